From an optimization exercise on the open Yosys and OpenROAD flow, aimed at small area, a short achievable clock period and few clock cycles per item; shortcuts taken in it are not production practice.
Where RTL was checked, it was by simulation tests only, not by an equivalence proof against the original.
Runs are listed by start time; runs that overlapped did not see each other's results, and the first one shown may already differ from the original design.
Not every run is shown, and edits may drop behaviour that the tests do not exercise.
Only the layout flow was run in run 1; the RTL was not checked for function there.
Power figures rest on the tool's default switching activity, not on a simulated workload.

<file path="design/flow/config.mk">
export PLATFORM = sky130hd
export DESIGN_NAME = SHA256
export DESIGN_NICKNAME = SHA256
export VERILOG_FILES = /design/flow/design.v
export SDC_FILE = /design/flow/constraint.sdc
export NUM_CORES = 4
export LEC_CHECK = 0
export CAP_MARGIN = 20
export CORE_MARGIN = 2
export CORE_UTILIZATION = 40
export SLEW_MARGIN = 20
</file>
<file path="design/flow/constraint.sdc">
create_clock -name core_clock -period 10.0 [get_ports {clk}]
set_input_delay 2.0000 -clock core_clock [delete_from_list [all_inputs] [get_ports {clk}]]
set_output_delay 2.0000 -clock core_clock [all_outputs]
set_load 0.01 [all_outputs]
</file>
<file path="design/flow/design.v">
`timescale 1ns / 1ps
module SHA256(
clk,
rst_n,
valid_in,
valid_out,
message,
Hash_result);
input clk, rst_n, valid_in;
input [439:0] message;
output reg valid_out;
output reg [255:0] Hash_result;
reg [1:0] next_state,state;
reg [6:0] count;
reg [31:0] a_temp, b_temp, c_temp, d_temp, e_temp, f_temp, g_temp, h_temp;
reg [31:0] k;
reg [511:0] chunk;
reg [31:0] mreg_0, mreg_1, mreg_2, mreg_3, mreg_4, mreg_5, mreg_6, mreg_7, mreg_8, mreg_9, mreg_10, mreg_11, mreg_12, mreg_13, mreg_14, mreg_15;
wire [31:0] sigma_0, sigma_1, cap_sigma_0, cap_sigma_1, maj, ch;
parameter H0 = 32'h6a09e667;
parameter H1 = 32'hbb67ae85;
parameter H2 = 32'h3c6ef372;
parameter H3 = 32'ha54ff53a;
parameter H5 = 32'h9b05688c;
parameter H4 = 32'h510e527f;
parameter H6 = 32'h1f83d9ab;
parameter H7 = 32'h5be0cd19;
parameter K0 = 32'h428a2f98;
parameter K1 = 32'h71374491;
parameter K2 = 32'hb5c0fbcf;
parameter K3 = 32'he9b5dba5;
parameter K4 = 32'h3956c25b;
parameter K5 = 32'h59f111f1;
parameter K6 = 32'h923f82a4;
parameter K7 = 32'hab1c5ed5;
parameter K8 = 32'hd807aa98;
parameter K9 = 32'h12835b01;
parameter K10 = 32'h243185be;
parameter K11 = 32'h550c7dc3;
parameter K12 = 32'h72be5d74;
parameter K13 = 32'h80deb1fe;
parameter K14 = 32'h9bdc06a7;
parameter K15 = 32'hc19bf174;
parameter K16 = 32'he49b69c1;
parameter K17 = 32'hefbe4786;
parameter K18 = 32'h0fc19dc6;
parameter K19 = 32'h240ca1cc;
parameter K20 = 32'h2de92c6f;
parameter K21 = 32'h4a7484aa;
parameter K22 = 32'h5cb0a9dc;
parameter K23 = 32'h76f988da;
parameter K24 = 32'h983e5152;
parameter K25 = 32'ha831c66d;
parameter K26 = 32'hb00327c8;
parameter K27 = 32'hbf597fc7;
parameter K28 = 32'hc6e00bf3;
parameter K29 = 32'hd5a79147;
parameter K30 = 32'h06ca6351;
parameter K31 = 32'h14292967;
parameter K32 = 32'h27b70a85;
parameter K33 = 32'h2e1b2138;
parameter K34 = 32'h4d2c6dfc;
parameter K35 = 32'h53380d13;
parameter K36 = 32'h650a7354;
parameter K37 = 32'h766a0abb;
parameter K38 = 32'h81c2c92e;
parameter K39 = 32'h92722c85;
parameter K40 = 32'ha2bfe8a1;
parameter K41 = 32'ha81a664b;
parameter K42 = 32'hc24b8b70;
parameter K43 = 32'hc76c51a3;
parameter K44 = 32'hd192e819;
parameter K45 = 32'hd6990624;
parameter K46 = 32'hf40e3585;
parameter K47 = 32'h106aa070;
parameter K48 = 32'h19a4c116;
parameter K49 = 32'h1e376c08;
parameter K50 = 32'h2748774c;
parameter K51 = 32'h34b0bcb5;
parameter K52 = 32'h391c0cb3;
parameter K53 = 32'h4ed8aa4a;
parameter K54 = 32'h5b9cca4f;
parameter K55 = 32'h682e6ff3;
parameter K56 = 32'h748f82ee;
parameter K57 = 32'h78a5636f;
parameter K58 = 32'h84c87814;
parameter K59 = 32'h8cc70208;
parameter K60 = 32'h90befffa;
parameter K61 = 32'ha4506ceb;
parameter K62 = 32'hbef9a3f7;
parameter K63 = 32'hc67178f2;
parameter PADDING = 'd0;
parameter COMPUTE = 'd1;
parameter IDLE = 'd2;
always@(next_state)begin   
	case(next_state)
		IDLE:  state = IDLE;
		COMPUTE:  state = COMPUTE;
		default:  state = IDLE;
	endcase
end
always@(posedge clk or negedge rst_n)begin
	if(!rst_n)begin
		next_state <= IDLE;
	end
	else begin
		if(next_state == IDLE && valid_in)begin
			next_state <= COMPUTE;
		end
      	else if(next_state == COMPUTE && count == 'd64)begin
			next_state <= IDLE;
		end
		else begin
			next_state <= next_state;
		end
	end
end
assign sigma_0 = ({a_temp[1:0], a_temp[31:2]}) ^ ({a_temp[12:0], a_temp[31:13]}) ^ ({a_temp[21:0], a_temp[31:22]});
assign sigma_1 = ({e_temp[5:0], e_temp[31:6]}) ^ ({e_temp[10:0], e_temp[31:11]}) ^ ({e_temp[24:0], e_temp[31:25]});
assign maj = (a_temp & b_temp) ^ (a_temp & c_temp) ^ (b_temp & c_temp);
assign ch = (e_temp & f_temp) ^ (~e_temp & g_temp);
assign cap_sigma_0 = {mreg_1[6:0], mreg_1[31:7]} ^ {mreg_1[17:0], mreg_1[31:18]} ^ (mreg_1[31:0] >> 2'b11) ;
  assign cap_sigma_1 = {mreg_14[16:0], mreg_14[31:17]} ^ {mreg_14[18:0], mreg_14[31:19]} ^ (mreg_14[31:0] >> 4'b1010);
always@(posedge clk or negedge rst_n)begin		 
	if(!rst_n)begin
		count <= 'd0;
	end
	else begin
		if(state == COMPUTE)begin
			count <= count + 'd1;
		end
		else begin
			count <= 0;
		end
	end
end
always@(posedge clk or negedge rst_n)begin		 
	if(!rst_n)begin
		chunk <= 'd0;
	end
	else begin
		if(state == IDLE && valid_in)begin
          chunk <= {message[408:0], {8'b10000000}, {55'b0,9'b110111000}, {32'b0}};
		end
		else if(state == IDLE)begin
			chunk <= chunk;
		end
		else begin
			chunk <= chunk << 'd32;
		end
	end
end
always@(posedge clk or negedge rst_n)begin		 
	if(!rst_n)begin
		a_temp <= 'd0;
		b_temp <= 'd0;
		c_temp <= 'd0;
		d_temp <= 'd0;
		e_temp <= 'd0;
		f_temp <= 'd0;
		g_temp <= 'd0;
		h_temp <= 'd0;
	end
	else begin
		if(state == IDLE)begin
			a_temp <= H0;
			b_temp <= H1;
			c_temp <= H2;
			d_temp <= H3;
			e_temp <= H4;
			f_temp <= H5;
			g_temp <= H6;
			h_temp <= H7;
		end
		else if(state == COMPUTE)begin
			a_temp <= h_temp + sigma_1 + ch + k + mreg_15 + sigma_0 + maj; 	 
			b_temp <= a_temp;
			c_temp <= b_temp;
			d_temp <= c_temp;
			e_temp <= d_temp + h_temp + sigma_1 + ch + k + mreg_15;		 
			f_temp <= e_temp;
			g_temp <= f_temp;
			h_temp <= g_temp;
		end
		else begin
			a_temp <= a_temp;
			b_temp <= b_temp;
			c_temp <= c_temp;
			d_temp <= d_temp;
			e_temp <= e_temp;
			f_temp <= f_temp;
			g_temp <= g_temp;
			h_temp <= h_temp;
		end
	end
end
always@(*)begin		 
	case(count)
		0: k = K0;
		1: k = K1;
		2: k = K2;
		3: k = K3;
		4: k = K4;
		5: k = K5;
		6: k = K6;
		7: k = K7;
		8: k = K8;
		9: k = K9;
		10: k = K10;
		11: k = K11;
		12: k = K12;
		13: k = K13;
		14: k = K14;
		15: k = K15;
		16: k = K16;
		17: k = K17;
		18: k = K18;
		19: k = K19;
		20: k = K20;
		21: k = K21;
		22: k = K22;
		23: k = K23;
		24: k = K24;
		25: k = K25;
		26: k = K26;
		27: k = K27;
		28: k = K28;
		29: k = K29;
		30: k = K30;
		31: k = K31;
		32: k = K32;
		33: k = K33;
		34: k = K34;
		35: k = K35;
		36: k = K36;
		37: k = K37;
		38: k = K38;
		39: k = K39;
		40: k = K40;
		41: k = K41;
		42: k = K42;
		43: k = K43;
		44: k = K44;
		45: k = K45;
		46: k = K46;
		47: k = K47;
		48: k = K48;
		49: k = K49;
		50: k = K50;
		51: k = K51;
		52: k = K52;
		53: k = K53;
		54: k = K54;
		55: k = K55;
		56: k = K56;
		57: k = K57;
		58: k = K58;
		59: k = K59;
		60: k = K60;
		61: k = K61;
		62: k = K62;
		63: k = K63;
		default: k = 32'd0;
	endcase
end
always@(posedge clk or negedge rst_n)begin		 
	if(!rst_n)begin
      	valid_out <= 'd0;
		Hash_result <= 'd0;
	end
	else begin
      if(state == COMPUTE && count == 'd64)begin
          	valid_out <= 'd1;
			Hash_result <= {H0 + a_temp, H1 + b_temp, H2 + c_temp, H3 + d_temp, H4 + e_temp, H5 + f_temp, H6 + g_temp, H7 + h_temp};
        end
      	else begin
          	valid_out <= 'd0;
			Hash_result <= 'd0;
        end
	end
end
always@(posedge clk or negedge rst_n)begin		 
	if(!rst_n)begin
		mreg_15 <= 'd0;
		mreg_14 <= 'd0;
		mreg_13 <= 'd0;
		mreg_12 <= 'd0;
		mreg_11 <= 'd0;
		mreg_10 <= 'd0;
		mreg_9 <= 'd0;
		mreg_8 <= 'd0;
		mreg_7 <= 'd0;
		mreg_6 <= 'd0;
		mreg_5 <= 'd0;
		mreg_4 <= 'd0;
		mreg_3 <= 'd0;
		mreg_2 <= 'd0;
		mreg_1 <= 'd0;
		mreg_0 <= 'd0;
	end
	else begin
      if(state== IDLE  && valid_in)begin
        mreg_15 <= message[439:408];
			mreg_14 <= mreg_15;
			mreg_13 <= mreg_14;
			mreg_12 <= mreg_13;
			mreg_11 <= mreg_12;
			mreg_10 <= mreg_11;
			mreg_9 <= mreg_10;
			mreg_8 <= mreg_9;
			mreg_7 <= mreg_8;
			mreg_6 <= mreg_7;
			mreg_5 <= mreg_6;
			mreg_4 <= mreg_5;
			mreg_3 <= mreg_4;
			mreg_2 <= mreg_3;
			mreg_1 <= mreg_2;
			mreg_0 <= mreg_1;
		end
      else if((count < 15 && state == COMPUTE))begin
			mreg_15 <= chunk[511:480];
			mreg_14 <= mreg_15;
			mreg_13 <= mreg_14;
			mreg_12 <= mreg_13;
			mreg_11 <= mreg_12;
			mreg_10 <= mreg_11;
			mreg_9 <= mreg_10;
			mreg_8 <= mreg_9;
			mreg_7 <= mreg_8;
			mreg_6 <= mreg_7;
			mreg_5 <= mreg_6;
			mreg_4 <= mreg_5;
			mreg_3 <= mreg_4;
			mreg_2 <= mreg_3;
			mreg_1 <= mreg_2;
			mreg_0 <= mreg_1;
		end
      else if(count >= 15 && state == COMPUTE)begin
			mreg_15 <= (mreg_0 + cap_sigma_0 + mreg_9 + cap_sigma_1);
			mreg_14 <= mreg_15;
			mreg_13 <= mreg_14;
			mreg_12 <= mreg_13;
			mreg_11 <= mreg_12;
			mreg_10 <= mreg_11;
			mreg_9 <= mreg_10;
			mreg_8 <= mreg_9;
			mreg_7 <= mreg_8;
			mreg_6 <= mreg_7;
			mreg_5 <= mreg_6;
			mreg_4 <= mreg_5;
			mreg_3 <= mreg_4;
			mreg_2 <= mreg_3;
			mreg_1 <= mreg_2;
			mreg_0 <= mreg_1;
		end
		else begin
			mreg_15 <= mreg_15;
			mreg_14 <= mreg_14;
			mreg_13 <= mreg_13;
			mreg_12 <= mreg_12;
			mreg_11 <= mreg_11;
			mreg_10 <= mreg_10;
			mreg_9 <= mreg_9;
			mreg_8 <= mreg_8;
			mreg_7 <= mreg_7;
			mreg_6 <= mreg_6;
			mreg_5 <= mreg_5;
			mreg_4 <= mreg_4;
			mreg_3 <= mreg_3;
			mreg_2 <= mreg_2;
			mreg_1 <= mreg_1;
			mreg_0 <= mreg_0;
		end
	end
end
endmodule
</file>
<file path="design/flow/run.sh">
#!/bin/bash
# synth_recipe.tcl (not shown) runs the flow's synth.tcl, then flattens the netlist and writes it again
# the make line also repeats each setting of config.mk as NAME=value (left out here)
make -C /OpenROAD-flow-scripts/flow DESIGN_CONFIG=/design/flow/config.mk WORK_HOME=/design/flow/orfs CLKGATE_MAP_FILE= SYNTH_SCRIPT=/design/flow/synth_recipe.tcl finish
</file>
==> results of run 1 <==
## worst min-delay path by stage
stage	from	to	slack, ns	cells after the start
2_1_floorplan	mreg_10[0]$_DFFE_PN0P_	mreg_10[0]$_DFFE_PN0P_	0.44	2
3_3_place_gp	mreg_10[5]$_DFFE_PN0P_	mreg_10[5]$_DFFE_PN0P_	0.45	2
3_5_place_dp	mreg_4[28]$_DFFE_PN0P_	mreg_4[28]$_DFFE_PN0P_	0.46	2
4_1_cts	mreg_6[4]$_DFFE_PN0P_	mreg_5[4]$_DFFE_PN0P_	0.45	2
5_1_grt	mreg_6[4]$_DFFE_PN0P_	mreg_5[4]$_DFFE_PN0P_	0.48	2
6_report	mreg_2[11]$_DFFE_PN0P_	mreg_1[11]$_DFFE_PN0P_	0.45	2
## cell usage after synthesis (all sizes together) (6+ instances only)
master,instances
nand2,1856
dfrtp,1445
o21ai,671
inv,597
clkbuf,462
mux2i,453
nor2,424
xnor2,345
fa,337
a21oi,216
xor2,166
nand2b,129
ha,124
and2,107
nor3,72
nand3,61
a21o,48
a31oi,46
a211oi,38
buf,35
or3,34
and3,32
maj3,29
o21a,28
nor2b,25
o31ai,24
o211ai,22
a311oi,14
nor4,14
or2,14
nand4,11
a21boi,10
o21bai,10
o311ai,10
mux2,9
o211a,9
a211o,8
a22oi,8
a31o,8
or4,8
o22ai,7
a2111oi,6
a221oi,6
nor3b,6
o41ai,6
## cells by family (layout without fill, tap and decap cells)
family                     after synthesis  after routing
buffers and inverters                 1097           1667
AOI/OAI and AO/OA                     1225           1225
DFF                                   1446           1446
other                                    0             31
muxes                                  466            466
and+or+nand+nor                       2808           2808
adders and majority gates              490            490
xor gates and xnor gates               511            511
## layout by cell type, fill, tap and decap left out, types with 215 or more instances in the layout
cell type        Yosys  final
o21ai_0            650    650
a21oi_1            215    215
nor2_1             424    423
dfrtp_1           1445   1442
clkdlybuf4s50_1      0    697
nand2_1           1856   1855
mux2i_1            453    452
inv_1              597    596
fa_1               337    337
xnor2_1            345    343
## critical path: cells and delay by family (launching register included)
kind | cells | cell delay (ns)
and+or+nand+nor | 4 | 1.41
DFF | 1 | 0.32
buffers and inverters | 3 | 0.81
muxes | 1 | 0.21
AOI/OAI and AO/OA | 9 | 2.15
adders and majority gates | 7 | 3.39
## metal layers
metal | vias to the layer above | wire (um) | GRT usage
met5 | - | 357 | 0
met4 | 52 | 12400 | 0.121
met3 | 414 | 21300 | 0.0677
met2 | 2053 | 125000 | 0.424
met1 | 29600 | 126000 | 0.407
li1 | 26800 | - | -
## power by group
group          switching [uW]  internal [uW]
combinational            2890           1940
clock                    2600           3620
sequential                421           6330
total                    5910          11900
## area by class of cell
cell class / count / share of cell area
diodes: 31 / 0.000846
repair buffers: 773 / 0.0844
clock inverters: 65 / 0.0105
inverters: 600 / 0.0246
multi-input cells: 5500 / 0.400
clock buffers: 229 / 0.0505
well taps: 2526 / 0.0345
flip-flops and latches: 1446 / 0.395
## stage by stage
stage | cell area [um2] | worst slack [ns] | hold WS [ns] | cells
2_1_floorplan | 77000 | 3.06 | 0.439 | 8043
3_3_place_gp | 86000 | 1.84 | 0.448 | 10800
3_5_place_dp | 86000 | 1.81 | 0.455 | 10800
4_1_cts | 91600 | 1.77 | 0.453 | 11100
5_1_grt | 91700 | 1.27 | 0.479 | 11200
6_report | 91700 | 1.58 | 0.454 | 11200
==> impl_metrics.tcl, run 1 <==
set metrics [dict create \
    totalPowerFinal_uw 17800 \
    cp-start-kind "flop" \
    area_growth_syn_to_layout_pct 19.2 \
    synth_area_mm2 0.0770 \
    slew_headroom 0.155 \
    synth_nets 8947 \
    finalHoldViolations 0 \
    synth_top_family_by_area "simple AND/OR/NAND/NOR gates" \
    cts_inserted_buffers 161 \
    powerDensity_mw_per_mm2 194 \
    r2r_end "a_temp[29]$_DFF_PN0_" \
    cts_tree "yes" \
    gp_congestion 1.02 \
    nets 9386 \
    clockRootBuffer "clkbuf_16" \
    ios 700 \
    fin_setup_tns_ns 0 \
    endpoint_kind "flop" \
    yosys.area.top_type "dfrtp_1" \
    drtPass1Iterations 6 \
    yosysSeqAreaShare 0.470 \
    synth_area_leaders "dfrtp_1 (47%), nand2_1 (9.1%), fa_1 (8.8%)" \
    cts_resized 0 \
    cp_slowest_cell "ha_1" \
    fp.dieW_um 443 \
    path_common_cell "fa_1" \
    endpoint "a_temp[29]$_DFF_PN0_" \
    synth_compound_gate_area_share 0.0921 \
    reg2regPathDepth 24 \
    synth_edf_count 0 \
    clock_tree.buffer_depth 3 \
    drv_slew 0 \
    post_drt_via_cell_ratio 5.27 \
    critPathKind "reg -> reg" \
    path_max_fanout 22 \
    fill_cells 18200 \
    cts_setup_buffers 0 \
    period_needed_ns 8.42 \
    worstSkewPairLatency_ns 0.86 \
    fin_worst_skew_ns 0.0685 \
    track_usage 0.288 \
    regToRegSetupSlack_ns 1.58 \
    vias 58900 \
    startpoint "count[0]$_DFF_PN0_" \
    holdBufCountCts 0 \
    first_global_vias 58100 \
    reg_top3 "chunk (412), Hash_result (256)" \
    drt-initial-drc-count 6025 \
    rsz0062_at_grt "false" \
    routedWlPerCell_um 25.5 \
    yosysWarnings 1 \
    outcome "timing/DRC/antenna clean" \
    fin_crit_sh 0.842 \
    r2r_start "count[0]$_DFF_PN0_" \
    grt_pass1_wl_um 412000 \
    core-area_mm2 0.192 \
    synth_top_area_frac 0.470 \
    cts_num_sinks 1446 \
    synthAdderAreaFrac 0.112 \
    finalWirelength_um 285000 \
    worst_ep_arrival_time_ns 9.18 \
    cp_slowest_stage_delay_ns 0.90 \
    max_freq_mhz 119 \
    power.leakage_uw 0.0421 \
    ys_types 84 \
    synthFlopType "dfrtp_1" \
    largest_reg_flops 412 \
    critPathRequiredTime_ns 10.76 \
    floorplan.initialDensity 0.401 \
    crit_path_cell_trace "buf_4, clkinv_1, ha_1, nand2_1, nand3_1, o21ai_0, o211a_1, or4_1, fa_1, fa_1, fa_1, inv_1, ha_1, ha_1, fa_1, a211oi_1, o21ai_1, a21oi_1, o41ai_2, a41oi_1, or3_1, a21boi_1, o31ai_1, mux2i_1" \
    peakVddDrop_v 0.000223 \
    port-buffer-count 699 \
    setup_violations 0 \
    yosys.area_share.simple 0.153 \
    cap_viol_max_count 0 \
    regArea_mm2 0.0362 \
    hp-class "reg -> reg" \
    dieArea_mm2 0.196 \
    htreeDepth 4 \
    synth-xor-area-share 0.0582 \
    clk_pin_slew_worst_paths_ns 0.06 \
    synth.area.mux_share 0.0614 \
    worst_pin_slew_ns 1.23 \
    avgSynthCellArea_um2 9.57 \
    netlist_instances 8043 \
    drc 0 \
    top_register "chunk" \
    antenna_left 0 \
    antenna_found_initial 66 \
    die_h_um 443 \
    multi_input_area_mm2 0.0367 \
    grt_overflow 0 \
    drive_above_1_share 0.0454 \
    synth-async-reset-ratio 1.00 \
    grt_max_degree 288 \
    rows 161 \
    utilization 0.478 \
    ys_seq_elements 1446 \
    hpwl_um 219000 \
]
==> run 2: changes to the inputs <==
==> design/flow/design.v (replaced) <==
`timescale 1ns / 1ps
module SHA256(
clk,
rst_n,
valid_in,
valid_out,
message,
Hash_result);
input clk, rst_n, valid_in;
input [439:0] message;
output reg valid_out;
output [255:0] Hash_result;
localparam [31:0] H0 = 32'h6a09e667, H1 = 32'hbb67ae85, H2 = 32'h3c6ef372, H3 = 32'ha54ff53a,
                  H4 = 32'h510e527f, H5 = 32'h9b05688c, H6 = 32'h1f83d9ab, H7 = 32'h5be0cd19;
function automatic [31:0] kconst(input [5:0] i);
  case (i)
    6'd0:  kconst = 32'h428a2f98; 6'd1:  kconst = 32'h71374491; 6'd2:  kconst = 32'hb5c0fbcf; 6'd3:  kconst = 32'he9b5dba5;
    6'd4:  kconst = 32'h3956c25b; 6'd5:  kconst = 32'h59f111f1; 6'd6:  kconst = 32'h923f82a4; 6'd7:  kconst = 32'hab1c5ed5;
    6'd8:  kconst = 32'hd807aa98; 6'd9:  kconst = 32'h12835b01; 6'd10: kconst = 32'h243185be; 6'd11: kconst = 32'h550c7dc3;
    6'd12: kconst = 32'h72be5d74; 6'd13: kconst = 32'h80deb1fe; 6'd14: kconst = 32'h9bdc06a7; 6'd15: kconst = 32'hc19bf174;
    6'd16: kconst = 32'he49b69c1; 6'd17: kconst = 32'hefbe4786; 6'd18: kconst = 32'h0fc19dc6; 6'd19: kconst = 32'h240ca1cc;
    6'd20: kconst = 32'h2de92c6f; 6'd21: kconst = 32'h4a7484aa; 6'd22: kconst = 32'h5cb0a9dc; 6'd23: kconst = 32'h76f988da;
    6'd24: kconst = 32'h983e5152; 6'd25: kconst = 32'ha831c66d; 6'd26: kconst = 32'hb00327c8; 6'd27: kconst = 32'hbf597fc7;
    6'd28: kconst = 32'hc6e00bf3; 6'd29: kconst = 32'hd5a79147; 6'd30: kconst = 32'h06ca6351; 6'd31: kconst = 32'h14292967;
    6'd32: kconst = 32'h27b70a85; 6'd33: kconst = 32'h2e1b2138; 6'd34: kconst = 32'h4d2c6dfc; 6'd35: kconst = 32'h53380d13;
    6'd36: kconst = 32'h650a7354; 6'd37: kconst = 32'h766a0abb; 6'd38: kconst = 32'h81c2c92e; 6'd39: kconst = 32'h92722c85;
    6'd40: kconst = 32'ha2bfe8a1; 6'd41: kconst = 32'ha81a664b; 6'd42: kconst = 32'hc24b8b70; 6'd43: kconst = 32'hc76c51a3;
    6'd44: kconst = 32'hd192e819; 6'd45: kconst = 32'hd6990624; 6'd46: kconst = 32'hf40e3585; 6'd47: kconst = 32'h106aa070;
    6'd48: kconst = 32'h19a4c116; 6'd49: kconst = 32'h1e376c08; 6'd50: kconst = 32'h2748774c; 6'd51: kconst = 32'h34b0bcb5;
    6'd52: kconst = 32'h391c0cb3; 6'd53: kconst = 32'h4ed8aa4a; 6'd54: kconst = 32'h5b9cca4f; 6'd55: kconst = 32'h682e6ff3;
    6'd56: kconst = 32'h748f82ee; 6'd57: kconst = 32'h78a5636f; 6'd58: kconst = 32'h84c87814; 6'd59: kconst = 32'h8cc70208;
    6'd60: kconst = 32'h90befffa; 6'd61: kconst = 32'ha4506ceb; 6'd62: kconst = 32'hbef9a3f7; default: kconst = 32'hc67178f2;
  endcase
endfunction
reg        busy;
reg  [5:0] cnt;
wire       start = valid_in & ~busy;
wire       last  = (cnt == 6'd63);
always @(posedge clk or negedge rst_n) begin
  if (!rst_n) begin
    busy      <= 1'b0;
    valid_out <= 1'b0;
  end else begin
    valid_out <= busy & last;
    if (start)     busy <= 1'b1;
    else if (last) busy <= 1'b0;
  end
end
always @(posedge clk) begin
  if (start) cnt <= 6'd0;
  else       cnt <= cnt + 6'd1;
end
reg  [31:0] w [0:15];
wire [511:0] blk = {message, 8'h80, 64'd440};
wire [31:0] ss0 = {w[1][6:0], w[1][31:7]} ^ {w[1][17:0], w[1][31:18]} ^ (w[1] >> 3);
wire [31:0] ss1 = {w[14][16:0], w[14][31:17]} ^ {w[14][18:0], w[14][31:19]} ^ (w[14] >> 10);
integer i;
always @(posedge clk) begin
  if (start) begin
    for (i = 0; i < 16; i = i + 1) w[i] <= blk[511 - 32*i -: 32];
  end else begin
    for (i = 0; i < 15; i = i + 1) w[i] <= w[i+1];
    w[15] <= wnew;
  end
end
reg [31:0] a, b, c, d, e, f, g, h;
wire [31:0] S0  = {a[1:0], a[31:2]} ^ {a[12:0], a[31:13]} ^ {a[21:0], a[31:22]};
wire [31:0] S1  = {e[5:0], e[31:6]} ^ {e[10:0], e[31:11]} ^ {e[24:0], e[31:25]};
wire [31:0] maj = (a & b) ^ (a & c) ^ (b & c);
wire [31:0] ch  = (e & f) ^ (~e & g);
wire [31:0] kt  = kconst(cnt);
function automatic [63:0] csa(input [31:0] x, input [31:0] y, input [31:0] z);
  csa = {((x & y) | (x & z) | (y & z)) << 1, x ^ y ^ z};
endfunction
wire [63:0] x1 = csa(h, w[0], kt);
wire [63:0] y1 = csa(S1, ch, S0);
wire [63:0] a2 = csa(x1[31:0], x1[63:32], maj);
wire [63:0] a3 = csa(a2[31:0], a2[63:32], y1[31:0]);
wire [63:0] a4 = csa(a3[31:0], a3[63:32], y1[63:32]);
wire [63:0] e2 = csa(x1[31:0], x1[63:32], d);
wire [63:0] e3 = csa(e2[31:0], e2[63:32], S1);
wire [63:0] e4 = csa(e3[31:0], e3[63:32], ch);
wire [63:0] w1 = csa(w[0], w[9], ss0);
wire [63:0] w2 = csa(w1[31:0], w1[63:32], ss1);
wire [31:0] wnew = w2[31:0] + w2[63:32];
wire [31:0] anew = a4[31:0] + a4[63:32];
wire [31:0] enew = e4[31:0] + e4[63:32];
always @(posedge clk) begin
  if (start) begin
    a <= H0; b <= H1; c <= H2; d <= H3; e <= H4; f <= H5; g <= H6; h <= H7;
  end else begin
    a <= anew; b <= a; c <= b; d <= c;
    e <= enew; f <= e; g <= f; h <= g;
  end
end
assign Hash_result = {a + H0, b + H1, c + H2, d + H3, e + H4, f + H5, g + H6, h + H7};
endmodule
==> run 2 against run 1 <==
- design area decreased by 38%
- sequential share of layout area fell by 11 points
- die area down 40%
- largest cell class unchanged
- via count down 33%
- final cell count decreased by 31%
- critical endpoint is now Hash_result[28]
- synthesized cell count decreased by 31%
- non-clock buffer count decreased by 38
==> impl_metrics.tcl, run 2 <==
set metrics [dict create \
    ys_types 92 \
    top_register "w" \
    regToRegSetupSlack_ns 4.14 \
    cp_slowest_stage_delay_ns 0.66 \
    cp_slowest_cell "clkdlybuf4s50_1" \
    yosysMostFrequentCell "nand2_1" \
    drive_above_1_share 0.0413 \
    avgSynthCellArea_um2 8.30 \
    holdBufCountCts 0 \
    critPathRequiredTime_ns 8.00 \
    synth_nets 6382 \
    synth_area_leaders "dfxtp_1 (35%), nand2_1 (13%), fa_1 (12%)" \
    synth_edf_count 0 \
    endpoint "Hash_result[28]" \
    drt-initial-drc-count 3790 \
    post_drt_via_cell_ratio 5.15 \
    setup_violations 0 \
    ys_top_cells_by_count "nand2_1 (1585), dfxtp_1 (806), inv_1 (400)" \
    vias 39500 \
    utilization 0.502 \
    max_freq_mhz 143 \
    cts_tree "yes" \
    gp_congestion 0.989 \
    synth-xor-area-share 0.111 \
    synth_compound_gate_area_share 0.0952 \
    critPathKind "reg -> out" \
    fin_setup_tns_ns 0 \
    yosysWarnings 2 \
    yosys.area_share.simple 0.212 \
    cp-start-kind "flop" \
    cts_num_sinks 808 \
    rows 124 \
    endpoint_kind "primary output" \
    drtPass1Iterations 7 \
    drc 0 \
    fin_worst_skew_ns 0.0355 \
    track_usage 0.308 \
    routedWlPerCell_um 24.4 \
    first_global_vias 37700 \
    synth-async-reset-ratio 0.00248 \
    fp.dieW_um 343 \
    outcome "timing/DRC/antenna clean" \
    clockRootBuffer "clkbuf_16" \
    finalWirelength_um 187000 \
    r2r_start "w[0][1]$_DFF_P_" \
    startpoint "h[0]$_SDFF_PP1_" \
    clock_tree.buffer_depth 3 \
    period_needed_ns 7.00 \
    rsz0062_at_grt "false" \
    fin_ws_ns 3.00 \
    ys_seq_elements 808 \
    antenna_found_initial 19 \
    core-area_mm2 0.114 \
    worstSkewPairLatency_ns 0.70 \
    mostFrequentLayoutCell "nand2_1" \
    r2r_end "e[31]$_SDFF_PP0_" \
    hpwl_um 150000 \
    place_ws_ns 3.74 \
    slew_headroom 0.213 \
    synth.area.mux_share 0.00822 \
    path_max_fanout 5 \
    cts_resized 0 \
    grt_max_degree 212 \
    hp-class "reg -> reg" \
    floorplan.initialDensity 0.403 \
    dieArea_mm2 0.118 \
    mostFrequentLayoutCells "nand2_1 (1583), dfxtp_1 (806), clkdlybuf4s50_1 (699)" \
    fill_cells 11100 \
    synth_top_area_frac 0.351 \
    largest_reg_flops 512 \
    finalHoldViolations 0 \
    die_h_um 343 \
    cts_setup_buffers 0 \
    synthAdderAreaFrac 0.164 \
    htreeDepth 3 \
    yosysSeqAreaShare 0.352 \
    synth_top_family_by_area "simple AND/OR/NAND/NOR gates" \
    worst_ep_arrival_time_ns 5.00 \
    synthFlopType "dfxtp_1" \
    drv_slew 0 \
    whs_ns 0.409 \
    min_from "w[11][6]$_DFF_P_" \
    antenna_left 0 \
    ios 700 \
    grt_pass1_wl_um 262000 \
    area_growth_syn_to_layout_pct 24.5 \
    port-buffer-count 699 \
    cts_inserted_buffers 90 \
    cap_viol_max_count 0 \
    fin_crit_sh 0.700 \
    clk_pin_slew_worst_paths_ns 0.06 \
    synth_area_mm2 0.0460 \
    yosys.area.top_type "dfxtp_1" \
    reg2regPathDepth 18 \
    path_common_cell "a211oi_1" \
    nets 6917 \
    worst_pin_slew_ns 1.18 \
    crit_path_cell_trace "ha_1, a211oi_1, nor4_1, o21ai_1, a211oi_1, nor3_1, nand4b_1, a21boi_1, nor2_1, xor2_1, clkdlybuf4s50_1" \
    netlist_instances 5539 \
    grt_overflow 0 \
]
[run 2: changes by cell type after synthesis, moves of 197 or more]
cell and change:
mux2i_1 -440, dfxtp_1 +806, o21ai_0 -503, inv_1 -197, dfrtp_1 -1443, clkbuf_1 -215
nand2_1 -271
[run 2: layout make-up]
| cell class | count | area (um2) | share of cell area |
|---|---|---|---|
| clock buffer | 120 | 2560 | 0.0446 |
| timing repair buffer | 735 | 7300 | 0.128 |
| clock inverter | 44 | 609 | 0.0106 |
| inverter | 402 | 1510 | 0.0263 |
| sequential | 808 | 16200 | 0.283 |
| tap | 1512 | 1890 | 0.0330 |
| multi-input combinational | 4037 | 27200 | 0.475 |
| antenna | 10 | 25.0 | 0.000437 |
[run 2: logic make-up after synthesis]
logic type,after synthesis
AOI/OAI and AO/OA,678
buffers and inverters,694
xor gates and xnor gates,585
DFF,808
and+or+nand+nor,2296
adders and majority gates,443
muxes,35
[run 2: worst min-delay path by stage]
| stage | to | cells after the start |
|---|---|---|
| after detailed placement | w[2][16]$_DFF_P_ | 2 |
| after global placement | w[10][26]$_DFF_P_ | 2 |
| after CTS | w[7][25]$_DFF_P_ | 2 |
| after global routing | w[7][25]$_DFF_P_ | 2 |
| final | w[10][6]$_DFF_P_ | 2 |
| after floorplan | w[10][0]$_DFF_P_ | 2 |
[run 2: critical path, delay by kind of cell (launching register included)]
kind / cells / cell delay (ns)
adder cells (fa/ha/maj): 1 / 0.25
AND/OR/NAND/NOR: 4 / 1.26
flip-flops: 1 / 0.45
buffers and inverters: 1 / 0.66
AO/OA/AOI/OAI: 4 / 1.17
XOR/XNOR: 1 / 0.51
[run 2: metrics by stage]
| stage | cell area (um2) | instances |
|---|---|---|
| after global placement | 54100 | 7494 |
| after detailed placement | 54100 | 7494 |
| after global routing | 57300 | 7668 |
| final | 57300 | 7668 |
| after floorplan | 46000 | 5539 |
| after CTS | 57200 | 7658 |
[run 2: per-layer routing]
layer | vias up | share of wire | GRT usage
met1 | 19100 | 0.43 | 0.429
met5 | - | 0.00043 | 0
met4 | 14 | 0.028 | 0.0892
met3 | 240 | 0.083 | 0.0649
met2 | 1501 | 0.45 | 0.480
li1 | 18600 | - | -
Testbench counts for the RTL of run 2, summed over its fixed seeds: cycles 16,648, hashes 256.
Power of run 2 is left out: the tool's default activity adds up to more than one toggle a clock period on the data nets, which glitch-free logic cannot reach.
==> run 3: changes to the inputs <==
--- a/design/flow/design.v
+++ b/design/flow/design.v
@@ -69,6 +69,25 @@
 wire [31:0] maj = (a & b) ^ (a & c) ^ (b & c);
 wire [31:0] ch  = (e & f) ^ (~e & g);
 wire [31:0] kt  = kconst(cnt);
+function automatic [31:0] add32(input [31:0] x, input [31:0] y);
+  reg [31:0] g, p, gn, pn;
+  integer l, j;
+  begin
+    g = x & y; p = x ^ y;
+    for (l = 1; l < 32; l = l * 2) begin
+      for (j = 0; j < 32; j = j + 1) begin
+        if (j >= l) begin
+          gn[j] = g[j] | (p[j] & g[j-l]);
+          pn[j] = p[j] & p[j-l];
+        end else begin
+          gn[j] = g[j]; pn[j] = p[j];
+        end
+      end
+      g = gn; p = pn;
+    end
+    add32 = (x ^ y) ^ {g[30:0], 1'b0};
+  end
+endfunction
 function automatic [63:0] csa(input [31:0] x, input [31:0] y, input [31:0] z);
   csa = {((x & y) | (x & z) | (y & z)) << 1, x ^ y ^ z};
 endfunction
@@ -82,9 +101,9 @@
 wire [63:0] e4 = csa(e3[31:0], e3[63:32], ch);
 wire [63:0] w1 = csa(w[0], w[9], ss0);
 wire [63:0] w2 = csa(w1[31:0], w1[63:32], ss1);
-wire [31:0] wnew = w2[31:0] + w2[63:32];
-wire [31:0] anew = a4[31:0] + a4[63:32];
-wire [31:0] enew = e4[31:0] + e4[63:32];
+wire [31:0] wnew = add32(w2[31:0], w2[63:32]);
+wire [31:0] anew = add32(a4[31:0], a4[63:32]);
+wire [31:0] enew = add32(e4[31:0], e4[63:32]);
 always @(posedge clk) begin
   if (start) begin
     a <= H0; b <= H1; c <= H2; d <= H3; e <= H4; f <= H5; g <= H6; h <= H7;
@@ -93,5 +112,6 @@
     e <= enew; f <= e; g <= f; h <= g;
   end
 end
-assign Hash_result = {a + H0, b + H1, c + H2, d + H3, e + H4, f + H5, g + H6, h + H7};
+assign Hash_result = {add32(a, H0), add32(b, H1), add32(c, H2), add32(d, H3),
+                       add32(e, H4), add32(f, H5), add32(g, H6), add32(h, H7)};
 endmodule
--- a/design/flow/config.mk
+++ b/design/flow/config.mk
@@ -8,4 +8,5 @@
 export CAP_MARGIN = 20
 export CORE_MARGIN = 2
 export CORE_UTILIZATION = 40
+export SETUP_SLACK_MARGIN = 5
 export SLEW_MARGIN = 20
==> run 3 against run 2 <==
- final cell count rose by 3.3%
- highest routed layer unchanged
- synthesized area grew 1.2%
- clock skew down 0.013 ns
- critical path depth decreased by 1
==> impl_metrics.tcl, run 3 <==
set metrics [dict create \
    cts_inserted_buffers 90 \
    grt_pass1_wl_um 270000 \
    area_growth_syn_to_layout_pct 30.4 \
    drtPass1Iterations 6 \
    synth_edf_count 0 \
    fin_crit_sh 0.524 \
    yosysSeqAreaShare 0.348 \
    fin_setup_tns_ns 0 \
    synth_area_leaders "dfxtp_1 (35%), nand2_1 (12%), fa_1 (12%)" \
    rows 125 \
    utilization 0.524 \
    synth_nets 6492 \
    fin_worst_skew_ns 0.0225 \
    holdBufCountCts 0 \
    routedWlPerCell_um 24.1 \
    track_usage 0.309 \
    vias 40600 \
    synth-async-reset-ratio 0.00248 \
    rsz0062_at_grt "true" \
    post_drt_via_cell_ratio 5.13 \
    yosysMostFrequentCell "nand2_1" \
    ys_types 96 \
    worst_pin_slew_ns 0.956 \
    dieArea_mm2 0.119 \
    nets 7159 \
    critPathRequiredTime_ns 8.00 \
    port-buffer-count 699 \
    slew_headroom 0.360 \
    crit_family "compound AO/OA/AOI/OAI gates" \
    critPathKind "reg -> out" \
    ys_top_cells_by_count "nand2_1 (1540), dfxtp_1 (806), inv_1 (514)" \
    dp.cells 7621 \
    first_global_vias 38700 \
    cap_viol_max_count 0 \
    hp-class "reg -> reg" \
    largest_reg_flops 512 \
    drv_slew 0 \
    grtUsageMet3 0.0575 \
    whs_ns 0.409 \
    clock_tree.buffer_depth 3 \
    path_max_fanout 4 \
    mostFrequentLayoutCells "nand2_1 (1533), dfxtp_1 (727), clkdlybuf4s50_1 (573)" \
    synth_top_area_frac 0.347 \
    worst-path-buf-inv 1 \
    gp_congestion 0.961 \
    cp_slowest_cell "or4_4" \
    period_needed_ns 5.24 \
    gr-usage-met2 0.487 \
    core-area_mm2 0.116 \
    fill_cells 10900 \
    ios 700 \
    yosys.area.top_type "dfxtp_1" \
    ys_seq_elements 808 \
    die_h_um 345 \
    outcome "timing/DRC/antenna clean" \
    grt_max_degree 201 \
    max_freq_mhz 191 \
    cp_slowest_stage_delay_ns 0.46 \
    synth_area_mm2 0.0465 \
    drt-initial-drc-count 4026 \
    crit_path_cell_trace "ha_4, or4_4, a31oi_4, o21bai_4, a211oi_4, o41ai_4, o211a_1, o21ai_2, xor2_1, buf_4" \
    worstSkewPairLatency_ns 0.68 \
    avgSynthCellArea_um2 8.24 \
    synthFlopType "dfxtp_1" \
    clockRootBuffer "clkbuf_16" \
    top_usage_layer "met2" \
    antenna_found_initial 22 \
    fp.dieW_um 345 \
    top_register "w" \
    clk_pin_slew_worst_paths_ns 0.06 \
    grt_use_met1 0.432 \
    cts_num_sinks 808 \
    hpwl_um 149000 \
    mostFrequentLayoutCell "nand2_1" \
    layout.cells.non_filler 7919 \
    finalWirelength_um 191000 \
    cp-start-kind "flop" \
    finalHoldViolations 0 \
    netlist_instances 5649 \
    drc 0 \
    yosysWarnings 2 \
    antenna_left 0 \
    floorplan.initialDensity 0.402 \
    cts_tree "yes" \
    drive_above_1_share 0.123 \
    endpoint_kind "primary output" \
    grt_overflow 0 \
    setup_violations 0 \
    htreeDepth 3 \
    worst_ep_arrival_time_ns 3.24 \
]
==> run 3: logic make-up after synthesis <==
| group | Yosys count | share of synthesized area |
|---|---|---|
| buffers and inverters | 814 | 0.0669 |
| xor gates and xnor gates | 569 | 0.107 |
| AOI/OAI and AO/OA | 694 | 0.0973 |
| muxes | 42 | 0.0100 |
| DFF | 808 | 0.348 |
| adders and majority gates | 431 | 0.159 |
| and+or+nand+nor | 2291 | 0.212 |
==> run 3: path summary, 6_finish.rpt <==
| kind | endpoint | depth (start not counted) | slack (ns) | from |
|---|---|---|---|---|
| max | Hash_result[159] | 10 | 4.76 | d[1]$_SDFF_PP1_ |
| min | w[14][15]$_SDFF_PP0_ | 1 | 0.41 | w[15][15]$_SDFF_PP0_ |
| max reg2reg | a[25]$_SDFF_PP1_ | 14 | 5.07 | e[18]$_SDFF_PP1_ |
| min reg2reg | w[14][15]$_SDFF_PP0_ | 1 | 0.41 | w[15][15]$_SDFF_PP0_ |
| max in group asynchronous | busy$_DFFE_PN0P_ | 1 | 8.40 | rst_n |
| min in group asynchronous | valid_out$_DFF_PN0_ | 1 | 1.48 | rst_n |
==> run 3: area by class of cell <==
cell class	instances	area, um2	share of cell area
clock buffers	126	2590	0.0427
multi-input cells	4030	29300	0.483
inverters	520	2010	0.0331
flip-flops and latches	808	16400	0.269
well taps	1524	1910	0.0314
repair buffers	866	8130	0.134
diodes	12	30.0	0.000495
clock inverters	33	350	0.00577
==> run 3: per-layer routing <==
layer / part of all wire / vias to the layer above / routed length (um)
met4: 0.031 / 12 / 5980
met5: 0.00049 / - / 93
met1: 0.44 / 19700 / 84500
met2: 0.45 / 1451 / 86900
met3: 0.072 / 281 / 13700
li1: - / 19100 / -
==> run 3: repair_timing <==
action / CTS / global route
pin swaps: 99 / 109
buffers inserted: 79 / 45
cloned: 3 / 0
setup endpoints to repair: 220 / 133
resized for setup: 566 / 281
==> run 3: through the flow <==
step / instance area (um2) / setup slack, ns
2_1_floorplan: 46500 / 5.27
3_3_place_gp: 54700 / 3.69
3_5_place_dp: 54700 / 3.52
4_1_cts: 59400 / 4.69
5_1_grt: 60700 / 4.67
6_report: 60700 / 4.76
Testbench counts for the RTL of run 3, summed over its fixed seeds: cycles 16,648, hashes 256.
Power of run 3 is left out for the same reason.
==> run 4: changes to the inputs <==
--- a/design/flow/design.v
+++ b/design/flow/design.v
@@ -29,13 +29,14 @@
     6'd48: kconst = 32'h19a4c116; 6'd49: kconst = 32'h1e376c08; 6'd50: kconst = 32'h2748774c; 6'd51: kconst = 32'h34b0bcb5;
     6'd52: kconst = 32'h391c0cb3; 6'd53: kconst = 32'h4ed8aa4a; 6'd54: kconst = 32'h5b9cca4f; 6'd55: kconst = 32'h682e6ff3;
     6'd56: kconst = 32'h748f82ee; 6'd57: kconst = 32'h78a5636f; 6'd58: kconst = 32'h84c87814; 6'd59: kconst = 32'h8cc70208;
-    6'd60: kconst = 32'h90befffa; 6'd61: kconst = 32'ha4506ceb; 6'd62: kconst = 32'hbef9a3f7; default: kconst = 32'hc67178f2;
+    6'd60: kconst = 32'h90befffa; 6'd61: kconst = 32'ha4506ceb; 6'd62: kconst = 32'hbef9a3f7; default: kconst = 32'hc67178f2 + 32'h6a09e667;  
   endcase
 endfunction
 reg        busy;
-reg  [5:0] cnt;
+reg  [5:0] idx;
 wire       start = valid_in & ~busy;
-wire       last  = (cnt == 6'd63);
+wire       last  = (idx == 6'd1);    
+wire       pre   = (idx == 6'd0);    
 always @(posedge clk or negedge rst_n) begin
   if (!rst_n) begin
     busy      <= 1'b0;
@@ -47,28 +48,9 @@
   end
 end
 always @(posedge clk) begin
-  if (start) cnt <= 6'd0;
-  else       cnt <= cnt + 6'd1;
+  if (start) idx <= 6'd2;
+  else       idx <= idx + 6'd1;
 end
-reg  [31:0] w [0:15];
-wire [511:0] blk = {message, 8'h80, 64'd440};
-wire [31:0] ss0 = {w[1][6:0], w[1][31:7]} ^ {w[1][17:0], w[1][31:18]} ^ (w[1] >> 3);
-wire [31:0] ss1 = {w[14][16:0], w[14][31:17]} ^ {w[14][18:0], w[14][31:19]} ^ (w[14] >> 10);
-integer i;
-always @(posedge clk) begin
-  if (start) begin
-    for (i = 0; i < 16; i = i + 1) w[i] <= blk[511 - 32*i -: 32];
-  end else begin
-    for (i = 0; i < 15; i = i + 1) w[i] <= w[i+1];
-    w[15] <= wnew;
-  end
-end
-reg [31:0] a, b, c, d, e, f, g, h;
-wire [31:0] S0  = {a[1:0], a[31:2]} ^ {a[12:0], a[31:13]} ^ {a[21:0], a[31:22]};
-wire [31:0] S1  = {e[5:0], e[31:6]} ^ {e[10:0], e[31:11]} ^ {e[24:0], e[31:25]};
-wire [31:0] maj = (a & b) ^ (a & c) ^ (b & c);
-wire [31:0] ch  = (e & f) ^ (~e & g);
-wire [31:0] kt  = kconst(cnt);
 function automatic [31:0] add32(input [31:0] x, input [31:0] y);
   reg [31:0] g, p, gn, pn;
   integer l, j;
@@ -91,27 +73,58 @@
 function automatic [63:0] csa(input [31:0] x, input [31:0] y, input [31:0] z);
   csa = {((x & y) | (x & z) | (y & z)) << 1, x ^ y ^ z};
 endfunction
-wire [63:0] x1 = csa(h, w[0], kt);
-wire [63:0] y1 = csa(S1, ch, S0);
-wire [63:0] a2 = csa(x1[31:0], x1[63:32], maj);
-wire [63:0] a3 = csa(a2[31:0], a2[63:32], y1[31:0]);
-wire [63:0] a4 = csa(a3[31:0], a3[63:32], y1[63:32]);
-wire [63:0] e2 = csa(x1[31:0], x1[63:32], d);
-wire [63:0] e3 = csa(e2[31:0], e2[63:32], S1);
-wire [63:0] e4 = csa(e3[31:0], e3[63:32], ch);
+reg  [31:0] w [0:15];
+wire [511:0] blk = {message, 8'h80, 64'd440};
+wire [31:0] ss0 = {w[1][6:0], w[1][31:7]} ^ {w[1][17:0], w[1][31:18]} ^ (w[1] >> 3);
+wire [31:0] ss1 = {w[14][16:0], w[14][31:17]} ^ {w[14][18:0], w[14][31:19]} ^ (w[14] >> 10);
 wire [63:0] w1 = csa(w[0], w[9], ss0);
 wire [63:0] w2 = csa(w1[31:0], w1[63:32], ss1);
 wire [31:0] wnew = add32(w2[31:0], w2[63:32]);
-wire [31:0] anew = add32(a4[31:0], a4[63:32]);
-wire [31:0] enew = add32(e4[31:0], e4[63:32]);
+integer i;
 always @(posedge clk) begin
+  if (start) begin
+    for (i = 0; i < 16; i = i + 1) w[i] <= blk[511 - 32*i -: 32];
+  end else begin
+    for (i = 0; i < 15; i = i + 1) w[i] <= w[i+1];
+    w[15] <= wnew;
+  end
+end
+reg [31:0] a, b, c, d, e, f, g, h;
+reg [31:0] kn;
+reg [31:0] ps, pc;
+wire [31:0] S0  = {a[1:0], a[31:2]} ^ {a[12:0], a[31:13]} ^ {a[21:0], a[31:22]};
+wire [31:0] S1  = {e[5:0], e[31:6]} ^ {e[10:0], e[31:11]} ^ {e[24:0], e[31:25]};
+wire [31:0] maj = (a & b) ^ (a & c) ^ (b & c);
+wire [31:0] ch  = (e & f) ^ (~e & g);
+localparam [31:0] K0 = 32'h428a2f98;
+wire [63:0] pn  = start ? csa(H7, K0, blk[511:480]) : csa(g, kn, w[1]);
+wire [63:0] a1 = csa(ps, pc, maj);
+wire [63:0] t1 = csa(S1, ch, S0);
+wire [63:0] a2 = csa(a1[31:0], a1[63:32], t1[31:0]);
+wire [63:0] a3 = csa(a2[31:0], a2[63:32], t1[63:32]);
+wire [63:0] e1 = csa(ps, pc, d);
+wire [63:0] e2 = csa(e1[31:0], e1[63:32], S1);
+wire [63:0] e3 = csa(e2[31:0], e2[63:32], ch);
+wire [31:0] anew = add32(a3[31:0], a3[63:32]);
+wire [31:0] enew = add32(e3[31:0], e3[63:32]);
+wire [31:0] ah1 = add32(a, H1), bh2 = add32(b, H2);
+wire [31:0] cd  = add32(c, last ? H3 : H4 - H0);
+wire [31:0] eh5 = add32(e, H5), fh6 = add32(f, H6), gh7 = add32(g, H7);
+always @(posedge clk) begin
+  kn <= start ? 32'h71374491 : kconst(idx);    
+  {pc, ps} <= pn;
   if (start) begin
     a <= H0; b <= H1; c <= H2; d <= H3; e <= H4; f <= H5; g <= H6; h <= H7;
   end else begin
-    a <= anew; b <= a; c <= b; d <= c;
-    e <= enew; f <= e; g <= f; h <= g;
+    a <= anew; e <= enew;
+    if (last) begin
+      b <= ah1; c <= bh2; d <= cd;
+      f <= eh5; g <= fh6; h <= gh7;
+    end else begin
+      b <= a; c <= b; d <= (pre ? cd : c);
+      f <= e; g <= f; h <= g;
+    end
   end
 end
-assign Hash_result = {add32(a, H0), add32(b, H1), add32(c, H2), add32(d, H3),
-                       add32(e, H4), add32(f, H5), add32(g, H6), add32(h, H7)};
+assign Hash_result = {a, b, c, d, e, f, g, h};
 endmodule
==> run 4 against run 3 <==
- non-clock buffer count is 97 lower
- maximum frequency is 4.1% higher
- worst setup slack better by 0.21 ns
- hold slack worse by 0.0061 ns
- sequential cell count is 63 higher
- critical path depth is 5 higher
- count of clock-buffer cells in the layout is 6 higher
==> impl_metrics.tcl, run 4 <==
set metrics [dict create \
    slew_headroom 0.117 \
    yosys.area.top_type "dfxtp_1" \
    antenna_left 0 \
    grt_max_degree 227 \
    setup_violations 0 \
    floorplan.initialDensity 0.404 \
    finalHoldViolations 0 \
    synth_area_leaders "dfxtp_1 (36%), fa_1 (13%), nand2_1 (13%)" \
    drive_above_1_share 0.0678 \
    drtPass1Iterations 6 \
    drt-initial-drc-count 4277 \
    hp-class "reg -> reg" \
    post_drt_via_cell_ratio 5.17 \
    ys_types 78 \
    synth-async-reset-ratio 0.00230 \
    synth_top_area_frac 0.364 \
    drc 0 \
    nets 7228 \
    worst_pin_slew_ns 1.32 \
    first_global_vias 39200 \
    finalWirelength_um 193000 \
    clock_tree.buffer_depth 3 \
    vias 41300 \
    synth_nets 6671 \
    grt_overflow 0 \
    worstSkewPairLatency_ns 0.71 \
    rsz0062_at_grt "true" \
    worst_ep_arrival_time_ns 5.59 \
    dieArea_mm2 0.122 \
    max_freq_mhz 199 \
    finish.instance_area_mm2 0.0603 \
    netlist_instances 5792 \
    synth_edf_count 0 \
    yosysMostFrequentCell "nand2_1" \
    fin_crit_sh 0.504 \
    gp_congestion 0.949 \
    ios 700 \
    track_usage 0.307 \
    synthFlopType "dfxtp_1" \
    yosysSeqAreaShare 0.365 \
    critPathKind "reg -> reg" \
    mostFrequentLayoutCell "nand2_1" \
    fill_cells 11400 \
    fin_worst_skew_ns 0.0518 \
    cap_viol_max_count 0 \
    largest_reg_flops 512 \
    fp.dieW_um 349 \
    outcome "timing/DRC/antenna clean" \
    yosysWarnings 2 \
    ys_top_cells_by_count "nand2_1 (1593), dfxtp_1 (869), inv_1 (562)" \
    place_ws_ns 4.00 \
    port-buffer-count 699 \
    mostFrequentLayoutCells "nand2_1 (1592), dfxtp_1 (792), clkdlybuf4s50_1 (699)" \
    cts_inserted_buffers 98 \
    path_max_fanout 7 \
    core-area_mm2 0.118 \
    clockRootBuffer "clkbuf_16" \
    fin_setup_tns_ns 0 \
    die_h_um 349 \
    antenna_found_initial 27 \
    clk_pin_slew_worst_paths_ns 0.06 \
    fin_ws_ns 4.96 \
    ys_seq_elements 871 \
    endpoint_kind "flop" \
    dpl_cell_area_mm2 0.0559 \
    drv_slew 0 \
    rows 126 \
    synth_area_mm2 0.0477 \
    cts_tree "yes" \
    top_register "w" \
    period_needed_ns 5.04 \
    grt_pass1_wl_um 273000 \
    routedWlPerCell_um 24.2 \
    area_growth_syn_to_layout_pct 26.3 \
    cp-start-kind "flop" \
    htreeDepth 3 \
    avgSynthCellArea_um2 8.24 \
    holdBufCountCts 0 \
    hpwl_um 152000 \
    cts_num_sinks 871 \
    critPathRequiredTime_ns 10.56 \
]
[run 4: cell count changes after synthesis, sizes merged, moves of 42 or more]
cell    delta
a21oi     +52
and2      -66
clkbuf    +42
dfxtp     +63
inv       +45
nand2     +53
nand2b    -92
o21ai     +63
xnor2     -86
[run 4: area by class of cell]
| class | instances | area [um2] | share of cell area |
|---|---|---|---|
| repair buffers | 769 | 7610 | 0.126 |
| multi-input cells | 4046 | 27600 | 0.458 |
| clock inverters | 49 | 583 | 0.00967 |
| well taps | 1536 | 1920 | 0.0319 |
| clock buffers | 132 | 2780 | 0.0461 |
| inverters | 563 | 2120 | 0.0351 |
| flip-flops and latches | 871 | 17600 | 0.292 |
| diodes | 18 | 45.0 | 0.000747 |
[run 4: final timing paths]
path	startpoint	to	slack, ns	depth (start not counted)
min in group asynchronous	rst_n	busy$_DFFE_PN0P_	1.52	1
max in group asynchronous	rst_n	valid_out$_DFF_PN0_	8.33	1
worst min-delay path	w[8][5]$_DFF_P_	w[7][5]$_DFF_P_	0.40	2
worst min register to register	w[8][5]$_DFF_P_	w[7][5]$_DFF_P_	0.40	2
worst max-delay path	w[1][27]$_DFF_P_	w[15][28]$_SDFF_PP0_	4.96	15
worst max register to register	w[1][27]$_DFF_P_	w[15][28]$_SDFF_PP0_	4.96	15
[run 4: metrics by stage]
| step | utilization | hold WS [ns] | instances |
|---|---|---|---|
| final | 0.510 | 0.403 | 7984 |
| after global routing | 0.510 | 0.427 | 7980 |
| after CTS | 0.504 | 0.411 | 7949 |
| after detailed placement | 0.473 | 0.405 | 7765 |
| after global placement | 0.473 | 0.403 | 7765 |
| after floorplan | - | 0.399 | 5792 |
[run 4: worst max-delay path, cell delays in order (launching register included)]
cell and delay, ns:
dfxtp_1 0.67, xor2_1 0.16, xnor2_1 0.44, fa_1 0.52, fa_1 0.55, inv_1 0.06, ha_1 0.35, a21o_1 0.20
a31o_2 0.23, a21oi_1 0.18, nand3_1 0.27, a221oi_4 0.44, o21ai_0 0.23, o32a_1 0.38, xnor2_1 0.14, nor2_1 0.05
[run 4: cells by family (layout without fill, tap and decap cells)]
| logic type | after synthesis | count (layout) | synth area share |
|---|---|---|---|
| adder cells (fa/ha/maj) | 467 | 467 | 0.169 |
| AO/OA/AOI/OAI | 800 | 800 | 0.104 |
| multiplexers | 43 | 43 | 0.0106 |
| XOR/XNOR | 451 | 451 | 0.0827 |
| buffers and inverters | 875 | 1513 | 0.0690 |
| other | 0 | 18 | 0 |
| AND/OR/NAND/NOR | 2285 | 2285 | 0.199 |
| flip-flops | 871 | 871 | 0.365 |
[run 4: repair_timing]
action,4_1_cts,5_1_grt
cloned,0,0
endpoints found under the hold margin,0,0
endpoints found under the setup margin,41,35
pin swaps,4,26
buffers inserted,3,17
gates resized for setup,83,113
[run 4: routing by layer]
| layer | share of wire | routed length (um) | track usage | vias to the layer above |
|---|---|---|---|---|
| met1 | 0.45 | 86100 | 0.440 | 19900 |
| li1 | - | - | - | 19500 |
| met3 | 0.081 | 15700 | 0.0610 | 273 |
| met5 | 0.00034 | 65 | 0 | - |
| met4 | 0.034 | 6650 | 0.102 | 12 |
| met2 | 0.44 | 84900 | 0.461 | 1610 |
Testbench counts for the RTL of run 4, summed over its fixed seeds: cycles 16,648, hashes 256.
Power of run 4 is left out for the same reason.
==> run 5: changes to the inputs <==
==> design/flow/flow/run.sh (new file) <==
#!/bin/bash
# The standard layout (standard.sh, whose synthesis is unchanged), with
# two changes to how the layout is made:
#  - repair_timing aims for a setup margin of 5.5 ns instead of 5 ns;
#  - the buffer put on every input and output port is buf_1.
# The make output goes to flow_make.log in this folder.
set -euo pipefail
bash standard.sh SETUP_SLACK_MARGIN=5.5 "BUFFER_PORTS_ARGS=-buffer_cell sky130_fd_sc_hd__buf_1" finish > flow_make.log 2>&1
==> design/flow/standard.sh (new file) <==
#!/bin/bash
# synth_recipe.tcl (not shown) runs the flow's synth.tcl, then flattens the netlist and writes it again
# the make line also repeats each setting of config.mk as NAME=value (left out here)
make -C /OpenROAD-flow-scripts/flow DESIGN_CONFIG=/design/flow/config.mk WORK_HOME=/design/flow/orfs CLKGATE_MAP_FILE= SYNTH_SCRIPT=/design/flow/synth_recipe.tcl "${@:-finish}"
removed: design/flow/run.sh
==> run 5 against run 4 <==
- still clean on timing, DRC and antenna
- register-to-register slack better by 0.31 ns
- non-clock buffer count rose by 45
- design area is 4.9% lower
- synthesized cell count did not move
- first-iteration DRC count up 9.2%
- hold slack better by 0.0099 ns
- via count rose by 1.8%
- final cell count rose by 0.36%
- synthesized area unchanged
- worst setup slack better by 0.31 ns
- global-route usage shrank 0.32 points
- clock skew up 0.0032 ns
- highest routed layer unchanged
==> impl_metrics.tcl, run 5 <==
set metrics [dict create \
    die_h_um 349 \
    floorplan.initialDensity 0.404 \
    yosys.area.top_type "dfxtp_1" \
    avgSynthCellArea_um2 8.24 \
    startpoint "a[3]$_SDFF_PP0_" \
    nets 7273 \
    fin_crit_sh 0.473 \
    ios 700 \
    antenna_found_initial 18 \
    setup_violations 0 \
    routedWlPerCell_um 24.1 \
    synth_area_leaders "dfxtp_1 (36%), fa_1 (13%), nand2_1 (13%)" \
    clock_tree.buffer_depth 3 \
    largest_reg_flops 512 \
    mostFrequentLayoutCell "nand2_1" \
    ys_types 78 \
    fp.dieW_um 349 \
    ys_seq_elements 871 \
    yosysSeqAreaShare 0.365 \
    reg2regPathDepth 17 \
    synth-async-reset-ratio 0.00230 \
    yosysWarnings 2 \
    dieArea_mm2 0.122 \
    rsz0062_at_grt "true" \
    drc 0 \
    cts_num_sinks 871 \
    drive_above_1_share 0.0951 \
    synth_area_mm2 0.0477 \
    post_drt_via_cell_ratio 5.24 \
    yosysMostFrequentCell "nand2_1" \
    r2r_start "a[3]$_SDFF_PP0_" \
    rows 126 \
    path_max_fanout 10 \
    gp_congestion 0.961 \
    max_freq_mhz 212 \
    vias 42000 \
    grt_overflow 0 \
    fin_worst_skew_ns 0.0550 \
    r2r_end "a[27]$_SDFF_PP1_" \
    hpwl_um 149000 \
    grt_pass1_wl_um 271000 \
    cts_inserted_buffers 96 \
    htreeDepth 3 \
    cp-start-kind "flop" \
    worst_pin_slew_ns 1.03 \
    finalHoldViolations 0 \
    worstSkewPairLatency_ns 0.71 \
    port-buffer-count 699 \
    core-area_mm2 0.118 \
    finalWirelength_um 193000 \
    top_register "w" \
    mostFrequentLayoutCells "nand2_1 (1592), dfxtp_1 (758), buf_1 (699)" \
    endpoint_kind "flop" \
    drtPass1Iterations 6 \
    cts_tree "yes" \
    slew_headroom 0.310 \
    drv_slew 0 \
    drt-initial-drc-count 4669 \
    first_global_vias 39600 \
    whs_ns 0.413 \
    critPathRequiredTime_ns 10.63 \
    area_growth_syn_to_layout_pct 20.1 \
    synth_top_area_frac 0.364 \
    clk_pin_slew_worst_paths_ns 0.06 \
    hp-class "reg -> reg" \
    period_needed_ns 4.73 \
    worst_ep_arrival_time_ns 5.36 \
    endpoint "a[27]$_SDFF_PP1_" \
    critPathKind "reg -> reg" \
    cap_viol_max_count 0 \
    ys_top_cells_by_count "nand2_1 (1593), dfxtp_1 (869), inv_1 (562)" \
    regToRegSetupSlack_ns 5.27 \
    fin_setup_tns_ns 0 \
    antenna_left 0 \
    clockRootBuffer "clkbuf_16" \
    synthFlopType "dfxtp_1" \
    synth_edf_count 0 \
    track_usage 0.304 \
    grt_max_degree 212 \
    outcome "timing/DRC/antenna clean" \
    fill_cells 11600 \
    synth_nets 6671 \
    netlist_instances 5792 \
]
[run 5: how the worst min path moves through the flow]
stage               cells after the start               end              from
finish                                  2  w[1][31]$_DFF_P_  w[2][31]$_DFF_P_
CTS                                     2  w[1][31]$_DFF_P_  w[2][31]$_DFF_P_
detailed placement                      2  w[1][31]$_DFF_P_  w[2][31]$_DFF_P_
global placement                        2  w[12][9]$_DFF_P_  w[13][9]$_DFF_P_
global route                            2  w[3][10]$_DFF_P_  w[4][10]$_DFF_P_
floorplan                               2  w[10][0]$_DFF_P_  w[11][0]$_DFF_P_
[run 5: metal layers]
| metal | global-route usage | part of all wire | vias to the layer above |
|---|---|---|---|
| met2 | 0.460 | 0.44 | 1830 |
| met4 | 0.108 | 0.039 | 10 |
| met5 | 0 | 0.00031 | - |
| met3 | 0.0563 | 0.085 | 314 |
| li1 | - | - | 19600 |
| met1 | 0.432 | 0.44 | 20300 |
[run 5: what timing repair did]
item / in CTS / in global routing
gates resized for setup: 241 / 159
hold buffers: 0 / 0
setup endpoints to repair: 90 / 44
pin swaps: 57 / 82
buffers inserted: 43 / 23
cloned: 1 / 1
[run 5: metrics by stage]
step	std cells	worst slack [ns]	instance area, um2	util
CTS	7982	5.28	56300	0.476
global placement	7764	4.19	51600	0.437
floorplan	5792	5.48	47900	-
detailed placement	7764	4.05	51600	0.437
global route	8011	5.14	57300	0.485
finish	8013	5.27	57300	0.485
[run 5: area by class of cell]
| class | count | area [um2] | share of cell area |
|---|---|---|---|
| timing repair buffer | 814 | 3570 | 0.0623 |
| tap | 1536 | 1920 | 0.0335 |
| sequential | 871 | 17700 | 0.310 |
| clock inverter | 45 | 702 | 0.0122 |
| inverter | 563 | 2120 | 0.0371 |
| clock buffer | 129 | 2760 | 0.0481 |
| antenna | 7 | 17.5 | 0.000306 |
| multi-input combinational | 4048 | 28500 | 0.497 |
[run 5: cells by family (layout without fill, tap and decap cells)]
group | after synthesis | in the layout | synth area share
AOI/OAI and AO/OA | 800 | 800 | 0.104
xor gates and xnor gates | 451 | 451 | 0.0827
adders and majority gates | 467 | 467 | 0.169
buffers and inverters | 875 | 1551 | 0.0690
DFF | 871 | 871 | 0.365
muxes | 43 | 43 | 0.0106
other | 0 | 7 | 0
and+or+nand+nor | 2285 | 2287 | 0.199
[run 5: worst max-delay path: stages (launching register included)]
cell	delay, ns
dfxtp_4	0.42
maj3_1	0.43
fa_1	0.52
inv_1	0.06
fa_1	0.55
inv_2	0.05
fa_2	0.50
ha_4	0.29
a211o_1	0.13
o211ai_1	0.14
a21oi_2	0.23
a31o_4	0.23
a21oi_4	0.08
o31ai_4	0.38
buf_4	0.18
a21oi_2	0.06
or3b_4	0.38
nand3_1	0.06
Power of run 5 is left out for the same reason.
==> run 6: changes to the inputs <==
==> design/flow/design.v (replaced) <==
`timescale 1ns / 1ps
module SHA256(
clk,
rst_n,
valid_in,
valid_out,
message,
Hash_result);
input clk, rst_n, valid_in;
input [439:0] message;
output reg valid_out;
output [255:0] Hash_result;
localparam [31:0] H0 = 32'h6a09e667, H1 = 32'hbb67ae85, H2 = 32'h3c6ef372, H3 = 32'ha54ff53a,
                  H4 = 32'h510e527f, H5 = 32'h9b05688c, H6 = 32'h1f83d9ab, H7 = 32'h5be0cd19;
function automatic [31:0] kconst(input [5:0] i);
  kconst =
    ({32{i == 6'd0}} & 32'h428a2f98) |
    ({32{i == 6'd1}} & 32'h71374491) |
    ({32{i == 6'd2}} & 32'hb5c0fbcf) |
    ({32{i == 6'd3}} & 32'he9b5dba5) |
    ({32{i == 6'd4}} & 32'h3956c25b) |
    ({32{i == 6'd5}} & 32'h59f111f1) |
    ({32{i == 6'd6}} & 32'h923f82a4) |
    ({32{i == 6'd7}} & 32'hab1c5ed5) |
    ({32{i == 6'd8}} & 32'hd807aa98) |
    ({32{i == 6'd9}} & 32'h12835b01) |
    ({32{i == 6'd10}} & 32'h243185be) |
    ({32{i == 6'd11}} & 32'h550c7dc3) |
    ({32{i == 6'd12}} & 32'h72be5d74) |
    ({32{i == 6'd13}} & 32'h80deb1fe) |
    ({32{i == 6'd14}} & 32'h9bdc06a7) |
    ({32{i == 6'd15}} & 32'hc19bf174) |
    ({32{i == 6'd16}} & 32'he49b69c1) |
    ({32{i == 6'd17}} & 32'hefbe4786) |
    ({32{i == 6'd18}} & 32'h0fc19dc6) |
    ({32{i == 6'd19}} & 32'h240ca1cc) |
    ({32{i == 6'd20}} & 32'h2de92c6f) |
    ({32{i == 6'd21}} & 32'h4a7484aa) |
    ({32{i == 6'd22}} & 32'h5cb0a9dc) |
    ({32{i == 6'd23}} & 32'h76f988da) |
    ({32{i == 6'd24}} & 32'h983e5152) |
    ({32{i == 6'd25}} & 32'ha831c66d) |
    ({32{i == 6'd26}} & 32'hb00327c8) |
    ({32{i == 6'd27}} & 32'hbf597fc7) |
    ({32{i == 6'd28}} & 32'hc6e00bf3) |
    ({32{i == 6'd29}} & 32'hd5a79147) |
    ({32{i == 6'd30}} & 32'h06ca6351) |
    ({32{i == 6'd31}} & 32'h14292967) |
    ({32{i == 6'd32}} & 32'h27b70a85) |
    ({32{i == 6'd33}} & 32'h2e1b2138) |
    ({32{i == 6'd34}} & 32'h4d2c6dfc) |
    ({32{i == 6'd35}} & 32'h53380d13) |
    ({32{i == 6'd36}} & 32'h650a7354) |
    ({32{i == 6'd37}} & 32'h766a0abb) |
    ({32{i == 6'd38}} & 32'h81c2c92e) |
    ({32{i == 6'd39}} & 32'h92722c85) |
    ({32{i == 6'd40}} & 32'ha2bfe8a1) |
    ({32{i == 6'd41}} & 32'ha81a664b) |
    ({32{i == 6'd42}} & 32'hc24b8b70) |
    ({32{i == 6'd43}} & 32'hc76c51a3) |
    ({32{i == 6'd44}} & 32'hd192e819) |
    ({32{i == 6'd45}} & 32'hd6990624) |
    ({32{i == 6'd46}} & 32'hf40e3585) |
    ({32{i == 6'd47}} & 32'h106aa070) |
    ({32{i == 6'd48}} & 32'h19a4c116) |
    ({32{i == 6'd49}} & 32'h1e376c08) |
    ({32{i == 6'd50}} & 32'h2748774c) |
    ({32{i == 6'd51}} & 32'h34b0bcb5) |
    ({32{i == 6'd52}} & 32'h391c0cb3) |
    ({32{i == 6'd53}} & 32'h4ed8aa4a) |
    ({32{i == 6'd54}} & 32'h5b9cca4f) |
    ({32{i == 6'd55}} & 32'h682e6ff3) |
    ({32{i == 6'd56}} & 32'h748f82ee) |
    ({32{i == 6'd57}} & 32'h78a5636f) |
    ({32{i == 6'd58}} & 32'h84c87814) |
    ({32{i == 6'd59}} & 32'h8cc70208) |
    ({32{i == 6'd60}} & 32'h90befffa) |
    ({32{i == 6'd61}} & 32'ha4506ceb) |
    ({32{i == 6'd62}} & 32'hbef9a3f7) |
    ({32{i == 6'd63}} & 32'h307b5f59);
endfunction
reg        busy;
reg  [5:0] idx;
wire       start = valid_in & ~busy;
wire       last  = (idx == 6'd0);    
wire       pre   = (idx == 6'd63);   
always @(posedge clk or negedge rst_n) begin
  if (!rst_n) begin
    busy      <= 1'b0;
    valid_out <= 1'b0;
  end else begin
    valid_out <= busy & last;
    if (start)     busy <= 1'b1;
    else if (last) busy <= 1'b0;
  end
end
always @(posedge clk) begin
  if (start) idx <= 6'd1;
  else       idx <= idx + 6'd1;
end
function automatic [31:0] add32(input [31:0] x, input [31:0] y);
  reg [31:0] g, p, gn, pn;
  integer l, j;
  begin
    g = x & y; p = x ^ y;
    for (l = 1; l < 32; l = l * 2) begin
      for (j = 0; j < 32; j = j + 1) begin
        if (j >= l) begin
          gn[j] = g[j] | (p[j] & g[j-l]);
          pn[j] = p[j] & p[j-l];
        end else begin
          gn[j] = g[j]; pn[j] = p[j];
        end
      end
      g = gn; p = pn;
    end
    add32 = (x ^ y) ^ {g[30:0], 1'b0};
  end
endfunction
function automatic [31:0] adds32(input [31:0] x, input [31:0] y);
  reg [31:0] g, p, gn, pn;
  integer l, j, m;
  begin
    g = x & y; p = x ^ y;
    for (l = 1; l < 32; l = l * 2) begin
      for (j = 0; j < 32; j = j + 1) begin
        m = (j / l) * l - 1;              
        if ((j / l) % 2 == 1) begin
          gn[j] = g[j] | (p[j] & g[m]);
          pn[j] = p[j] & p[m];
        end else begin
          gn[j] = g[j]; pn[j] = p[j];
        end
      end
      g = gn; p = pn;
    end
    adds32 = (x ^ y) ^ {g[30:0], 1'b0};
  end
endfunction
function automatic [63:0] csa(input [31:0] x, input [31:0] y, input [31:0] z);
  csa = {((x & y) | (x & z) | (y & z)) << 1, x ^ y ^ z};
endfunction
reg  [31:0] w [0:15];
wire [511:0] blk = {message, 8'h80, 64'd440};
wire [31:0] ss0 = {w[1][6:0], w[1][31:7]} ^ {w[1][17:0], w[1][31:18]} ^ (w[1] >> 3);
wire [31:0] ss1 = {w[14][16:0], w[14][31:17]} ^ {w[14][18:0], w[14][31:19]} ^ (w[14] >> 10);
wire [63:0] w1 = csa(w[0], w[9], ss0);
wire [63:0] w2 = csa(w1[31:0], w1[63:32], ss1);
wire [31:0] wnew = adds32(w2[31:0], w2[63:32]);
integer i;
always @(posedge clk) begin
  if (start) begin
    for (i = 0; i < 16; i = i + 1) w[i] <= blk[511 - 32*i -: 32];
  end else begin
    for (i = 0; i < 15; i = i + 1) w[i] <= w[i+1];
    w[15] <= wnew;
  end
end
reg [31:0] a, b, c, d, e, f, g, h;
reg [31:0] ps, pc;
wire [31:0] S0  = {a[1:0], a[31:2]} ^ {a[12:0], a[31:13]} ^ {a[21:0], a[31:22]};
wire [31:0] S1  = {e[5:0], e[31:6]} ^ {e[10:0], e[31:11]} ^ {e[24:0], e[31:25]};
wire [31:0] maj = (a & b) ^ (a & c) ^ (b & c);
wire [31:0] ch  = (e & f) ^ (~e & g);
localparam [31:0] K0 = 32'h428a2f98;
wire [63:0] pn  = start ? csa(H7, K0, blk[511:480]) : csa(g, kconst(idx), w[1]);
wire [63:0] a1 = csa(ps, pc, maj);
wire [63:0] t1 = csa(S1, ch, S0);
wire [63:0] a2 = csa(a1[31:0], a1[63:32], t1[31:0]);
wire [63:0] a3 = csa(a2[31:0], a2[63:32], t1[63:32]);
wire [63:0] e1 = csa(ps, pc, d);
wire [63:0] e2 = csa(e1[31:0], e1[63:32], S1);
wire [63:0] e3 = csa(e2[31:0], e2[63:32], ch);
wire [31:0] anew = add32(a3[31:0], a3[63:32]);
wire [31:0] enew = add32(e3[31:0], e3[63:32]);
wire [31:0] ah1 = adds32(a, H1), bh2 = adds32(b, H2);
wire [31:0] cd  = adds32(c, last ? H3 : H4 - H0);
wire [31:0] eh5 = adds32(e, H5), fh6 = adds32(f, H6), gh7 = adds32(g, H7);
always @(posedge clk) begin
  {pc, ps} <= pn;
  if (start) begin
    a <= H0; b <= H1; c <= H2; d <= H3; e <= H4; f <= H5; g <= H6; h <= H7;
  end else begin
    a <= anew; e <= enew;
    if (last) begin
      b <= ah1; c <= bh2; d <= cd;
      f <= eh5; g <= fh6; h <= gh7;
    end else begin
      b <= a; c <= b; d <= (pre ? cd : c);
      f <= e; g <= f; h <= g;
    end
  end
end
assign Hash_result = {a, b, c, d, e, f, g, h};
endmodule
==> run 6 against run 5 <==
- design area shrank 3.2%
- non-clock buffer count down 16
- maximum frequency is 3.7% lower
- highest routed layer unchanged
- largest cell class unchanged
- hold slack improved by 0.0031 ns
- clock skew decreased by 0.026 ns
==> impl_metrics.tcl, run 6 <==
set metrics [dict create \
    mostFrequentLayoutCells "nand2_1 (1536), dfxtp_1 (746), buf_1 (699)" \
    hpwl_um 153000 \
    finalHoldViolations 0 \
    path_max_fanout 3 \
    vias 41100 \
    yosysMostFrequentCell "nand2_1" \
    yosys.area.top_type "dfxtp_1" \
    rows 125 \
    grt_pass1_wl_um 276000 \
    clk_pin_slew_worst_paths_ns 0.06 \
    fill_cells 11500 \
    hold_depth 2 \
    floorplan.initialDensity 0.402 \
    yosysSeqAreaShare 0.361 \
    endpoint_kind "flop" \
    fin_setup_tns_ns 0 \
    worstHoldEndpoint "w[1][4]$_DFF_P_" \
    drtPass1Iterations 6 \
    dieArea_mm2 0.119 \
    fp.dieW_um 345 \
    clock_tree.buffer_depth 3 \
    first_global_vias 39800 \
    largest_reg_flops 512 \
    fin_worst_skew_ns 0.0292 \
    cts_num_sinks 839 \
    post_drt_via_cell_ratio 5.21 \
    reg2regPathDepth 21 \
    port-buffer-count 699 \
    ios 700 \
    finalWirelength_um 194000 \
    multi_input_area_mm2 0.0276 \
    r2r_end "a[28]$_SDFF_PP0_" \
    drt-initial-drc-count 3504 \
    regToRegSetupSlack_ns 5.09 \
    htreeDepth 3 \
    avgSynthCellArea_um2 8.18 \
    ys_top_cells_by_count "nand2_1 (1539), dfxtp_1 (837), inv_1 (610)" \
    synth_top_area_frac 0.360 \
    synth_edf_count 0 \
    cap_viol_max_count 0 \
    grt_max_degree 216 \
    cts_tree "yes" \
    r2r_start "a[24]$_SDFF_PP0_" \
    slew_headroom 0.160 \
    critPathKind "reg -> reg" \
    synth-async-reset-ratio 0.00238 \
    drc 0 \
    outcome "timing/DRC/antenna clean" \
    period_needed_ns 4.91 \
    top_register "w" \
    mostFrequentLayoutCell "nand2_1" \
    drv_slew 0 \
    area_growth_syn_to_layout_pct 19.2 \
    antenna_left 0 \
    die_h_um 345 \
    grt_overflow 0 \
    fin_crit_sh 0.491 \
    synth_area_leaders "dfxtp_1 (36%), fa_1 (13%), nand2_1 (12%)" \
    ys_types 77 \
    cp-start-kind "flop" \
    track_usage 0.317 \
    min_from "w[2][4]$_DFF_P_" \
    nets 7168 \
    drive_above_1_share 0.0845 \
    yosysWarnings 2 \
    rsz0062_at_grt "true" \
    netlist_instances 5688 \
    antenna_found_initial 16 \
    cts_inserted_buffers 95 \
    synth_nets 6578 \
    regArea_mm2 0.0170 \
    clockRootBuffer "clkbuf_16" \
    hp-class "reg -> reg" \
    max_freq_mhz 204 \
    synth_area_mm2 0.0465 \
    ys_seq_elements 839 \
    critPathRequiredTime_ns 10.55 \
    synthFlopType "dfxtp_1" \
    core-area_mm2 0.116 \
    worstSkewPairLatency_ns 0.71 \
    holdBufCountCts 0 \
    routedWlPerCell_um 24.7 \
    worst_pin_slew_ns 1.25 \
    worst_ep_arrival_time_ns 5.46 \
    setup_violations 0 \
    gp_congestion 1.03 \
]
==> run 6: cells by family (layout without fill, tap and decap cells) <==
kind of cell | after synthesis | after routing | synth area share
AOI/OAI and AO/OA | 773 | 773 | 0.101
xor gates and xnor gates | 444 | 444 | 0.0836
adders and majority gates | 477 | 477 | 0.177
buffers and inverters | 921 | 1589 | 0.0747
DFF | 839 | 839 | 0.361
muxes | 23 | 23 | 0.00495
other | 0 | 5 | 0
and+or+nand+nor | 2211 | 2211 | 0.198
==> run 6: repair_timing <==
| action | CTS | global route |
|---|---|---|
| cloned | 1 | 0 |
| endpoints found under the setup margin | 80 | 51 |
| gates resized for setup | 199 | 127 |
| buffers inserted | 22 | 23 |
| pin swaps | 43 | 44 |
==> run 6: critical path: stages, from the launching register on <==
cell,delay [ns]
dfxtp_4,0.40
xor2_4,0.25
xnor2_2,0.14
fa_1,0.54
inv_1,0.05
fa_1,0.47
inv_1,0.05
fa_1,0.42
inv_1,0.06
ha_2,0.17
inv_2,0.04
fa_2,0.36
nor2b_2,0.13
o21a_1,0.13
o211ai_1,0.14
a31oi_2,0.28
o211ai_1,0.13
buf_4,0.18
a2111oi_4,0.40
o31a_1,0.23
o21a_1,0.14
nor3_2,0.04
==> run 6: routing by layer <==
| metal | track usage | vias to the layer above | share of wire | wire length (um) |
|---|---|---|---|---|
| met5 | 0 | - | 0.00047 | 92 |
| met4 | 0.132 | 14 | 0.047 | 9130 |
| met3 | 0.0591 | 367 | 0.076 | 14700 |
| met2 | 0.526 | 1793 | 0.47 | 91400 |
| met1 | 0.404 | 19800 | 0.41 | 79100 |
| li1 | - | 19100 | - | - |
==> run 6: how the worst max path moves through the flow <==
stage,end,slack (ns),start,cells past startpoint
6_report,a[28]$_SDFF_PP0_,5.09,a[24]$_SDFF_PP0_,21
5_1_grt,a[30]$_SDFF_PP1_,4.95,e[27]$_SDFF_PP0_,22
4_1_cts,a[28]$_SDFF_PP0_,5.20,e[27]$_SDFF_PP0_,18
3_5_place_dp,a[30]$_SDFF_PP1_,4.08,a[24]$_SDFF_PP0_,20
3_3_place_gp,a[30]$_SDFF_PP1_,4.08,a[24]$_SDFF_PP0_,20
2_1_floorplan,a[30]$_SDFF_PP1_,5.30,e[27]$_SDFF_PP0_,22
==> run 6: stage by stage <==
stage / setup slack (ns) / instance area, um2 / utilization / hold WS (ns) / cells
6_report: 5.09 / 55500 / 0.479 / 0.416 / 7885
5_1_grt: 4.95 / 55500 / 0.479 / 0.423 / 7884
4_1_cts: 5.20 / 54700 / 0.473 / 0.406 / 7857
3_5_place_dp: 4.08 / 50500 / 0.436 / 0.403 / 7659
3_3_place_gp: 4.08 / 50500 / 0.436 / 0.402 / 7659
2_1_floorplan: 5.30 / 46600 / - / 0.399 / 5688
==> run 6: final cells by class <==
| class | count | area share |
|---|---|---|
| Multi-Input combinational cell | 3928 | 0.497 |
| Inverter | 616 | 0.0420 |
| Tap cell | 1524 | 0.0344 |
| Antenna cell | 5 | 0.000226 |
| Clock buffer | 136 | 0.0493 |
| Timing Repair Buffer | 798 | 0.0631 |
| Clock inverter | 39 | 0.00794 |
| Sequential cell | 839 | 0.306 |
Testbench counts for the RTL of run 6, summed over its fixed seeds: cycles 16,648, hashes 256.
Power of run 6 is left out for the same reason.
==> run 7: changes to the inputs <==
==> design/flow/flow/run.sh (replaced) <==
#!/bin/bash
# The standard layout (standard.sh, whose synthesis is unchanged), with
# two changes to how the layout is made:
#  - repair_timing aims for a setup margin of 6 ns instead of 5 ns;
#  - the buffer put on every input and output port is buf_1.
# The make output goes to flow_make.log in this folder.
set -euo pipefail
bash standard.sh SETUP_SLACK_MARGIN=6 "BUFFER_PORTS_ARGS=-buffer_cell sky130_fd_sc_hd__buf_1" finish > flow_make.log 2>&1
==> run 7 against run 6 <==
- die area did not move
- now fails the layout checks on antenna violations
- maximum frequency rose by 0.36%
- utilization rose by 0.98 points
- routed wire length rose by 1.9%
- critical path type unchanged
==> impl_metrics.tcl, run 7 <==
set metrics [dict create \
    drive_above_1_share 0.111 \
    grt_max_degree 235 \
    period_needed_ns 4.89 \
    path_max_fanout 3 \
    outcome "failed layout checks" \
    track_usage 0.323 \
    top_register "w" \
    max_freq_mhz 204 \
    regToRegSetupSlack_ns 5.11 \
    hpwl_um 155000 \
    largest_reg_flops 512 \
    cp-start-kind "flop" \
    nets 7199 \
    slew_headroom 0.229 \
    ios 700 \
    worstSkewPairLatency_ns 0.72 \
    grt_overflow 0 \
    finalWirelength_um 198000 \
    netlist_instances 5688 \
    avgSynthCellArea_um2 8.18 \
    yosys.area.top_type "dfxtp_1" \
    setup_violations 0 \
    clk_pin_slew_worst_paths_ns 0.06 \
    yosysSeqAreaShare 0.361 \
    cts_num_sinks 839 \
    drv_slew 0 \
    htreeDepth 3 \
    rows 125 \
    ys_seq_elements 839 \
    port-buffer-count 699 \
    synth_top_area_frac 0.360 \
    so_faults "antenna violations" \
    multi_input_area_mm2 0.0282 \
    routedWlPerCell_um 25.0 \
    synth_area_leaders "dfxtp_1 (36%), fa_1 (13%), nand2_1 (12%)" \
    fin_setup_tns_ns 0 \
    mostFrequentLayoutCell "nand2_1" \
    drt-initial-drc-count 3899 \
    critPathKind "reg -> reg" \
    mostFrequentLayoutCells "nand2_1 (1529), dfxtp_1 (718), buf_1 (699)" \
    gp_congestion 0.974 \
    worst_pin_slew_ns 1.16 \
    critPathRequiredTime_ns 10.52 \
    place_ws_ns 4.16 \
    worst_ep_arrival_time_ns 5.41 \
    antenna_left 1 \
    fp.dieW_um 345 \
    hp-class "reg -> reg" \
    clockRootBuffer "clkbuf_16" \
    antenna_found_initial 29 \
    fill_cells 11500 \
    core-area_mm2 0.116 \
    fin_ws_ns 5.11 \
    synth-async-reset-ratio 0.00238 \
    synth_area_mm2 0.0465 \
    drc 0 \
    fin_worst_skew_ns 0.0449 \
    cap_viol_max_count 0 \
    synth_edf_count 0 \
    finalHoldViolations 0 \
    clock_tree.buffer_depth 3 \
    die_h_um 345 \
    floorplan.initialDensity 0.402 \
    ys_types 77 \
    drtPass1Iterations 6 \
    yosysMostFrequentCell "nand2_1" \
    post_drt_via_cell_ratio 5.20 \
    yosysWarnings 2 \
    grt_pass1_wl_um 281000 \
    endpoint_kind "flop" \
    synth_nets 6578 \
    vias 41200 \
    regArea_mm2 0.0171 \
    dieArea_mm2 0.119 \
    cts_inserted_buffers 93 \
    area_growth_syn_to_layout_pct 21.7 \
    synthFlopType "dfxtp_1" \
    fin_crit_sh 0.489 \
    rsz0062_at_grt "true" \
    ys_top_cells_by_count "nand2_1 (1539), dfxtp_1 (837), inv_1 (610)" \
    first_global_vias 39800 \
    holdBufCountCts 0 \
    cts_tree "yes" \
]
## run 7: cell counts after synthesis
No cell type changed its count.
## run 7: area by class of cell
cell class | instances | area share
flip-flops and latches | 839 | 0.302
inverters | 616 | 0.0412
clock buffers | 123 | 0.0461
diodes | 13 | 0.000575
clock inverters | 48 | 0.0119
repair buffers | 831 | 0.0674
well taps | 1524 | 0.0337
multi-input cells | 3928 | 0.498
## run 7: cells by family after synthesis
logic type	share of synthesized area
AO/OA/AOI/OAI	0.101
XOR/XNOR	0.0836
adder cells (fa/ha/maj)	0.177
buffers and inverters	0.0747
flip-flops	0.361
multiplexers	0.00495
AND/OR/NAND/NOR	0.198
## run 7: final timing paths
kind / startpoint / endpoint / cells past startpoint
setup / recovery: e[27]$_SDFF_PP0_ / a[28]$_SDFF_PP0_ / 22
hold reg to reg: w[13][31]$_DFF_P_ / w[12][31]$_DFF_P_ / 2
hold / removal: w[13][31]$_DFF_P_ / w[12][31]$_DFF_P_ / 2
setup reg to reg: e[27]$_SDFF_PP0_ / a[28]$_SDFF_PP0_ / 22
max in group asynchronous: rst_n / valid_out$_DFF_PN0_ / 1
min in group asynchronous: rst_n / busy$_DFFE_PN0P_ / 1
## run 7: layer usage
| metal | vias to the layer above | global-route usage | wire length [um] |
|---|---|---|---|
| met1 | 19900 | 0.421 | 81600 |
| met5 | - | 0 | 192 |
| li1 | 19100 | - | - |
| met3 | 367 | 0.0668 | 16200 |
| met2 | 1768 | 0.528 | 91800 |
| met4 | 28 | 0.119 | 8430 |
## run 7: timing repair
action	in CTS	in global routing
gates resized for setup	339	166
gates cloned	1	1
endpoints found under the setup margin	151	143
buffers inserted	51	31
pin swaps	82	70
## run 7: worst max-delay path, cell delays in order, from the launching register on
cell and delay, ns:
dfxtp_4 0.38, xnor2_4 0.15, xnor2_4 0.23, inv_2 0.06, fa_1 0.47, inv_1 0.05, fa_1 0.49, inv_2 0.04
fa_1 0.48, inv_2 0.08, ha_4 0.13, inv_2 0.03, fa_2 0.34, nor2b_2 0.14, o21a_1 0.14, o211ai_1 0.15
a31oi_2 0.26, o211ai_1 0.13, buf_4 0.19, a2111oi_4 0.37, o31a_1 0.22, o21a_1 0.15, nor3_2 0.04
## run 7: per-stage QoR
stage | hold WS (ns) | instance area, um2 | util | instances
floorplan | 0.399 | 46800 | - | 5688
global placement | 0.402 | 50500 | 0.437 | 7654
detailed placement | 0.404 | 50500 | 0.437 | 7654
CTS | 0.388 | 55600 | 0.480 | 7877
global route | 0.405 | 56600 | 0.489 | 7914
finish | 0.392 | 56600 | 0.489 | 7922
Power of run 7 is left out for the same reason.
==> run 8: changes to the inputs <==
==> design/flow/flow/run.sh (replaced) <==
#!/bin/bash
# The standard layout (standard.sh, whose synthesis is unchanged), with
# two changes to how the layout is made:
#  - repair_timing aims for a setup margin of 5.5 ns instead of 5 ns;
#  - the buffer put on every input and output port is buf_1.
# The make output goes to flow_make.log in this folder.
set -euo pipefail
bash standard.sh SETUP_SLACK_MARGIN=5.5 "BUFFER_PORTS_ARGS=-buffer_cell sky130_fd_sc_hd__buf_1" finish > flow_make.log 2>&1
--- a/design/flow/config.mk
+++ b/design/flow/config.mk
@@ -8,5 +8,7 @@
 export CAP_MARGIN = 20
 export CORE_MARGIN = 2
 export CORE_UTILIZATION = 40
+export CTS_CLUSTER_DIAMETER = 80
+export CTS_CLUSTER_SIZE = 20
 export SETUP_SLACK_MARGIN = 5
 export SLEW_MARGIN = 20
==> run 8 against run 7 <==
- now clean on timing, DRC and antenna
- maximum frequency down 1.1%
- sequential share of layout area up 1.3 points
- synthesized area unchanged
- design area down 4.7%
- hold slack worse by 0.016 ns
- first-iteration DRC count down 13%
- count of clock-buffer cells in the layout down 65
==> impl_metrics.tcl, run 8 <==
set metrics [dict create \
    drive_above_1_share 0.0731 \
    grt_pass1_wl_um 274000 \
    synth_area_mm2 0.0465 \
    cts_inserted_buffers 55 \
    fin_crit_sh 0.495 \
    slew_headroom 0.0431 \
    finalHoldViolations 0 \
    synth_area_leaders "dfxtp_1 (36%), fa_1 (13%), nand2_1 (12%)" \
    fin_worst_skew_ns 0.0744 \
    startpoint "a[24]$_SDFF_PP0_" \
    synth-async-reset-ratio 0.00238 \
    grt_max_degree 216 \
    yosysWarnings 2 \
    gp_congestion 1.03 \
    rsz0062_at_grt "true" \
    r2r_start "a[24]$_SDFF_PP0_" \
    fin_setup_tns_ns 0 \
    hpwl_um 153000 \
    yosysMostFrequentCell "nand2_1" \
    min_from "w[11][17]$_DFF_P_" \
    rows 125 \
    avgSynthCellArea_um2 8.18 \
    routedWlPerCell_um 24.8 \
    finalWirelength_um 193000 \
    area_growth_syn_to_layout_pct 15.9 \
    path_max_fanout 3 \
    synth_edf_count 0 \
    grt_overflow 0 \
    outcome "timing/DRC/antenna clean" \
    clockRootBuffer "clkbuf_16" \
    critPathRequiredTime_ns 10.62 \
    worstSkewPairLatency_ns 0.73 \
    mostFrequentLayoutCells "nand2_1 (1536), dfxtp_1 (750), buf_1 (699)" \
    cts_tree "yes" \
    ys_seq_elements 839 \
    mostFrequentLayoutCell "nand2_1" \
    htreeDepth 2 \
    synth_top_area_frac 0.360 \
    antenna_found_initial 19 \
    holdBufCountCts 0 \
    max_freq_mhz 202 \
    nets 7136 \
    worst_ep_arrival_time_ns 5.57 \
    hp-class "reg -> reg" \
    ys_top_cells_by_count "nand2_1 (1539), dfxtp_1 (837), inv_1 (610)" \
    cp-start-kind "flop" \
    post_drt_via_cell_ratio 5.21 \
    drv_slew 0 \
    setup_violations 0 \
    synth_nets 6578 \
    drc 0 \
    drtPass1Iterations 6 \
    netlist_instances 5688 \
    clock_tree.buffer_depth 3 \
    drt-initial-drc-count 3405 \
    fill_cells 11700 \
    cts_num_sinks 839 \
    period_needed_ns 4.95 \
    die_h_um 345 \
    largest_reg_flops 512 \
    worst_pin_slew_ns 1.44 \
    track_usage 0.314 \
    synthFlopType "dfxtp_1" \
    utilization 0.466 \
    first_global_vias 39300 \
    yosys.area.top_type "dfxtp_1" \
    fp.dieW_um 345 \
    dieArea_mm2 0.119 \
    top_register "w" \
    floorplan.initialDensity 0.402 \
    yosysSeqAreaShare 0.361 \
    ys_types 77 \
    endpoint_kind "flop" \
    antenna_left 0 \
    ios 700 \
    cap_viol_max_count 0 \
    vias 40600 \
    port-buffer-count 699 \
    critPathKind "reg -> reg" \
    core-area_mm2 0.116 \
    clk_pin_slew_worst_paths_ns 0.08 \
]
-- run 8: changes by cell type in the layout (fill, tap and decap cells not counted), moves of 15 or more --
cell and delta:
clkbuf_16 -40, dfxtp_1 +32, inv_1 +27, clkinv_2 -25
inv_2 -25, xnor2_1 +21, ha_1 +19, ha_4 -19
dfxtp_4 -17, dfxtp_2 -15, xnor2_2 -15
-- run 8: kinds of logic (layout without fill, tap and decap cells) --
logic type | count (synthesis) | after routing | share of synthesized area
and+or+nand+nor | 2211 | 2211 | 0.198
buffers and inverters | 921 | 1502 | 0.0747
DFF | 839 | 839 | 0.361
AOI/OAI and AO/OA | 773 | 773 | 0.101
adders and majority gates | 477 | 477 | 0.177
xor gates and xnor gates | 444 | 444 | 0.0836
muxes | 23 | 23 | 0.00495
other | 0 | 6 | 0
-- run 8: path summary, 6_finish.rpt --
kind / to / cells after the start / slack, ns
worst max-delay path: a[30]$_SDFF_PP1_ / 21 / 5.05
worst min-delay path: w[10][17]$_DFF_P_ / 2 / 0.38
worst max register to register: a[30]$_SDFF_PP1_ / 21 / 5.05
worst min register to register: w[10][17]$_DFF_P_ / 2 / 0.38
max in group asynchronous: busy$_DFFE_PN0P_ / 1 / 8.78
min in group asynchronous: valid_out$_DFF_PN0_ / 1 / 1.10
-- run 8: layout make-up --
type,instances,area [um2],area share
Antenna cell,6,15.0,0.000278
Clock buffer,58,1410,0.0261
Clock inverter,22,312,0.00578
Inverter,616,2330,0.0432
Multi-Input combinational cell,3928,27400,0.508
Sequential cell,839,17000,0.315
Tap cell,1524,1910,0.0354
Timing Repair Buffer,806,3560,0.0660
-- run 8: worst max-delay path: stages, from the launching register on --
cell       delay (ns)
dfxtp_4          0.41
xor2_4           0.27
xnor2_2          0.14
fa_1             0.54
inv_1            0.05
fa_1             0.47
inv_1            0.05
fa_1             0.46
inv_1            0.06
ha_2             0.17
inv_2            0.04
fa_2             0.34
nor2b_2          0.13
o21a_1           0.14
o211ai_1         0.14
a31oi_2          0.28
o211ai_1         0.12
buf_4            0.18
a2111oi_4        0.42
o31ai_1          0.15
and3b_1          0.18
o21ai_1          0.12
-- run 8: metal layers --
layer	track usage	part of all wire	vias up
li1	-	-	19000
met1	0.402	0.41	19600
met2	0.525	0.47	1672
met3	0.0562	0.072	363
met4	0.125	0.049	18
met5	0	0.00059	-
-- run 8: timing repair --
| action | in CTS | in global routing |
|---|---|---|
| setup buffers | 25 | 28 |
| pin swaps | 37 | 36 |
| setup endpoints to repair | 77 | 52 |
| cloned | 1 | 0 |
| gates resized for setup | 192 | 115 |
-- run 8: per-stage QoR --
stage | setup WS (ns) | std cells | hold WS (ns) | instance area, um2
3_5_place_dp | 4.08 | 7659 | 0.403 | 50500
2_1_floorplan | 5.30 | 5688 | 0.399 | 46600
3_3_place_gp | 4.08 | 7659 | 0.402 | 50500
5_1_grt | 4.88 | 7796 | 0.405 | 53900
6_report | 5.05 | 7799 | 0.377 | 53900
4_1_cts | 5.18 | 7765 | 0.372 | 53200
Power of run 8 is left out for the same reason.
==> run 9: changes to the inputs <==
--- a/design/flow/design.v
+++ b/design/flow/design.v
@@ -164,13 +164,12 @@
 wire [31:0] ch  = (e & f) ^ (~e & g);
 localparam [31:0] K0 = 32'h428a2f98;
 wire [63:0] pn  = start ? csa(H7, K0, blk[511:480]) : csa(g, kconst(idx), w[1]);
-wire [63:0] a1 = csa(ps, pc, maj);
-wire [63:0] t1 = csa(S1, ch, S0);
-wire [63:0] a2 = csa(a1[31:0], a1[63:32], t1[31:0]);
+wire [63:0] x1 = csa(ps, pc, ch);
+wire [63:0] t1 = csa(S1, S0, maj);
+wire [63:0] a2 = csa(x1[31:0], x1[63:32], t1[31:0]);
 wire [63:0] a3 = csa(a2[31:0], a2[63:32], t1[63:32]);
-wire [63:0] e1 = csa(ps, pc, d);
-wire [63:0] e2 = csa(e1[31:0], e1[63:32], S1);
-wire [63:0] e3 = csa(e2[31:0], e2[63:32], ch);
+wire [63:0] e2 = csa(x1[31:0], x1[63:32], d);
+wire [63:0] e3 = csa(e2[31:0], e2[63:32], S1);
 wire [31:0] anew = add32(a3[31:0], a3[63:32]);
 wire [31:0] enew = add32(e3[31:0], e3[63:32]);
 wire [31:0] ah1 = adds32(a, H1), bh2 = adds32(b, H2);
==> design/flow/flow/run.sh (replaced) <==
#!/bin/bash
# The standard layout (standard.sh, whose synthesis is unchanged), with
# two changes to how the layout is made:
#  - repair_timing aims for a setup margin of 6 ns instead of 5 ns;
#  - the buffer put on every input and output port is buf_1.
# The make output goes to flow_make.log in this folder.
set -euo pipefail
bash standard.sh SETUP_SLACK_MARGIN=6 "BUFFER_PORTS_ARGS=-buffer_cell sky130_fd_sc_hd__buf_1" finish > flow_make.log 2>&1
--- a/design/flow/config.mk
+++ b/design/flow/config.mk
@@ -5,6 +5,7 @@
 export SDC_FILE = /design/flow/constraint.sdc
 export NUM_CORES = 4
 export LEC_CHECK = 0
+export ABC_AREA = 1
 export CAP_MARGIN = 20
 export CORE_MARGIN = 2
 export CORE_UTILIZATION = 40
==> run 9 against run 8 <==
- largest cell class unchanged
- count of clock-buffer cells in the layout did not move
- critical path depth fell by 5
- non-clock buffer count rose by 115
- final cell count rose by 12%
- via count rose by 13%
- clock skew fell by 0.023 ns
==> impl_metrics.tcl, run 9 <==
set metrics [dict create \
    cts_num_sinks 839 \
    slew_headroom 0.180 \
    vias 46100 \
    drt-initial-drc-count 5534 \
    routedWlPerCell_um 24.7 \
    cp_slowest_cell "fa_2" \
    endpoint_kind "flop" \
    path_max_fanout 5 \
    hp-class "reg -> reg" \
    synth_top_area_frac 0.356 \
    drtPass1Iterations 8 \
    cts_tree "yes" \
    nets 8011 \
    area_growth_syn_to_layout_pct 22.3 \
    worst-path-buf-inv 3 \
    drive_above_1_share 0.131 \
    finalWirelength_um 215000 \
    yosysSeqAreaShare 0.357 \
    first_global_vias 43200 \
    worstSkewPairLatency_ns 0.74 \
    cp-start-kind "flop" \
    top_register "w" \
    ys_types 45 \
    floorplan.initialDensity 0.404 \
    yosys.area.top_type "dfxtp_1" \
    htreeDepth 2 \
    grt_overflow 0 \
    worst_pin_slew_ns 1.23 \
    drv_slew 0 \
    dieArea_mm2 0.121 \
    mostFrequentLayoutCell "nand2_1" \
    cts_inserted_buffers 55 \
    largest_reg_flops 512 \
    fin_worst_skew_ns 0.0514 \
    critPathKind "reg -> reg" \
    ios 700 \
    track_usage 0.340 \
    synthFlopType "dfxtp_1" \
    rows 125 \
    avgSynthCellArea_um2 7.34 \
    drc 0 \
    worst_ep_arrival_time_ns 4.66 \
    crit_path_cell_trace "buf_4, nand2_1, o21ai_2, fa_2, inv_1, fa_1, fa_1, inv_1, ha_4, a21oi_2, o21a_1, nor2_1, nor2_2, nand3_2, o21ai_0, a21oi_1" \
    max_freq_mhz 246 \
    ys_seq_elements 839 \
    grt_pass1_wl_um 299000 \
    drt-met1-wl_um 88000 \
    core-area_mm2 0.117 \
    clk_pin_slew_worst_paths_ns 0.09 \
    synth_nets 7273 \
    dr_wl_met2_um 99200 \
    period_needed_ns 4.06 \
    port-buffer-count 699 \
    setup_violations 0 \
    antenna_left 0 \
    grt_max_degree 222 \
    ys_top_cells_by_count "nand2_1 (2042), inv_1 (857), dfxtp_1 (837)" \
    hpwl_um 170000 \
    critPathRequiredTime_ns 10.59 \
    mostFrequentLayoutCells "nand2_1 (1984), inv_1 (818), buf_1 (699)" \
    finalHoldViolations 0 \
    met3_length_um 17300 \
    rsz0062_at_grt "true" \
    fp.dieW_um 347 \
    synth-async-reset-ratio 0.00238 \
    clockRootBuffer "clkbuf_16" \
    synth_area_leaders "dfxtp_1 (36%), nand2_1 (16%), fa_1 (12%)" \
    yosysMostFrequentCell "nand2_1" \
    synth_edf_count 0 \
    antenna_found_initial 11 \
    fill_cells 11700 \
    netlist_instances 6414 \
    cap_viol_max_count 0 \
    cp_slowest_stage_delay_ns 0.65 \
    post_drt_via_cell_ratio 5.29 \
    yosysWarnings 2 \
    die_h_um 347 \
    fin_setup_tns_ns 0 \
    synth_area_mm2 0.0471 \
    gp_congestion 1.05 \
    routed.top_layer "met5" \
    crit_family "adder cells" \
    clock_tree.buffer_depth 3 \
    outcome "timing/DRC/antenna clean" \
    fin_crit_sh 0.406 \
]
==> run 9: per-layer routing <==
layer	up-vias	global-route usage
met2	2154	0.556
met4	6	0.131
li1	21300	-
met5	-	0
met1	22100	0.453
met3	484	0.0508
==> run 9: area by class of cell <==
cell class              count  area, um2  share of cell area
multi-input cells        4467      28900               0.502
repair buffers            921       4640              0.0806
well taps                1524       1910              0.0331
diodes                      6       15.0            0.000261
clock inverters            20        289             0.00502
flip-flops and latches    839      17200               0.298
inverters                 868       3300              0.0572
clock buffers              58       1390              0.0241
==> run 9: stage by stage <==
stage               instances  setup slack (ns)  hold WS (ns)  cell area (um2)   util
global placement         8417              5.02         0.394            50900  0.437
floorplan                6414              5.97         0.394            47100      -
global route             8703              5.80         0.421            57600  0.494
finish                   8703              5.94         0.412            57600  0.494
CTS                      8578              5.92         0.412            54700  0.470
detailed placement       8417              4.96         0.400            50900  0.437
==> run 9: path summary, 6_finish.rpt <==
path / depth (start not counted) / to / slack (ns) / startpoint
max: 16 / a[22]$_SDFF_PP0_ / 5.94 / e[15]$_SDFF_PP0_
max in group asynchronous: 1 / valid_out$_DFF_PN0_ / 8.81 / rst_n
min: 2 / w[14][16]$_SDFF_PP0_ / 0.41 / w[15][16]$_SDFF_PP0_
min reg2reg: 2 / w[14][16]$_SDFF_PP0_ / 0.41 / w[15][16]$_SDFF_PP0_
max reg2reg: 16 / a[22]$_SDFF_PP0_ / 5.94 / e[15]$_SDFF_PP0_
min in group asynchronous: 1 / busy$_DFFE_PN0P_ / 1.06 / rst_n
==> run 9: logic make-up after synthesis <==
family                   count (synthesis)  synth area share
AND/OR/NAND/NOR                       3082             0.269
flip-flops                             839             0.357
XOR/XNOR                               262            0.0487
AO/OA/AOI/OAI                          707            0.0802
buffers and inverters                 1108            0.0902
adder cells (fa/ha/maj)                416             0.155
==> run 9: worst reg2reg max path: stages (launching register included) <==
cell and delay, ns:
dfxtp_4 0.41, buf_4 0.16, nand2_1 0.08, o21ai_2 0.07
fa_2 0.65, inv_1 0.07, fa_1 0.48, fa_1 0.56
inv_1 0.08, ha_4 0.28, a21oi_2 0.20, o21a_1 0.24
nor2_1 0.08, nor2_2 0.20, nand3_2 0.16, o21ai_0 0.19
a21oi_1 0.05
==> run 9: what timing repair did <==
action | CTS | global route
resized for setup | 446 | 420
gates cloned | 0 | 1
pin swaps | 48 | 174
hold buffers | 0 | 0
endpoints found under the setup margin | 202 | 86
buffers inserted | 83 | 118
Testbench counts for the RTL of run 9, summed over its fixed seeds: cycles 16,648, hashes 256.
Power of run 9 is left out for the same reason.
==> run 10: changes to the inputs <==
--- a/design/flow/design.v
+++ b/design/flow/design.v
@@ -137,6 +137,24 @@
     adds32 = (x ^ y) ^ {g[30:0], 1'b0};
   end
 endfunction
+function automatic [31:0] addb32(input [31:0] x, input [31:0] y);
+  reg [31:0] g, p;
+  integer l, j;
+  begin
+    g = x & y; p = x ^ y;
+    for (l = 1; l < 32; l = l * 2)
+      for (j = 2 * l - 1; j < 32; j = j + 2 * l) begin
+        g[j] = g[j] | (p[j] & g[j-l]);
+        p[j] = p[j] & p[j-l];
+      end
+    for (l = 8; l >= 1; l = l / 2)
+      for (j = 3 * l - 1; j < 32; j = j + 2 * l) begin
+        g[j] = g[j] | (p[j] & g[j-l]);
+        p[j] = p[j] & p[j-l];
+      end
+    addb32 = (x ^ y) ^ {g[30:0], 1'b0};
+  end
+endfunction
 function automatic [63:0] csa(input [31:0] x, input [31:0] y, input [31:0] z);
   csa = {((x & y) | (x & z) | (y & z)) << 1, x ^ y ^ z};
 endfunction
@@ -146,7 +164,7 @@
 wire [31:0] ss1 = {w[14][16:0], w[14][31:17]} ^ {w[14][18:0], w[14][31:19]} ^ (w[14] >> 10);
 wire [63:0] w1 = csa(w[0], w[9], ss0);
 wire [63:0] w2 = csa(w1[31:0], w1[63:32], ss1);
-wire [31:0] wnew = adds32(w2[31:0], w2[63:32]);
+wire [31:0] wnew = addb32(w2[31:0], w2[63:32]);
 integer i;
 always @(posedge clk) begin
   if (start) begin
@@ -172,9 +190,9 @@
 wire [63:0] e3 = csa(e2[31:0], e2[63:32], S1);
 wire [31:0] anew = add32(a3[31:0], a3[63:32]);
 wire [31:0] enew = add32(e3[31:0], e3[63:32]);
-wire [31:0] ah1 = adds32(a, H1), bh2 = adds32(b, H2);
-wire [31:0] cd  = adds32(c, last ? H3 : H4 - H0);
-wire [31:0] eh5 = adds32(e, H5), fh6 = adds32(f, H6), gh7 = adds32(g, H7);
+wire [31:0] ah1 = addb32(a, H1), bh2 = addb32(b, H2);
+wire [31:0] cd  = addb32(c, last ? H3 : H4 - H0);
+wire [31:0] eh5 = addb32(e, H5), fh6 = addb32(f, H6), gh7 = addb32(g, H7);
 always @(posedge clk) begin
   {pc, ps} <= pn;
   if (start) begin
==> run 10 against run 9 <==
- sequential share of layout area increased by 0.43 points
- maximum frequency increased by 0.28%
- utilization decreased by 0.30 points
- highest routed layer unchanged
- final cell count decreased by 3.4%
- still clean
- critical endpoint is now e[28]$_SDFF_PP1_
- design area decreased by 1.1%
- critical path depth decreased by 1
- die area decreased by 1.1%
- worst setup slack improved by 0.011 ns
- routed wire length decreased by 1.7%
- sequential cell count unchanged
- synthesized area decreased by 1.1%
==> impl_metrics.tcl, run 10 <==
set metrics [dict create \
    drt-initial-drc-count 4519 \
    post_drt_via_cell_ratio 5.29 \
    track_usage 0.337 \
    cap_viol_max_count 0 \
    netlist_instances 6148 \
    cp-start-kind "flop" \
    fp.dieW_um 345 \
    r2r_start "e[19]$_SDFF_PP1_" \
    regToRegSetupSlack_ns 5.95 \
    place_ws_ns 5.10 \
    worst_ep_arrival_time_ns 4.58 \
    period_needed_ns 4.05 \
    crit_path_cell_trace "buf_4, nand2_1, o21ai_2, fa_2, fa_1, inv_1, fa_1, inv_1, ha_2, nand2_1, o21ai_0, o21bai_2, a21oi_2, nand3_1, nand3_1" \
    min_from "w[15][12]$_SDFF_PP0_" \
    mostFrequentLayoutCells "nand2_1 (1779), inv_1 (769), buf_1 (699)" \
    avgSynthCellArea_um2 7.58 \
    layout.cells.non_filler 8406 \
    rsz0062_at_grt "true" \
    dp.cells 8152 \
    fin_ws_ns 5.95 \
    holdBufCountCts 0 \
    grt_pass1_wl_um 292000 \
    antenna_left 0 \
    synth_top_area_frac 0.360 \
    finish.instance_area_mm2 0.0569 \
    fin_crit_sh 0.405 \
    critPathKind "reg -> reg" \
    dieArea_mm2 0.119 \
    top_register "w" \
    finalWirelength_um 211000 \
    port-buffer-count 699 \
    cts_tree "yes" \
    hpwl_um 169000 \
    cp_slowest_stage_delay_ns 0.53 \
    synth_area_leaders "dfxtp_1 (36%), nand2_1 (15%), fa_1 (13%)" \
    die_h_um 345 \
    worst_pin_slew_ns 1.12 \
    cts_num_sinks 839 \
    max_freq_mhz 247 \
    path_max_fanout 6 \
    routedWlPerCell_um 25.1 \
    synth-async-reset-ratio 0.00238 \
    fin_setup_tns_ns 0 \
    synthFlopType "dfxtp_1" \
    yosysSeqAreaShare 0.361 \
    cp_slowest_cell "fa_2" \
    setup_violations 0 \
    antenna_found_initial 15 \
    core-area_mm2 0.116 \
    startpoint "e[19]$_SDFF_PP1_" \
    drv_slew 0 \
    fill_cells 11600 \
    htreeDepth 2 \
    dpl_cell_area_mm2 0.0504 \
    fin_worst_skew_ns 0.0702 \
    clock_tree.buffer_depth 3 \
    slew_headroom 0.245 \
    mostFrequentLayoutCell "nand2_1" \
    vias 44400 \
    yosys.area.top_type "dfxtp_1" \
    rows 125 \
    grt_max_degree 211 \
    drtPass1Iterations 7 \
    crit_family "adder cells" \
    gp_congestion 1.05 \
    worstSkewPairLatency_ns 0.72 \
    synth_area_mm2 0.0466 \
    multi_input_area_mm2 0.0286 \
    largest_reg_flops 512 \
    hp-class "reg -> reg" \
    synth_edf_count 0 \
    floorplan.initialDensity 0.402 \
    synth_nets 7082 \
    first_global_vias 41700 \
    grt_overflow 0 \
    yosysWarnings 2 \
    area_growth_syn_to_layout_pct 22.2 \
    clk_pin_slew_worst_paths_ns 0.09 \
    outcome "timing/DRC/antenna clean" \
    yosysMostFrequentCell "nand2_1" \
    finalHoldViolations 0 \
    worst-path-buf-inv 3 \
    drc 0 \
    ys_types 41 \
    drive_above_1_share 0.132 \
    ys_top_cells_by_count "nand2_1 (1829), dfxtp_1 (837), inv_1 (809)" \
    clockRootBuffer "clkbuf_16" \
    regArea_mm2 0.0172 \
    ios 700 \
    critPathRequiredTime_ns 10.53 \
    cts_inserted_buffers 54 \
    endpoint_kind "flop" \
    nets 7789 \
    ys_seq_elements 839 \
]
## run 10: worst paths after layout
kind	endpoint	cells past startpoint
setup reg to reg	e[28]$_SDFF_PP1_	15
max in group asynchronous	valid_out$_DFF_PN0_	1
setup / recovery	e[28]$_SDFF_PP1_	15
hold / removal	w[14][12]$_SDFF_PP0_	2
min in group asynchronous	busy$_DFFE_PN0P_	1
hold reg to reg	w[14][12]$_SDFF_PP0_	2
## run 10: metal layers
metal / share of wire / GRT usage / routed length, um
met2: 0.46 / 0.548 / 97700
met5: 0.00059 / 0 / 125
met1: 0.39 / 0.424 / 83400
met4: 0.051 / 0.153 / 10800
met3: 0.091 / 0.0796 / 19300
## run 10: worst register-to-register path: stages, from the launching register on
cell and delay, ns:
dfxtp_4 0.46, buf_4 0.19, nand2_1 0.07, o21ai_2 0.12, fa_2 0.53, fa_1 0.51
inv_1 0.06, fa_1 0.47, inv_1 0.04, ha_2 0.40, nand2_1 0.12, o21ai_0 0.39
o21bai_2 0.27, a21oi_2 0.12, nand3_1 0.08, nand3_1 0.07
## run 10: area by class of cell
| cell class | count | share of cell area |
|---|---|---|
| Multi-Input combinational cell | 4247 | 0.502 |
| Sequential cell | 839 | 0.302 |
| Timing Repair Buffer | 891 | 0.0766 |
| Inverter | 822 | 0.0555 |
| Tap cell | 1524 | 0.0335 |
| Clock buffer | 58 | 0.0242 |
| Clock inverter | 20 | 0.00598 |
| Antenna cell | 5 | 0.000220 |
## run 10: logic make-up after synthesis
| kind of cell | synth area share |
|---|---|
| AND/OR/NAND/NOR | 0.234 |
| buffers and inverters | 0.0863 |
| flip-flops | 0.361 |
| AO/OA/AOI/OAI | 0.0885 |
| adder cells (fa/ha/maj) | 0.179 |
| XOR/XNOR | 0.0507 |
## run 10: stage by stage
| step | util | hold slack (ns) |
|---|---|---|
| global route | 0.491 | 0.412 |
| floorplan | - | 0.394 |
| detailed placement | 0.435 | 0.398 |
| finish | 0.491 | 0.406 |
| global placement | 0.435 | 0.395 |
| CTS | 0.468 | 0.403 |
## run 10: timing repair
action / in CTS / in global routing
endpoints found under the setup margin: 100 / 241
gates resized for setup: 465 / 394
buffers inserted: 67 / 102
pin swaps: 46 / 138
cloned: 0 / 2
Testbench counts for the RTL of run 10, summed over its fixed seeds: cycles 16,648, hashes 256.
Power of run 10 is left out for the same reason.
==> run 11: changes to the inputs <==
--- a/design/flow/config.mk
+++ b/design/flow/config.mk
@@ -8,7 +8,7 @@
 export ABC_AREA = 1
 export CAP_MARGIN = 20
 export CORE_MARGIN = 2
-export CORE_UTILIZATION = 40
+export CORE_UTILIZATION = 55
 export CTS_CLUSTER_DIAMETER = 80
 export CTS_CLUSTER_SIZE = 20
 export SETUP_SLACK_MARGIN = 5
==> run 11 against run 10 <==
- synthesized area unchanged
- worst setup slack got worse by 0.042 ns
- design area decreased by 1.5%
- critical path depth increased by 1
- first-iteration DRC count increased by 27%
- die area decreased by 27%
- via count increased by 4.1%
- largest cell class unchanged
- highest routed layer unchanged
==> impl_metrics.tcl, run 11 <==
set metrics [dict create \
    finalHoldViolations 0 \
    avgSynthCellArea_um2 7.58 \
    port-buffer-count 699 \
    worstSkewPairLatency_ns 0.69 \
    r2r_end "e[24]$_SDFF_PP1_" \
    synth_edf_count 0 \
    routedWlPerCell_um 26.0 \
    critPathKind "reg -> reg" \
    drv_slew 0 \
    cp-start-kind "flop" \
    cts_inserted_buffers 54 \
    track_usage 0.445 \
    r2r_start "g[3]$_SDFF_PP1_" \
    nets 7789 \
    netlist_instances 6148 \
    grt_overflow 0 \
    drtPass1Iterations 9 \
    critPathRequiredTime_ns 10.50 \
    area_growth_syn_to_layout_pct 20.3 \
    fin_setup_tns_ns 0 \
    fin_worst_skew_ns 0.0396 \
    fin_crit_sh 0.409 \
    drc 0 \
    yosys.area.top_type "dfxtp_1" \
    clockRootBuffer "clkbuf_16" \
    regToRegSetupSlack_ns 5.91 \
    antenna_left 0 \
    worst_ep_arrival_time_ns 4.60 \
    reg2regPathDepth 16 \
    clock_tree.buffer_depth 3 \
    yosysWarnings 2 \
    ys_seq_elements 839 \
    layout.cells.non_filler 8017 \
    outcome "timing/DRC/antenna clean" \
    die_h_um 295 \
    synth_top_area_frac 0.360 \
    grt_pass1_wl_um 280000 \
    largest_reg_flops 512 \
    cap_viol_max_count 0 \
    mostFrequentLayoutCells "nand2_1 (1781), inv_1 (777), buf_1 (699)" \
    drive_above_1_share 0.131 \
    period_needed_ns 4.09 \
    dp.cells 7760 \
    mostFrequentLayoutCell "nand2_1" \
    floorplan.initialDensity 0.556 \
    fp.dieW_um 295 \
    worstHoldEndpoint "w[14][0]$_SDFF_PP0_" \
    vias 46300 \
    ios 700 \
    yosysSeqAreaShare 0.361 \
    yosysMostFrequentCell "nand2_1" \
    synth_area_leaders "dfxtp_1 (36%), nand2_1 (15%), fa_1 (13%)" \
    dieArea_mm2 0.0871 \
    max_freq_mhz 244 \
    first_global_vias 42700 \
    antenna_found_initial 15 \
    grt_max_degree 227 \
    setup_violations 0 \
    ys_types 41 \
    synth-async-reset-ratio 0.00238 \
    min_from "w[15][0]$_SDFF_PP0_" \
    cts_tree "yes" \
    fill_cells 6958 \
    core-area_mm2 0.0838 \
    ys_top_cells_by_count "nand2_1 (1829), dfxtp_1 (837), inv_1 (809)" \
    rows 106 \
    synth_nets 7082 \
    synth_area_mm2 0.0466 \
    hpwl_um 161000 \
    top_register "w" \
    slew_headroom 0.178 \
    finalWirelength_um 208000 \
    hp-class "reg -> reg" \
    rsz0062_at_grt "true" \
    holdBufCountCts 0 \
    cts_num_sinks 839 \
    endpoint_kind "flop" \
    worst_pin_slew_ns 1.22 \
    post_drt_via_cell_ratio 5.77 \
    htreeDepth 2 \
    path_max_fanout 7 \
    drt-initial-drc-count 5749 \
    gp_congestion 1.11 \
    clk_pin_slew_worst_paths_ns 0.09 \
    synthFlopType "dfxtp_1" \
    hold_depth 2 \
]
## run 11: worst max-delay path, stage by stage, from the launching register on
cell and delay [ns]:
dfxtp_2 0.37, inv_2 0.10, o21ai_2 0.16, fa_1 0.48, fa_1 0.52, inv_1 0.06
fa_2 0.62, inv_1 0.10, ha_4 0.25, a21oi_2 0.24, nand2_2 0.15, nand2_1 0.10
o211ai_1 0.25, nand3_1 0.20, nand3_1 0.09, nand2_1 0.07, nand3_1 0.10
## run 11: how the worst max path moves through the flow
stage / start / endpoint / cells after the start
floorplan: e[21]$_SDFF_PP0_ / a[19]$_SDFF_PP1_ / 16
global placement: valid_in / a[11]$_SDFF_PP0_ / 7
detailed placement: valid_in / a[11]$_SDFF_PP0_ / 7
CTS: e[13]$_SDFF_PP0_ / a[30]$_SDFF_PP1_ / 20
global route: w[1][15]$_DFF_P_ / w[15][31]$_SDFF_PP0_ / 22
finish: g[3]$_SDFF_PP1_ / e[24]$_SDFF_PP1_ / 16
## run 11: final cells by class
type	instances	area (um2)	share of cell area
multi-input cells	4247	28300	0.505
flip-flops and latches	839	17200	0.307
repair buffers	891	4320	0.0769
inverters	822	3130	0.0558
well taps	1134	1420	0.0253
clock buffers	59	1400	0.0250
clock inverters	15	233	0.00415
diodes	10	25.0	0.000446
## run 11: per-stage QoR
step | utilization | setup WS [ns] | hold slack [ns] | area [um2]
finish | 0.669 | 5.91 | 0.405 | 56100
global route | 0.669 | 5.81 | 0.425 | 56100
CTS | 0.635 | 5.87 | 0.412 | 53200
detailed placement | 0.596 | 4.84 | 0.401 | 49900
global placement | 0.596 | 4.87 | 0.395 | 49900
floorplan | - | 6.00 | 0.394 | 46600
## run 11: cell families after synthesis
family / after synthesis / share of synthesized area
AO/OA/AOI/OAI: 774 / 0.0885
XOR/XNOR: 270 / 0.0507
flip-flops: 839 / 0.361
AND/OR/NAND/NOR: 2712 / 0.234
adder cells (fa/ha/maj): 491 / 0.179
buffers and inverters: 1062 / 0.0863
## run 11: layer usage
| metal | vias up | share of wire | track usage | wire (um) |
|---|---|---|---|---|
| met4 | 18 | 0.080 | 0.272 | 16700 |
| li1 | 20400 | - | - | - |
| met2 | 3271 | 0.42 | 0.656 | 88100 |
| met3 | 916 | 0.13 | 0.142 | 27900 |
| met1 | 21700 | 0.36 | 0.569 | 75500 |
| met5 | - | 0.00099 | 0.00831 | 206 |
## run 11: what timing repair did
action                     4_1_cts  5_1_grt
setup endpoints to repair      170       88
cloned                           0        3
setup buffers                   65      104
pin swaps                       37      129
resized for setup              381      469
Power of run 11 is left out for the same reason.
==> run 12: changes to the inputs <==
==> design/flow/flow/run.sh (replaced) <==
#!/bin/bash
# The standard layout (standard.sh, whose synthesis is unchanged), with
# two changes to how the layout is made:
#  - repair_timing aims for a setup margin of 6.25 ns instead of 5 ns;
#  - the buffer put on every input and output port is buf_1.
# The make output goes to flow_make.log in this folder.
set -euo pipefail
bash standard.sh SETUP_SLACK_MARGIN=6.25 "BUFFER_PORTS_ARGS=-buffer_cell sky130_fd_sc_hd__buf_1" finish > flow_make.log 2>&1
--- a/design/flow/config.mk
+++ b/design/flow/config.mk
@@ -8,7 +8,7 @@
 export ABC_AREA = 1
 export CAP_MARGIN = 20
 export CORE_MARGIN = 2
-export CORE_UTILIZATION = 55
+export CORE_UTILIZATION = 40
 export CTS_CLUSTER_DIAMETER = 80
 export CTS_CLUSTER_SIZE = 20
 export SETUP_SLACK_MARGIN = 5
==> run 12 against run 11 <==
- still clean
- via count is 2.2% lower
- synthesized cell count stayed put
- first-iteration DRC count decreased by 23%
- global-route usage down 9.5 points
- design area up 7.4%
- critical path type unchanged
==> impl_metrics.tcl, run 12 <==
set metrics [dict create \
    synthAdderAreaFrac 0.179 \
    vias 45300 \
    rsz0062_at_grt "true" \
    layout.cells.non_filler 8548 \
    hp-class "reg -> reg" \
    cap_viol_max_count 0 \
    drv_slew 0 \
    critPathRequiredTime_ns 10.61 \
    yosys.area_share.simple 0.234 \
    fin_setup_tns_ns 0 \
    largest_reg_flops 512 \
    holdBufCountCts 0 \
    finish.instance_area_mm2 0.0602 \
    cts_num_sinks 839 \
    dieArea_mm2 0.119 \
    yosysWarnings 2 \
    finalHoldViolations 0 \
    r2r_start "e[22]$_SDFF_PP0_" \
    setup_violations 0 \
    cp-start-kind "flop" \
    synth-xor-area-share 0.0507 \
    netlist_instances 6148 \
    yosysMostFrequentCell "nand2_1" \
    track_usage 0.351 \
    synth_area_leaders "dfxtp_1 (36%), nand2_1 (15%), fa_1 (13%)" \
    antenna_left 0 \
    clockRootBuffer "clkbuf_16" \
    synth.area.mux_share 0 \
    die_h_um 345 \
    drc 0 \
    ys_types 41 \
    dpl_cell_area_mm2 0.0506 \
    synth_area_mm2 0.0466 \
    path_max_fanout 6 \
    htreeDepth 2 \
    post_drt_via_cell_ratio 5.30 \
    yosysSeqAreaShare 0.361 \
    hpwl_um 170000 \
    floorplan.initialDensity 0.402 \
    critPathKind "reg -> reg" \
    cts_inserted_buffers 56 \
    worst_ep_arrival_time_ns 4.60 \
    clk_pin_slew_worst_paths_ns 0.09 \
    finalWirelength_um 221000 \
    clock_tree.buffer_depth 3 \
    synth_top_family_by_area "simple AND/OR/NAND/NOR gates" \
    max_freq_mhz 250 \
    synth_compound_gate_area_share 0.0885 \
    rows 125 \
    grt_overflow 0 \
    fin_crit_sh 0.400 \
    fin_worst_skew_ns 0.0623 \
    outcome "timing/DRC/antenna clean" \
    endpoint_kind "flop" \
    fp.dieW_um 345 \
    mostFrequentLayoutCells "nand2_1 (1722), inv_1 (708), buf_1 (699)" \
    nets 7922 \
    gp_congestion 1.05 \
    drtPass1Iterations 8 \
    worstSkewPairLatency_ns 0.74 \
    synth_nets 7082 \
    min_from "w[15][5]$_SDFF_PP1_" \
    regToRegSetupSlack_ns 6.00 \
    antenna_found_initial 20 \
    worst_pin_slew_ns 0.948 \
    period_needed_ns 4.00 \
    synth_top_area_frac 0.360 \
    routedWlPerCell_um 25.8 \
    slew_headroom 0.363 \
    yosys.area.top_type "dfxtp_1" \
    first_global_vias 43200 \
    synth-async-reset-ratio 0.00238 \
    ys_top_cells_by_count "nand2_1 (1829), dfxtp_1 (837), inv_1 (809)" \
    ys_seq_elements 839 \
    top_register "w" \
    startpoint "e[22]$_SDFF_PP0_" \
    grt_max_degree 190 \
    utilization 0.520 \
    dp.cells 8147 \
    core-area_mm2 0.116 \
    drive_above_1_share 0.188 \
    port-buffer-count 699 \
    grt_pass1_wl_um 302000 \
    synth_edf_count 0 \
    cts_tree "yes" \
    drt-initial-drc-count 4444 \
    mostFrequentLayoutCell "nand2_1" \
    synthFlopType "dfxtp_1" \
    ios 700 \
    avgSynthCellArea_um2 7.58 \
    area_growth_syn_to_layout_pct 29.2 \
]
## run 12: cell types whose count changed in the layout (fill, tap and decap cells not counted), moves of 18 or more
cell and delta:
nand3_2 +21, nand2_4 +24, inv_2 +46, nand2_1 -59, ha_4 +33, nand3_1 -25
buf_4 +80, nor2_4 +23, a21oi_1 -19, inv_1 -69, o21ai_4 +18, buf_6 +39
nor2_1 -30, nand2_2 +33
## run 12: critical path: stages (launching register included)
cell     delay, ns
dfxtp_4       0.41
buf_6         0.13
buf_6         0.12
o21ai_4       0.23
fa_2          0.53
buf_4         0.16
inv_1         0.08
fa_2          0.46
fa_1          0.50
inv_1         0.07
ha_4          0.30
nand2_1       0.09
nor2_2        0.15
inv_1         0.10
nor3_1        0.19
nand3_1       0.11
nand3_1       0.11
nand2_1       0.06
nand2_1       0.06
nor2_1        0.05
## run 12: area by class of cell
cell class                 instances  area (um2)
tap                             1524        1910
timing repair buffer            1022        5680
sequential                       839       17300
clock inverter                    23         362
multi-input combinational       4247       30300
fill                           11100       55700
antenna                           10        25.0
inverter                         822        3220
clock buffer                      61        1440
## run 12: final timing paths
| path | end | cells after the start |
|---|---|---|
| worst max-delay path | a[24]$_SDFF_PP0_ | 19 |
| worst min-delay path | w[14][5]$_SDFF_PP0_ | 2 |
| worst max register to register | a[24]$_SDFF_PP0_ | 19 |
| worst min register to register | w[14][5]$_SDFF_PP0_ | 2 |
| max in group asynchronous | valid_out$_DFF_PN0_ | 1 |
| min in group asynchronous | busy$_DFFE_PN0P_ | 1 |
## run 12: cell families after synthesis
logic type | Yosys count
adder cells (fa/ha/maj) | 491
buffers and inverters | 1062
AO/OA/AOI/OAI | 774
AND/OR/NAND/NOR | 2712
XOR/XNOR | 270
flip-flops | 839
## run 12: per-stage QoR
| stage | hold slack, ns | setup WS [ns] |
|---|---|---|
| floorplan | 0.394 | 6.24 |
| finish | 0.411 | 6.00 |
| detailed placement | 0.399 | 5.13 |
| CTS | 0.413 | 6.02 |
| global placement | 0.394 | 5.11 |
| global route | 0.421 | 5.89 |
## run 12: repair_timing
item / CTS / global route
pin swaps: 180 / 326
endpoints found under the setup margin: 242 / 363
resized for setup: 800 / 505
buffers inserted: 192 / 110
gates cloned: 2 / 3
## run 12: layer usage
| metal | part of all wire | vias to the layer above | GRT usage | routed length [um] |
|---|---|---|---|---|
| met1 | 0.37 | 21500 | 0.422 | 82100 |
| li1 | - | 20700 | - | - |
| met4 | 0.070 | 16 | 0.202 | 15500 |
| met3 | 0.090 | 658 | 0.0765 | 19800 |
| met2 | 0.47 | 2369 | 0.578 | 103000 |
| met5 | 0.00069 | - | 0 | 152 |
Power of run 12 is left out for the same reason.

-- re-timing with driven ports --
Ports are ideal in the flow. The routed layouts listed here were re-timed in OpenROAD. Step 1 sets driving cells, clkbuf_16 on the clock port and buf_2 on the other inputs (assumed; they add their load-dependent delay and slew). Step 2 times the ports against the registers' clock, not the clock port: input delays grow and output delays shrink by t, the midpoint of the rising clock arrivals with the driver on. Slacks: ideal ports / drivers / drivers and shift; pairs: ideal ports / drivers.
| run | shift t [ns] | setup WS [ns] | hold WS [ns] | worst setup path after step 2 | pins driven straight from the clock port |
|---|---|---|---|---|---|
| run 1 | 0.922 | 1.581 / 1.581 / 1.581 | 0.454 / 0.454 / 0.454 | register to register | 1 |
| run 2 | 0.760 | 3.005 / 2.928 / 3.642 | 0.409 / 0.409 / 0.409 | input to register | 1 |
| run 3 | 0.746 | 4.759 / 4.677 / 4.402 | 0.409 / 0.409 / 0.409 | input to register | 1 |
| run 4 | 0.757 | 4.964 / 4.964 / 4.638 | 0.403 / 0.403 / 0.403 | input to register | 1 |
| run 5 | 0.752 | 5.272 / 5.272 / 5.008 | 0.413 / 0.413 / 0.413 | input to register | 1 |
| run 6 | 0.778 | 5.092 / 5.092 / 5.092 | 0.416 / 0.416 / 0.416 | register to register | 1 |
| run 7 | 0.784 | 5.109 / 5.109 / 5.109 | 0.392 / 0.392 / 0.392 | register to register | 1 |
| run 8 | 0.779 | 5.053 / 5.053 / 5.053 | 0.377 / 0.377 / 0.377 | register to register | 1 |
| run 9 | 0.792 | 5.938 / 5.938 / 5.501 | 0.412 / 0.412 / 0.412 | input to register | 1 |
| run 10 | 0.775 | 5.949 / 5.949 / 5.368 | 0.406 / 0.406 / 0.406 | input to register | 1 |
| run 11 | 0.749 | 5.908 / 5.908 / 5.297 | 0.405 / 0.405 / 0.405 | input to register | 1 |
| run 12 | 0.779 | 6.004 / 6.004 / 5.608 | 0.411 / 0.411 / 0.411 | input to register | 1 |
For run 11, which loses most, drivers alone change the setup slack by 0.000 ns; drivers and shift together by -0.611 ns.
